Source: an optimization exercise on an open RTL-to-GDS flow (aim: small area and a short achievable clock period). Production flows keep margins and buffers that such runs may drop. Only simulation tests tie the RTL to the original design; equivalence was not proved. Runs are listed by start time; runs that overlapped did not see each other's results, and the first one shown may already differ from the original design. Some runs may be left out. An edit can pass the tests and still lose a function that they never use.

File: design/flow/config.mk
export PLATFORM = sky130hd
export DESIGN_NAME = divider_top
export DESIGN_NICKNAME = divider_top
export VERILOG_FILES = /design/flow/design.v
export SDC_FILE = /design/flow/constraint.sdc
export NUM_CORES = 4
export LEC_CHECK = 0
export CAP_MARGIN = 20
export CORE_MARGIN = 2
export CORE_UTILIZATION = 40
export SLEW_MARGIN = 20
File: design/flow/constraint.sdc
create_clock -name core_clock -period 140.0 [get_ports {clk}]
set_input_delay 28.0000 -clock core_clock [delete_from_list [all_inputs] [get_ports {clk}]]
set_output_delay 28.0000 -clock core_clock [all_outputs]
set_load 0.01 [all_outputs]
File: design/flow/design.v
module divider_top (
    input  wire        clk,
    input  wire [31:0] dividend,
    input  wire [31:0] divisor,
    output reg  [31:0] quotient,
    output reg  [31:0] remainder
);
    reg  [31:0] dividend_q, divisor_q;
    wire [31:0] quotient_d, remainder_d;
    signed_divider #(.WIDTH(32)) u_div (
        .dividend (dividend_q),
        .divisor  (divisor_q),
        .quotient (quotient_d),
        .remainder(remainder_d)
    );
    always @(posedge clk) begin
        dividend_q <= dividend;
        divisor_q  <= divisor;
        quotient   <= quotient_d;
        remainder  <= remainder_d;
    end
endmodule

module signed_divider #(parameter WIDTH = 8) (
    input  signed [WIDTH-1:0] dividend,
    input  signed [WIDTH-1:0] divisor,
    output reg   signed [WIDTH-1:0] quotient,
    output reg   signed [WIDTH-1:0] remainder
);
    integer i;
    reg [WIDTH-1:0] abs_dividend, abs_divisor;
    reg [WIDTH:0]   abs_rem;       
    reg [WIDTH-1:0] abs_quotient;
    reg             dividend_sign, divisor_sign;
    always @(*) begin
        dividend_sign = dividend[WIDTH-1];
        divisor_sign  = divisor[WIDTH-1];
        abs_dividend = dividend_sign ? -dividend : dividend;
        abs_divisor  = divisor_sign  ? -divisor  : divisor;
        abs_quotient = 0;
        abs_rem      = 0;
        for (i = WIDTH-1; i >= 0; i = i - 1) begin
            abs_rem = {abs_rem[WIDTH-1:0], abs_dividend[i]};
            if (abs_rem >= abs_divisor) begin
                abs_rem = abs_rem - abs_divisor;
                abs_quotient[i] = 1'b1;
            end else begin
                abs_quotient[i] = 1'b0;
            end
        end
        if (dividend_sign ^ divisor_sign)
            quotient = -abs_quotient;
        else
            quotient = abs_quotient;
        if (dividend_sign)
            remainder = -abs_rem[WIDTH-1:0];
        else
            remainder = abs_rem[WIDTH-1:0];
    end
endmodule
File: design/flow/run.sh
#!/bin/bash
# synth_recipe.tcl (not shown) runs the flow's synth.tcl, then flattens the netlist and writes it again
# the make line also repeats each setting of config.mk as NAME=value (left out here)
make -C /OpenROAD-flow-scripts/flow DESIGN_CONFIG=/design/flow/config.mk WORK_HOME=/design/flow/orfs CLKGATE_MAP_FILE= SYNTH_SCRIPT=/design/flow/synth_recipe.tcl finish
==> results of run 1 <==
[cell usage in the layout, fill, tap and decap left out, types with 80 or more instances in the layout]
| master | count |
|---|---|
| buf_4 | 2478 |
| nor2_1 | 690 |
| o21ai_2 | 88 |
| o21ai_1 | 142 |
| a21o_1 | 363 |
| mux2_2 | 593 |
| xor2_1 | 264 |
| xnor2_1 | 519 |
| inv_1 | 520 |
| o21a_1 | 94 |
| mux2i_1 | 122 |
| ha_1 | 990 |
| nor3_1 | 139 |
| dfxtp_1 | 125 |
| nand3_1 | 140 |
| nor2b_1 | 91 |
| nand2b_1 | 91 |
| clkdlybuf4s50_1 | 128 |
| a21oi_1 | 658 |
| nand2_1 | 796 |
| a21boi_1 | 80 |
| o21ai_0 | 421 |
| nand4_1 | 206 |
[area by class of cell]
cell class | instances | area [um2]
Antenna cell | 1 | 2.502
Clock buffer | 17 | 425.4
Clock inverter | 15 | 165.2
Fill cell | 15200 | 69370
Inverter | 527 | 1981
Multi-Input combinational cell | 7929 | 61410
Sequential cell | 128 | 2569
Tap cell | 2072 | 2592
Timing Repair Buffer | 2629 | 20240
[state kept, by name (all words and copies together), names as in the netlist]
name and count:
dividend_q 32, quotient 32, divisor_q 32, remainder 32
[metrics by stage]
| step | hold slack [ps] | instance area [um2] | setup TNS, ps | worst slack, ps |
|---|---|---|---|---|
| 6_report | 863.2 | 89380 | 0 | 7287 |
| 5_1_grt | 860.3 | 89380 | -31820 | -1326 |
| 4_1_cts | 839.8 | 87320 | 0 | 14.21 |
| 3_5_place_dp | 821.8 | 86470 | -226580 | -4966 |
| 3_3_place_gp | 811.4 | 86470 | -3289 | -732.8 |
| 2_1_floorplan | 481.3 | 64950 | 0 | 22.45 |
[repair_timing]
action | in CTS | in global routing
resized for setup | 108 | 500
setup endpoints to repair | 64 | 64
endpoints found under the hold margin | 0 | 0
setup buffers | 11 | 87
gates cloned | 0 | 1
pin swaps | 18 | 357
[cell families after synthesis]
kind of cell / count (synthesis) / share of synthesized area (%)
multiplexers: 756 / 13.01
XOR/XNOR: 813 / 11.10
AND/OR/NAND/NOR: 2620 / 19.58
AO/OA/AOI/OAI: 2711 / 27.43
adder cells (fa/ha/maj): 1029 / 20.44
buffers and inverters: 737 / 4.436
flip-flops: 128 / 3.995
[routing by layer]
metal | share of wire [%] | vias up
li1 | - | 37400
met1 | 44 | 37000
met2 | 44 | 2850
met3 | 6.8 | 613
met4 | 5.7 | 0
met5 | 0 | -
==> metrics.yaml, run 1 <==
yosysMostFrequentCell: "ha_1"
fmax_ghz: 0.007535
synthTopCellsByCount: "ha_1, nand2_1, a21oi_1, nor2_1, o21ai_0"
cpMaxStageDelayCell: "or4_1"
grt_util_met3_pct: 3.908
crit_top_cell: "o21ai_1"
io_buffers: 128
cp-start-kind: "flop"
status: "no timing/DRC/antenna violations"
clk_path_buf_depth: 2
path_delay_family: "compound AO/OA/AOI/OAI gates"
cts_tree: "done"
grt_util_met1_pct: 46.89
crit_end: "quotient[31]"
finalClockSkew_ps: 35.52
slew_viol_final: 0
ys_ff_latch: 128
ys_types: 121
numCtsBuffers: 17
yosysSeqAreaShare_pct: 3.995
grt_first_pass_wirelength_um: 443500
clk_pin_slew_ps: 70
drtIter0Drc: 6464
via_per_inst: 5.846
finalCriticalPeriod_ps: 132710
rows: 146
r2r_end: "quotient[31]"
ant_nets: 0
r2r_start: "dividend_q[3]"
min_to: "remainder[1]"
grt_use_total_pct: 35.04
design.core.area_um2: 158700
drt-total-wl_um: 299100
initial_core_util_pct: 40.40
num_io_pins: 129
cts_max_level: 4
syn_area_um2: 64140
synth_top_area_share_pct: 19.47
grt_max_degree: 56
hold_class: "reg2reg"
crit_type: "reg2reg"
synth_edf_count: 0
setup_viol: 0
dp.cells: 13190
max_stage_delay_ps: 540
die_y_um: 404.4
busiest_layer: "met2"
reg2reg_depth: 757
cp_num_buf_inv: 42
cp.depth: 934
min_delay_path_depth: 3
die_w_um: 404.4
cts_hold_buf: 0
required_ps: 140440
grt_util_met2_pct: 55.74
cap_violations: 0
finalCritPeriodShare_pct: 94.80
endpoint_kind: "flop"
syn_to_final_growth_pct: 39.36
post_drt_wl_per_cell_um: 22.46
postSynthCellCount: 8794
slew_headroom_pct: 25.53
dieArea_um2: 163600
avgSynthCellArea_um2: 7.293
post-route-util_pct: 56.30
grt_pass1_vias: 74820
drc: 0
synth_area_leaders: "ha_1, mux2_2, xnor2_1, a21oi_1, o21ai_0"
nets: 12330
yosysTopAreaCell: "ha_1"
synth_ff_type: "dfxtp_1"
r2r_slack_ps: 7290
max_slew.worst_pin.slew_ps: 1115
antenna_found_initial: 8
clockRootBuffer: "clkbuf_16"
place.gp.congestion: 1.031
synth_nets: 9888
cp.arrival_ps: 133150
vias: 77860
layout-drive-gt1-share_pct: 32.83
worstSkewPairLatency_ps: 570
crit_start: "dividend_q[3]"
hpwl_um: 244500
overflow: 0
clock_sinks: 128
async_reset_ff_share_pct: 0
final_hold_viol_count: 0
dr.pass1.iters: 8
yosysWarnings: 2
worstHoldStart: "dividend_q[31]"
crit_fanout: 11
instances_no_fill: 13320
Power of run 1 is not shown: the default activity estimate is doubtful for this run.
==> run 2: too many edits to list; what changed since run 1 <==
design/flow/design.v: 60 -> 6345 lines; modules unchanged: 1
  signed_divider: edited, 37 -> 6322 lines, shown in part
==> module signed_divider, changes in run 2, first 48 of 6355 lines <==
@@ -1,37 +1,6322 @@
 module signed_divider #(parameter WIDTH = 8) (
     input  signed [WIDTH-1:0] dividend,
     input  signed [WIDTH-1:0] divisor,
-    output reg   signed [WIDTH-1:0] quotient,
-    output reg   signed [WIDTH-1:0] remainder
+    output signed [WIDTH-1:0] quotient,
+    output signed [WIDTH-1:0] remainder
 );
-    integer i;
-    reg [WIDTH-1:0] abs_dividend, abs_divisor;
-    reg [WIDTH:0]   abs_rem;       
-    reg [WIDTH-1:0] abs_quotient;
-    reg             dividend_sign, divisor_sign;
-    always @(*) begin
-        dividend_sign = dividend[WIDTH-1];
-        divisor_sign  = divisor[WIDTH-1];
-        abs_dividend = dividend_sign ? -dividend : dividend;
-        abs_divisor  = divisor_sign  ? -divisor  : divisor;
-        abs_quotient = 0;
-        abs_rem      = 0;
-        for (i = WIDTH-1; i >= 0; i = i - 1) begin
-            abs_rem = {abs_rem[WIDTH-1:0], abs_dividend[i]};
-            if (abs_rem >= abs_divisor) begin
-                abs_rem = abs_rem - abs_divisor;
-                abs_quotient[i] = 1'b1;
-            end else begin
-                abs_quotient[i] = 1'b0;
-            end
-        end
-        if (dividend_sign ^ divisor_sign)
-            quotient = -abs_quotient;
-        else
-            quotient = abs_quotient;
-        if (dividend_sign)
-            remainder = -abs_rem[WIDTH-1:0];
-        else
-            remainder = abs_rem[WIDTH-1:0];
-    end
+  wire sa = dividend[WIDTH-1];
+  wire sb = divisor[WIDTH-1];
+  wire [31:0] ua = sa ? -dividend : dividend;
+  wire [31:0] ub = sb ? -divisor : divisor;
+  wire [33:0] m1 = 34'd1 * {2'd0, ub};
+  wire [33:0] m2 = 34'd2 * {2'd0, ub};
+  wire [33:0] m3 = 34'd3 * {2'd0, ub};
+  wire [1:0] t1 = {ua[31], ua[30]};
+  wire G2 = t1[0] & ~m1[0];
--- a/design/flow/config.mk
+++ b/design/flow/config.mk
@@ -5,6 +5,7 @@
 export SDC_FILE = /design/flow/constraint.sdc
 export NUM_CORES = 4
 export LEC_CHECK = 0
+export ABC_AREA = 1
 export CAP_MARGIN = 20
 export CORE_MARGIN = 2
 export CORE_UTILIZATION = 40
==> metrics.yaml, run 2 <==
numCtsBuffers: 17  # unchanged
met3_wirelength_um: 14710  # was 20390 um
drtIter0Drc: 4132  # was 6464
layout_commonest_cell: "nand2_1"  # was buf_4
drt-total-wl_um: 174900  # was 299100 um
worstSkewPairLatency_ps: 570  # about the same
cts-resized-gates: 0  # was 108
cp-start-kind: "flop"  # unchanged
die_y_um: 335.0  # was 404.4 um
synth_ff_type: "dfxtp_1"  # unchanged
finalCriticalPeriod_ps: 62330  # was 132710 ps
max_slew.worst_pin.slew_ps: 1054  # was 1115 ps
cts_hold_buf: 0  # unchanged
hold_class: "reg2reg"  # unchanged
finalCritPeriodShare_pct: 44.52  # was 94.80%
syn_area_um2: 43830  # was 64140 um2
cts_tree: "done"  # unchanged
drc: 0  # unchanged
cts_max_level: 4  # unchanged
highest_layer: "met5"  # was met4
layout_common_cells: "nand2_1, inv_1, ha_1"  # was buf_4, ha_1, nand2_1
via_per_inst: 5.618  # was 5.846
avgSynthCellArea_um2: 6.564  # was 7.293 um2
die_w_um: 335.0  # was 404.4 um
yosysMostFrequentCell: "nand2_1"  # was ha_1
crit_fanout: 31  # was 11
max_stage_delay_ps: 900  # was 540 ps
synth_area_leaders: "ha_1, nand2_1, fa_1, inv_1, dfxtp_1"  # was ha_1, mux2_2, xnor2_1, a21oi_1, o21ai_0
final_hold_viol_count: 0  # unchanged
clockRootBuffer: "clkbuf_16"  # unchanged
setup_slack_ps: 77670  # was 7287 ps
yosysSeqAreaShare_pct: 5.847  # was 3.995%
ys_types: 76  # was 121
initial_core_util_pct: 40.32  # was 40.40%
slew_viol_final: 0  # unchanged
postCtsSetupRepairBufs: 0  # was 11
async_reset_ff_share_pct: 0  # unchanged
dr.pass1.iters: 9  # was 8
num_io_pins: 129  # unchanged
io_buffers: 128  # unchanged
route.met2.wl_um: 76660  # was 130300 um
pre_cts_slack_ps: 79400  # was -4966 ps
endpoint_kind: "flop"  # unchanged
layout-drive-gt1-share_pct: 9.587  # was 32.83%
grt_first_pass_wirelength_um: 263400  # was 443500 um
cpMaxStageDelayCell: "clkinv_1"  # was or4_1
status: "no timing/DRC/antenna violations"  # unchanged
grt_pass1_vias: 43810  # was 74820
ant_nets: 0  # unchanged
clk_path_buf_depth: 2  # unchanged
antenna_found_initial: 5  # was 8
synth_nets: 7708  # was 9888
design.core.area_um2: 108700  # was 158700 um2
ys_ff_latch: 128  # unchanged
nets: 7850  # was 12330
slew_headroom_pct: 29.49  # was 25.53%
crit_type: "reg2reg"  # unchanged
synth_edf_count: 0  # unchanged
clk_pin_slew_ps: 110  # was 70 ps
cap_violations: 0  # unchanged
rows: 121  # was 146
setup_viol: 0  # unchanged
holdWs_ps: 598.9  # was 863.2 ps
synthTopCellsByCount: "nand2_1, inv_1, ha_1, nor2_1, a21oi_1"  # was ha_1, nand2_1, a21oi_1, nor2_1, o21ai_0
overflow: 0  # unchanged
crit_top_cell: "nand2_1"  # was o21ai_1
post-route-util_pct: 43.94  # was 56.30%
dieArea_um2: 112200  # was 163600 um2
clock_sinks: 128  # unchanged
rsz0062_at_grt: "no"
postSynthCellCount: 6677  # was 8794
grt_use_total_pct: 30.80  # was 35.04%
synth_top_area_share_pct: 22.44  # was 19.47%
cp.arrival_ps: 62780  # was 133150 ps
finalSetupTns_ps: 0  # unchanged
fmax_ghz: 0.01604  # was 0.007535 GHz
grt_max_degree: 46  # was 56
yosysTopAreaCell: "ha_1"  # unchanged
post_drt_wl_per_cell_um: 21.20  # was 22.46 um
hpwl_um: 141000  # was 244500 um
finalClockSkew_ps: 42.27  # was 35.52 ps
routedLengthMet1_um: 74270  # was 131300 um
syn_to_final_growth_pct: 8.973  # was 39.36%
place.gp.congestion: 1.034  # was 1.031
vias: 46330  # was 77860
yosysWarnings: 1  # was 2
required_ps: 140450  # was 140440 ps
## run 2: cell type report
class / instances / area (um2)
clock buffers: 17 / 425.4
flip-flops and latches: 128 / 2566
diodes: 1 / 2.502
clock inverters: 15 / 217.7
repair buffers: 203 / 1844
inverters: 905 / 3405
well taps: 1414 / 1769
fillers: 11370 / 60940
multi-input cells: 5564 / 37530
## run 2: path summary, 6_finish.rpt
path | startpoint | to | slack (ps) | cells past startpoint
setup / recovery | divisor_q[0] | quotient[26] | 77670 | 380
hold / removal | dividend_q[0] | remainder[0] | 600 | 2
setup reg to reg | divisor_q[0] | quotient[26] | 77670 | 380
hold reg to reg | dividend_q[0] | remainder[0] | 600 | 2
## run 2: critical path, delay by kind of cell, from the launching register on
kind | cells | cell delay, ps
DFF | 1 | 340
xor gates and xnor gates | 2 | 360
buffers and inverters | 33 | 8680
and+or+nand+nor | 276 | 36730
adders and majority gates | 18 | 6060
AOI/OAI and AO/OA | 51 | 9760
## run 2: logic make-up after synthesis
family                   share of synthesized area (%)
AND/OR/NAND/NOR                                  32.05
buffers and inverters                            8.759
XOR/XNOR                                         7.894
adder cells (fa/ha/maj)                          30.66
flip-flops                                       5.847
AO/OA/AOI/OAI                                    14.79
## run 2: routing by layer
layer,vias up,track usage (%)
li1,22480,-
met1,21450,39.73
met2,1951,49.79
met3,441,5.384
met4,2,14.35
met5,-,0
## run 2: through the flow
step	std cells	cell area (um2)
finish	8247	47760
global route	8246	47760
CTS	8246	47760
detailed placement	8214	47110
global placement	8214	47110
floorplan	6677	43830
Power of run 2 is not shown: the default activity estimate is doubtful for this run.
==> run 3: too many edits to list; what changed since run 2 <==
design/flow/design.v: 6345 -> 4832 lines; modules unchanged: 1
  signed_divider: edited, 6322 -> 4809 lines, shown in part
==> module signed_divider as of run 3, first 51 of 4809 lines <==
module signed_divider #(parameter WIDTH = 8) (
    input  signed [WIDTH-1:0] dividend,
    input  signed [WIDTH-1:0] divisor,
    output signed [WIDTH-1:0] quotient,
    output signed [WIDTH-1:0] remainder
);
  wire sa = dividend[WIDTH-1];
  wire sb = divisor[WIDTH-1];
  wire [31:0] ua = sa ? -dividend : dividend;
  wire [31:0] ub = sb ? -divisor : divisor;
  wire [33:0] m1 = 34'd1 * {2'd0, ub};
  wire [33:0] m2 = 34'd2 * {2'd0, ub};
  wire [33:0] m3 = 34'd3 * {2'd0, ub};
  wire [1:0] t1 = {ua[31], ua[30]};
  wire G2 = t1[0] & ~m1[0];
  wire T3 = t1[0] | ~m1[0];
  wire G4 = t1[1] & ~m1[1];
  wire T5 = t1[1] | ~m1[1];
  wire g6 = G4 | (T5 & T3);
  wire p7 = T5 & T3;
  wire ge8 = g6 & ~|m1[33:2];
  wire G9 = t1[0] & ~m2[0];
  wire T10 = t1[0] | ~m2[0];
  wire G11 = t1[1] & ~m2[1];
  wire T12 = t1[1] | ~m2[1];
  wire g13 = G11 | (T12 & T10);
  wire p14 = T12 & T10;
  wire ge15 = g13 & ~|m2[33:2];
  wire G16 = t1[0] & ~m3[0];
  wire T17 = t1[0] | ~m3[0];
  wire G18 = t1[1] & ~m3[1];
  wire T19 = t1[1] | ~m3[1];
  wire g20 = G18 | (T19 & T17);
  wire p21 = T19 & T17;
  wire ge22 = g20 & ~|m3[33:2];
  wire sel23 = ~ge8;
  wire sel24 = ge8 & ~ge15;
  wire sel25 = ge15 & ~ge22;
  wire sel26 = ge22;
  wire uq30 = sel24 | sel26;
  wire uq31 = sel25 | sel26;
  wire [1:0] r27;
  assign r27[0] = t1[0] ^ ((sel24 & ~m1[0]) | (sel25 & ~m2[0]) | (sel26 & ~m3[0])) ^ ((sel24 & 1'b1) | (sel25 & 1'b1) | (sel26 & 1'b1));
  assign r27[1] = t1[1] ^ ((sel24 & ~m1[1]) | (sel25 & ~m2[1]) | (sel26 & ~m3[1])) ^ ((sel24 & T3) | (sel25 & T10) | (sel26 & T17));
  wire [3:0] t28 = {r27[1], r27[0], ua[29], ua[28]};
  wire G29 = t28[0] & ~m1[0];
  wire T30 = t28[0] | ~m1[0];
  wire G31 = t28[1] & ~m1[1];
  wire T32 = t28[1] | ~m1[1];
  wire G33 = t28[2] & ~m1[2];
  wire T34 = t28[2] | ~m1[2];
removed: design/flow/run.sh
==> design/flow/flow/run.sh (new file) <==
#!/bin/bash
# The standard layout (standard.sh), with ORFS's repair_timing steps asked to
# leave a setup margin of 98 ns, so that they size and buffer the divider's
# critical paths; clock period, constraints and every other step are unchanged.
set -euo pipefail
bash standard.sh SETUP_SLACK_MARGIN=98 finish > standard_make.log 2>&1
==> design/flow/standard.sh (new file) <==
#!/bin/bash
# synth_recipe.tcl (not shown) runs the flow's synth.tcl, then flattens the netlist and writes it again
# the make line also repeats each setting of config.mk as NAME=value (left out here)
make -C /OpenROAD-flow-scripts/flow DESIGN_CONFIG=/design/flow/config.mk WORK_HOME=/design/flow/orfs CLKGATE_MAP_FILE= SYNTH_SCRIPT=/design/flow/synth_recipe.tcl "${@:-finish}"
==> metrics.yaml, run 3 <==
fmax_ghz: 0.02470  # was 0.01604 GHz
post_drt_wl_per_cell_um: 24.21  # was 21.20 um
required_ps: 140450  # about the same
yosysSeqAreaShare_pct: 4.738  # was 5.847%
worstHoldStart: "dividend_q[0]"  # unchanged
layout_common_cells: "nand2_1, nand3_1, nor2_1"  # was nand2_1, inv_1, ha_1
fillCellCount: 15140  # was 11370
finalSetupTns_ps: 0  # unchanged
synth_nets: 10760  # was 7708
final_hold_viol_count: 0  # unchanged
layout_commonest_cell: "nand2_1"  # unchanged
crit_type: "reg2reg"  # unchanged
cap_violations: 0  # unchanged
worstSkewPairLatency_ps: 570  # about the same
placed_area_um2: 55260  # was 47110 um2
max_slew.worst_pin.slew_ps: 1354  # was 1054 ps
regArea_um2: 2564  # was 2566 um2
drc: 0  # unchanged
endpoint_kind: "flop"  # unchanged
avgSynthCellArea_um2: 5.073  # was 6.564 um2
max_stage_delay_ps: 600  # was 900 ps
syn_area_um2: 54080  # was 43830 um2
path_delay_family: "simple AND/OR/NAND/NOR gates"  # unchanged
numCtsBuffers: 17  # unchanged
rows: 134  # was 121
design.core.area_um2: 133800  # was 108700 um2
grt_use_total_pct: 41.50  # was 30.80%
synthTopCellsByCount: "nand2_1, nand3_1, nor2_1, inv_1, a21oi_1"  # was nand2_1, inv_1, ha_1, nor2_1, a21oi_1
setup_viol: 0  # unchanged
clockRootBuffer: "clkbuf_16"  # unchanged
die_y_um: 371.7  # was 335.0 um
place.gp.congestion: 1.088  # was 1.034
synth_top_area_share_pct: 28.75  # was 22.44%
clk_path_buf_depth: 2  # unchanged
r2r_slack_ps: 99520  # was 77670 ps
cp_num_buf_inv: 32  # was 33
cp.arrival_ps: 40930  # was 62780 ps
ant_nets: 0  # unchanged
slew_viol_final: 0  # unchanged
cpMaxStageDelayCell: "buf_4"  # was clkinv_1
synth_area_leaders: "nand2_1, nand3_1, nor2_1, inv_1, dfxtp_1"  # was ha_1, nand2_1, fa_1, inv_1, dfxtp_1
slew_headroom_pct: 8.896  # was 29.49%
overflow: 0  # unchanged
rsz0062_at_grt: "no"  # unchanged
r2r_end: "quotient[20]"  # was quotient[26]
status: "no timing/DRC/antenna violations"  # unchanged
cp-start-kind: "flop"  # unchanged
hold_class: "reg2reg"  # unchanged
clock_sinks: 128  # unchanged
via_per_inst: 6.104  # was 5.618
cts_tree: "done"  # unchanged
postSynthCellCount: 10660  # was 6677
ys_ff_latch: 128  # unchanged
min_delay_path_depth: 2  # unchanged
die_w_um: 371.7  # was 335.0 um
drtIter0Drc: 10950  # was 4132
yosysWarnings: 1  # unchanged
grt_pass1_vias: 66690  # was 43810
design_area_um2: 56950  # was 47760 um2
io_buffers: 128  # unchanged
finalClockSkew_ps: 43.13  # was 42.27 ps
reg2reg_depth: 245  # was 380
yosysTopAreaCell: "nand2_1"  # was ha_1
synth_ff_type: "dfxtp_1"  # unchanged
dr.pass1.iters: 12  # was 9
crit_fanout: 46  # was 31
finalCriticalPeriod_ps: 40480  # was 62330 ps
ys_types: 92  # was 76
cts_max_level: 4  # unchanged
vias: 75770  # was 46330
grt_max_degree: 54  # was 46
drt-total-wl_um: 300500  # was 174900 um
min_to: "remainder[0]"  # unchanged
clk_pin_slew_ps: 100  # was 110 ps
yosysMostFrequentCell: "nand2_1"  # unchanged
num_io_pins: 129  # unchanged
r2r_start: "divisor_q[0]"  # unchanged
finalCritPeriodShare_pct: 28.92  # was 44.52%
grt_first_pass_wirelength_um: 430500  # was 263400 um
cts_hold_buf: 0  # unchanged
layout-drive-gt1-share_pct: 12.46  # was 9.587%
async_reset_ff_share_pct: 0  # unchanged
synth_edf_count: 0  # unchanged
hpwl_um: 221500  # was 141000 um
syn_to_final_growth_pct: 5.298  # was 8.973%
antenna_found_initial: 20  # was 5
dieArea_um2: 138200  # was 112200 um2
nets: 10720  # was 7850
initial_core_util_pct: 40.42  # was 40.32%
multiInputGateArea_um2: 44460  # was 37530 um2
crit_top_cell: "nand2_1"  # unchanged
dp.cells: 12300  # was 8214
instances_no_fill: 12410  # was 8247
holdWs_ps: 737.4  # was 598.9 ps
==> run 3: changes by cell type in the layout (fill, tap and decap cells not counted), sizes merged, moves of 131 or more <==
cell and change:
fa -179, ha -753, nand2 +2796, nand3 +1445, nand4 +270, nor2 +331, xnor2 -131
==> run 3: what timing repair did <==
action / 4_1_cts / 5_1_grt
gates cloned: 4 / 4
pin swaps: 7 / 24
gates resized for setup: 15 / 90
buffers inserted: 6 / 49
setup endpoints to repair: 64 / 64
==> run 3: logic make-up after synthesis <==
logic type / share of synthesized area, %
adders and majority gates: 0.8375
and+or+nand+nor: 66.25
AOI/OAI and AO/OA: 10.88
xor gates and xnor gates: 2.846
DFF: 4.738
buffers and inverters: 14.44
==> run 3: final cells by class <==
type / count / area share, %
Multi-Input combinational cell: 9064 / 78.06
Tap cell: 1768 / 3.884
Timing Repair Buffer: 323 / 5.141
Sequential cell: 128 / 4.502
Clock inverter: 13 / 0.2636
Clock buffer: 19 / 0.7778
Antenna cell: 15 / 0.06591
Inverter: 1083 / 7.301
==> run 3: tightest hold or removal path, cell delays in order, from the launching register on <==
cell	delay, ps
dfxtp_1	400
o21ai_1	110
nand2_1	140
==> run 3: layer usage <==
metal | routed length (um) | vias up | share of wire [%] | GRT usage [%]
met5 | 112 | - | 0.037 | 0
met1 | 113900 | 34400 | 38 | 52.37
li1 | - | 34550 | - | -
met2 | 117500 | 5512 | 39 | 58.95
met4 | 25100 | 18 | 8.4 | 29.53
met3 | 43810 | 1299 | 15 | 13.40
==> run 3: worst max path at each step <==
stage / start / to / slack, ps / cells after the start
after floorplan: divisor_q[0] / remainder[20] / 111520 / 268
after global placement: divisor_q[1] / remainder[28] / 95370 / 254
after detailed placement: divisor_q[1] / remainder[28] / 95320 / 251
after CTS: divisor_q[0] / remainder[28] / 98020 / 253
after global routing: divisor_q[1] / remainder[28] / 98030 / 266
final: divisor_q[0] / quotient[20] / 99520 / 245
==> run 3: metrics by stage <==
step / utilization (%) / worst slack, ps
floorplan: - / 111520
global placement: 41.28 / 95370
detailed placement: 41.30 / 95320
CTS: 41.86 / 98020
global route: 42.55 / 98030
finish: 42.56 / 99520
Power of run 3 is not shown: the default activity estimate is doubtful for this run.
## Run 4: large edit since run 3, in outline
design/flow/design.v: 4832 -> 3592 lines; modules unchanged: 1
  signed_divider: edited, 4809 -> 3569 lines, shown in part
==> module signed_divider, changes in run 4, first 51 of 8353 lines <==
@@ -8,4802 +8,3562 @@
   wire sb = divisor[WIDTH-1];
   wire [31:0] ua = sa ? -dividend : dividend;
   wire [31:0] ub = sb ? -divisor : divisor;
-  wire [33:0] m1 = 34'd1 * {2'd0, ub};
-  wire [33:0] m2 = 34'd2 * {2'd0, ub};
-  wire [33:0] m3 = 34'd3 * {2'd0, ub};
-  wire [1:0] t1 = {ua[31], ua[30]};
+  wire [32:0] m1 = 33'd1 * {1'd0, ub};
+  wire [0:0] t1 = {ua[31]};
   wire G2 = t1[0] & ~m1[0];
   wire T3 = t1[0] | ~m1[0];
-  wire G4 = t1[1] & ~m1[1];
-  wire T5 = t1[1] | ~m1[1];
-  wire g6 = G4 | (T5 & T3);
-  wire p7 = T5 & T3;
-  wire ge8 = g6 & ~|m1[33:2];
-  wire G9 = t1[0] & ~m2[0];
-  wire T10 = t1[0] | ~m2[0];
-  wire G11 = t1[1] & ~m2[1];
-  wire T12 = t1[1] | ~m2[1];
+  wire ge4 = T3 & ~|m1[32:1];
+  wire sel5 = ~ge4;
+  wire sel6 = ge4;
+  wire uq31 = sel6;
+  wire [0:0] r7;
+  assign r7[0] = t1[0] ^ ((sel6 & ~m1[0])) ^ ((sel6 & 1'b1));
+  wire [1:0] t8 = {r7[0], ua[30]};
+  wire G9 = t8[0] & ~m1[0];
+  wire T10 = t8[0] | ~m1[0];
+  wire G11 = t8[1] & ~m1[1];
+  wire T12 = t8[1] | ~m1[1];
   wire g13 = G11 | (T12 & T10);
   wire p14 = T12 & T10;
-  wire ge15 = g13 & ~|m2[33:2];
-  wire G16 = t1[0] & ~m3[0];
-  wire T17 = t1[0] | ~m3[0];
-  wire G18 = t1[1] & ~m3[1];
-  wire T19 = t1[1] | ~m3[1];
-  wire g20 = G18 | (T19 & T17);
-  wire p21 = T19 & T17;
-  wire ge22 = g20 & ~|m3[33:2];
-  wire sel23 = ~ge8;
-  wire sel24 = ge8 & ~ge15;
-  wire sel25 = ge15 & ~ge22;
-  wire sel26 = ge22;
-  wire uq30 = sel24 | sel26;
-  wire uq31 = sel25 | sel26;
-  wire [1:0] r27;
-  assign r27[0] = t1[0] ^ ((sel24 & ~m1[0]) | (sel25 & ~m2[0]) | (sel26 & ~m3[0])) ^ ((sel24 & 1'b1) | (sel25 & 1'b1) | (sel26 & 1'b1));
-  assign r27[1] = t1[1] ^ ((sel24 & ~m1[1]) | (sel25 & ~m2[1]) | (sel26 & ~m3[1])) ^ ((sel24 & T3) | (sel25 & T10) | (sel26 & T17));
==> design/flow/flow/run.sh (replaced) <==
#!/bin/bash
# The standard layout (standard.sh), with ORFS's repair_timing steps asked to
# leave a setup margin of 96 ns, so that they size and buffer the divider's
# critical paths; clock period, constraints and every other step are unchanged.
set -euo pipefail
bash standard.sh SETUP_SLACK_MARGIN=96 finish > standard_make.log 2>&1
==> metrics.yaml, run 4 <==
syn_to_final_growth_pct: 11.23  # was 5.298%
setup_viol: 0  # unchanged
cts_hold_buf: 0  # unchanged
yosysWarnings: 1  # unchanged
ys_types: 84  # was 92
multiInputGateArea_um2: 36980  # was 44460 um2
finalSetupTns_ps: 0  # unchanged
clk_pin_slew_ps: 70  # was 100 ps
drt-total-wl_um: 190100  # was 300500 um
nets: 8294  # was 10720
r2r_end: "quotient[20]"  # unchanged
synthTopCellsByCount: "nand2_1, nand3_1, inv_1, nor2_1, nand2_2"  # was nand2_1, nand3_1, nor2_1, inv_1, a21oi_1
final_hold_viol_count: 0  # unchanged
crit_top_cell: "nand2_1"  # unchanged
yosysMostFrequentCell: "nand2_1"  # unchanged
endpoint_kind: "flop"  # unchanged
ys_ff_latch: 128  # unchanged
synth_ff_type: "dfxtp_1"  # unchanged
rsz0062_at_grt: "no"  # unchanged
avgSynthCellArea_um2: 5.661  # was 5.073 um2
post-route-util_pct: 44.92  # was 42.56%
setup_slack_ps: 98630  # was 99520 ps
place.gp.congestion: 1.008  # was 1.088
cp-start-kind: "flop"  # unchanged
clockRootBuffer: "clkbuf_16"  # unchanged
fmax_ghz: 0.02417  # was 0.02470 GHz
finalCritPeriodShare_pct: 29.55  # was 28.92%
regArea_um2: 2572  # was 2564 um2
grt_use_total_pct: 29.91  # was 41.50%
cts_max_level: 4  # unchanged
r2r_start: "divisor_q[0]"  # unchanged
status: "no timing/DRC/antenna violations"  # unchanged
grt_max_degree: 60  # was 54
crit_fanout: 22  # was 46
grt_pass1_vias: 45490  # was 66690
cts_tree: "done"  # unchanged
dieArea_um2: 116400  # was 138200 um2
slew_viol_final: 0  # unchanged
required_ps: 140410  # was 140450 ps
finalCriticalPeriod_ps: 41370  # was 40480 ps
fillCellCount: 12190  # was 15140
io_buffers: 128  # unchanged
pre_cts_slack_ps: 92090  # was 95320 ps
ant_nets: 0  # unchanged
drtIter0Drc: 5623  # was 10950
overflow: 0  # unchanged
cpMaxStageDelayCell: "a211oi_1"  # was buf_4
synth_nets: 8103  # was 10760
syn_area_um2: 45490  # was 54080 um2
antenna_found_initial: 8  # was 20
reg2reg_depth: 334  # was 245
die_y_um: 341.2  # was 371.7 um
yosysSeqAreaShare_pct: 5.633  # was 4.738%
worstSkewPairLatency_ps: 550  # was 570 ps
cp_num_buf_inv: 39  # was 32
min_delay_path_depth: 3  # was 2
worstHoldStart: "dividend_q[0]"  # unchanged
hpwl_um: 135200  # was 221500 um
die_w_um: 341.2  # was 371.7 um
layout_common_cells: "nand2_1, nand3_1, inv_1"  # was nand2_1, nand3_1, nor2_1
max_slew.worst_pin.slew_ps: 1102  # was 1354 ps
synth_area_leaders: "nand2_1, nand3_1, inv_1, nand2_2, xor2_1"  # was nand2_1, nand3_1, nor2_1, inv_1, dfxtp_1
postSynthCellCount: 8035  # was 10660
grt_first_pass_wirelength_um: 269800  # was 430500 um
path_delay_family: "simple AND/OR/NAND/NOR gates"  # unchanged
cap_violations: 0  # unchanged
layout-drive-gt1-share_pct: 23.15  # was 12.46%
max_stage_delay_ps: 560  # was 600 ps
synth_top_area_share_pct: 23.25  # was 28.75%
synth_edf_count: 0  # unchanged
clk_path_buf_depth: 2  # unchanged
r2r_slack_ps: 98630  # was 99520 ps
via_per_inst: 5.432  # was 6.104
initial_core_util_pct: 40.38  # was 40.42%
min_to: "remainder[0]"  # unchanged
crit_type: "reg2reg"  # unchanged
slew_headroom_pct: 26.29  # was 8.896%
clock_sinks: 128  # unchanged
design.core.area_um2: 112700  # was 133800 um2
rows: 123  # was 134
hold_class: "reg2reg"  # unchanged
post_drt_wl_per_cell_um: 19.51  # was 24.21 um
layout_commonest_cell: "nand2_1"  # unchanged
finalClockSkew_ps: 33.76  # was 43.13 ps
cp.arrival_ps: 41780  # was 40930 ps
num_io_pins: 129  # unchanged
dr.pass1.iters: 6  # was 12
drc: 0  # unchanged
yosysTopAreaCell: "nand2_1"  # unchanged
async_reset_ff_share_pct: 0  # unchanged
numCtsBuffers: 17  # unchanged
vias: 52940  # was 75770
run 4: changes by cell type in the layout (fill, tap and decap cells not counted), moves of 58 or more:
cell	delta
nand2_1	-1397
nand3_1	-752
nor2_1	-445
a21oi_1	-291
xor2_1	+269
nand2_2	+178
o21ai_0	-131
inv_2	-101
buf_4	+95
nor2_2	+90
inv_1	+82
nand4_1	-73
nand2_4	+58
run 4: cell families (layout without fill, tap and decap cells):
family                   count (synthesis)  count (layout)  synth area share [%]
other                                    0               6                     0
buffers and inverters                 1412            1560                 19.00
adder cells (fa/ha/maj)                  5               5                0.1320
flip-flops                             128             128                 5.633
AND/OR/NAND/NOR                       5626            5677                 60.77
AO/OA/AOI/OAI                          466             471                 6.623
XOR/XNOR                               398             398                 7.845
run 4: timing repair:
item / 4_1_cts / 5_1_grt
endpoints found under the setup margin: 64 / 64
gates resized for setup: 54 / 435
buffers inserted: 24 / 206
cloned: 13 / 48
pin swaps: 14 / 145
run 4: worst min-delay path, stage by stage (launching register included):
cell and delay (ps):
dfxtp_1 370, inv_2 110, buf_4 140, xor2_4 110
run 4: routing by layer:
metal	global-route usage, %	up-vias	routed length, um
li1	-	25740	-
met4	14.42	2	11260
met2	45.88	2558	79700
met5	0	-	18
met3	4.889	485	19300
met1	40.54	24150	79840
run 4: cell type report:
type / count / area share [%]
diodes: 6 / 0.02967
clock buffers: 20 / 0.8828
clock inverters: 12 / 0.2943
inverters: 1090 / 8.944
multi-input cells: 6551 / 73.09
flip-flops and latches: 128 / 5.084
well taps: 1500 / 3.709
repair buffers: 437 / 7.953
repair inverters: 1 / 0.01731
run 4: worst max path at each step:
stage                     slack [ps]    startpoint            end  cells past startpoint
after floorplan               105040  divisor_q[0]  remainder[18]                    366
after global placement         92860  divisor_q[0]   quotient[20]                    332
after global routing           95720  divisor_q[1]  remainder[22]                    380
after detailed placement       92090  divisor_q[0]  remainder[31]                    340
final                          98630  divisor_q[0]   quotient[20]                    334
after CTS                      96000  divisor_q[0]  remainder[31]                    359
run 4: per-stage QoR:
step           instance area [um2]  hold slack [ps]  instances
2_1_floorplan                45490            507.0       8035
3_3_place_gp                 45140            714.6       9416
3_5_place_dp                 45140            715.5       9416
4_1_cts                      46370            688.4       9485
5_1_grt                      50590            786.2       9743
6_report                     50600            794.6       9745
Power of run 4 is not shown: the default activity estimate is doubtful for this run.
==> inputs of run 5 (changes only) <==
==> design/flow/flow/run.sh (replaced) <==
#!/bin/bash
# The standard layout (standard.sh), with ORFS's repair_timing steps asked to
# leave a setup margin of 99 ns and limited to resizing gates (no buffering,
# cloning, buffer removal or pin swaps), so the netlist's structure stays that of
# the standard synthesis; clock period, constraints and every other step are unchanged.
set -euo pipefail
bash standard.sh SETUP_SLACK_MARGIN=99 SETUP_MOVE_SEQUENCE=sizeup SKIP_GATE_CLONING=1 \
  SKIP_BUFFER_REMOVAL=1 SKIP_PIN_SWAP=1 finish > standard_make.log 2>&1
==> metrics.yaml, run 5 <==
setup_viol: 0  # unchanged
layout-drive-gt1-share_pct: 26.58  # was 23.15%
cpMaxStageDelayCell: "dfxtp_4"  # was a211oi_1
pre_cts_slack_ps: 92090  # unchanged
r2r_slack_ps: 95830  # was 98630 ps
synth_ff_type: "dfxtp_1"  # unchanged
cp-start-kind: "flop"  # unchanged
max_stage_delay_ps: 910  # was 560 ps
drc: 0  # unchanged
hpwl_um: 135200  # unchanged
clk_path_buf_depth: 2  # unchanged
syn_area_um2: 45490  # unchanged
grt_max_degree: 80  # was 60
reg2reg_depth: 325  # was 334
cts_tree: "done"  # unchanged
drt-total-wl_um: 179200  # was 190100 um
yosysWarnings: 1  # unchanged
min_delay_path_depth: 2  # was 3
antenna_found_initial: 8  # unchanged
grt_pass1_vias: 45700  # was 45490
fillCellCount: 12170  # was 12190
ys_types: 84  # unchanged
drtIter0Drc: 4888  # was 5623
cts_max_level: 4  # unchanged
holdWs_ps: 722.0  # was 794.6 ps
setup_slack_ps: 95830  # was 98630 ps
dr.pass1.iters: 6  # unchanged
grt_use_total_pct: 29.60  # was 29.91%
numCtsBuffers: 17  # unchanged
ant_nets: 0  # unchanged
r2r_start: "divisor_q[0]"  # unchanged
async_reset_ff_share_pct: 0  # unchanged
initial_core_util_pct: 40.38  # unchanged
layout_common_cells: "nand2_1, inv_1, nand3_1"  # was nand2_1, nand3_1, inv_1
yosysSeqAreaShare_pct: 5.633  # unchanged
routedLengthMet1_um: 78330  # was 79840 um
rows: 123  # unchanged
endpoint_kind: "flop"  # unchanged
final_hold_viol_count: 0  # unchanged
crit_top_cell: "nand2_4"  # was nand2_1
synth_edf_count: 0  # unchanged
nets: 8004  # was 8294
finalClockSkew_ps: 33.20  # was 33.76 ps
io_buffers: 128  # unchanged
hold_class: "reg2reg"  # unchanged
syn_to_final_growth_pct: 10.36  # was 11.23%
synthTopCellsByCount: "nand2_1, nand3_1, inv_1, nor2_1, nand2_2"  # unchanged
design.core.area_um2: 112700  # unchanged
dieArea_um2: 116400  # unchanged
min_to: "remainder[0]"  # unchanged
synth_nets: 8103  # unchanged
yosysTopAreaCell: "nand2_1"  # unchanged
clock_sinks: 128  # unchanged
route.met2.wl_um: 76530  # was 79700 um
required_ps: 140430  # was 140410 ps
crit_type: "reg2reg"  # unchanged
place.gp.congestion: 1.008  # unchanged
finalSetupTns_ps: 0  # unchanged
highest_layer: "met4"  # was met5
clockRootBuffer: "clkbuf_16"  # unchanged
r2r_end: "quotient[31]"  # was quotient[20]
die_y_um: 341.2  # unchanged
slew_viol_final: 0  # unchanged
crit_fanout: 79  # was 22
ys_ff_latch: 128  # unchanged
grt_first_pass_wirelength_um: 268200  # was 269800 um
synth_area_leaders: "nand2_1, nand3_1, inv_1, nand2_2, xor2_1"  # unchanged
status: "no timing/DRC/antenna violations"  # unchanged
slew_headroom_pct: 21.83  # was 26.29%
vias: 51240  # was 52940
postSynthCellCount: 8035  # unchanged
overflow: 0  # unchanged
met3_wirelength_um: 15090  # was 19300 um
clk_pin_slew_ps: 70  # about the same
via_per_inst: 5.420  # was 5.432
cp.arrival_ps: 44590  # was 41780 ps
worstSkewPairLatency_ps: 550  # about the same
fmax_ghz: 0.02264  # was 0.02417 GHz
worstHoldStart: "dividend_q[0]"  # unchanged
synth_top_area_share_pct: 23.25  # unchanged
cap_violations: 0  # unchanged
avgSynthCellArea_um2: 5.661  # unchanged
yosysMostFrequentCell: "nand2_1"  # unchanged
finalCriticalPeriod_ps: 44170  # was 41370 ps
rsz0062_at_grt: "yes"  # was no
post_drt_wl_per_cell_um: 18.95  # was 19.51 um
finalCritPeriodShare_pct: 31.55  # was 29.55%
max_slew.worst_pin.slew_ps: 1168  # was 1102 ps
die_w_um: 341.2  # unchanged
num_io_pins: 129  # unchanged
layout_commonest_cell: "nand2_1"  # unchanged
[run 5: cell counts after synthesis]
Identical to the previous run, type by type.
[run 5: worst max-delay path, delay by kind of cell, from the launching register on]
| family | cells | cell delay [ps] |
|---|---|---|
| xor gates and xnor gates | 6 | 1060 |
| AOI/OAI and AO/OA | 24 | 5730 |
| and+or+nand+nor | 266 | 32850 |
| DFF | 1 | 910 |
| buffers and inverters | 29 | 3080 |
[run 5: worst max path at each step]
stage,from,endpoint,cells after the start
finish,divisor_q[0],quotient[31],325
global route,divisor_q[0],remainder[22],363
CTS,divisor_q[0],quotient[31],356
detailed placement,divisor_q[0],remainder[31],340
global placement,divisor_q[0],quotient[20],332
floorplan,divisor_q[0],remainder[18],366
[run 5: kinds of logic after synthesis]
logic type      after synthesis  share of synthesized area (%)
compound gates              466                          6.623
flops                       128                          5.633
buf+inv                    1412                          19.00
xor+xnor                    398                          7.845
fa+ha+maj                     5                         0.1320
simple gates               5626                          60.77
[run 5: layer usage]
metal,global-route usage (%),vias up
li1,-,25040
met1,40.35,23810
met2,45.50,2036
met3,4.517,365
met4,13.99,0
met5,0,-
[run 5: area by class of cell]
| cell class | instances | area, um2 | share of cell area, % |
|---|---|---|---|
| Antenna cell | 6 | 15.01 | 0.02991 |
| Clock buffer | 20 | 446.7 | 0.8897 |
| Clock inverter | 12 | 148.9 | 0.2966 |
| Inverter | 1090 | 4584 | 9.132 |
| Multi-Input combinational cell | 6495 | 38670 | 77.04 |
| Sequential cell | 128 | 2569 | 5.117 |
| Tap cell | 1500 | 1877 | 3.738 |
| Timing Repair Buffer | 204 | 1888 | 3.761 |
[run 5: repair_timing]
item	4_1_cts	5_1_grt
resized for setup	585	520
endpoints found under the setup margin	64	64
endpoints found under the hold margin	0	0
hold buffers	0	0
buffers inserted	0	0
[run 5: through the flow]
step                area [um2]  instances  utilization [%]
global placement         45140       9416            40.07
finish                   50200       9455            44.56
global route             50200       9454            44.56
CTS                      48200       9448            42.79
floorplan                45490       8035                -
detailed placement       45140       9416            40.07
Power of run 5 is not shown: the default activity estimate is doubtful for this run.
==> inputs of run 6 (changes only) <==
==> design/flow/run.sh (new file) <==
#!/bin/bash
# synth_recipe.tcl (not shown) runs the flow's synth.tcl, then flattens the netlist and writes it again
# the make line also repeats each setting of config.mk as NAME=value (left out here)
make -C /OpenROAD-flow-scripts/flow DESIGN_CONFIG=/design/flow/config.mk WORK_HOME=/design/flow/orfs CLKGATE_MAP_FILE= SYNTH_SCRIPT=/design/flow/synth_recipe.tcl finish
removed: design/flow/flow/run.sh
removed: design/flow/standard.sh
==> metrics.yaml, run 6 <==
status: "no timing/DRC/antenna violations"  # unchanged
post_drt_wl_per_cell_um: 18.48  # was 18.95 um
ys_types: 84  # unchanged
crit_fanout: 44  # was 79
clockRootBuffer: "clkbuf_16"  # unchanged
layout-drive-gt1-share_pct: 17.31  # was 26.58%
synth_top_area_share_pct: 23.25  # unchanged
final_hold_viol_count: 0  # unchanged
vias: 50390  # was 51240
crit_top_cell: "nand2_1"  # was nand2_4
finalClockSkew_ps: 31.62  # was 33.20 ps
synth_area_leaders: "nand2_1, nand3_1, inv_1, nand2_2, xor2_1"  # unchanged
cts_hold_buf: 0  # unchanged
rows: 123  # unchanged
yosysMostFrequentCell: "nand2_1"  # unchanged
grt_pass1_vias: 44840  # was 45700
slew_viol_final: 0  # unchanged
max_slew.worst_pin.slew_ps: 1114  # was 1168 ps
layout_commonest_cell: "nand2_1"  # unchanged
syn_to_final_growth_pct: 0.5858  # was 10.36%
fmax_ghz: 0.02051  # was 0.02264 GHz
grt_first_pass_wirelength_um: 264600  # was 268200 um
yosysTopAreaCell: "nand2_1"  # unchanged
finalCritPeriodShare_pct: 34.83  # was 31.55%
overflow: 0  # unchanged
initial_core_util_pct: 40.38  # unchanged
io_buffers: 128  # unchanged
cp.arrival_ps: 49170  # was 44590 ps
async_reset_ff_share_pct: 0  # unchanged
cap_violations: 0  # unchanged
numCtsBuffers: 17  # unchanged
antenna_found_initial: 7  # was 8
finalCriticalPeriod_ps: 48760  # was 44170 ps
yosysWarnings: 1  # unchanged
drt-total-wl_um: 174700  # was 179200 um
yosysSeqAreaShare_pct: 5.633  # unchanged
design.core.area_um2: 112700  # unchanged
synth_nets: 8103  # unchanged
synthTopCellsByCount: "nand2_1, nand3_1, inv_1, nor2_1, nand2_2"  # unchanged
grt_use_total_pct: 29.24  # was 29.60%
clk_pin_slew_ps: 70  # about the same
syn_area_um2: 45490  # unchanged
place.gp.congestion: 1.008  # unchanged
cpMaxStageDelayCell: "dfxtp_4"  # unchanged
dr.pass1.iters: 6  # unchanged
grt_max_degree: 80  # unchanged
nets: 8003  # was 8004
drc: 0  # unchanged
crit_type: "reg2reg"  # unchanged
cp-start-kind: "flop"  # unchanged
via_per_inst: 5.330  # was 5.420
synth_edf_count: 0  # unchanged
clk_path_buf_depth: 2  # unchanged
die_w_um: 341.2  # unchanged
cts-resized-gates: 0  # was 585
ys_ff_latch: 128  # unchanged
die_y_um: 341.2  # unchanged
avgSynthCellArea_um2: 5.661  # unchanged
synth_ff_type: "dfxtp_1"  # unchanged
finalSetupTns_ps: 0  # unchanged
num_io_pins: 129  # unchanged
dieArea_um2: 116400  # unchanged
worstSkewPairLatency_ps: 540  # was 550 ps
clock_sinks: 128  # unchanged
hold_class: "reg2reg"  # unchanged
slew_headroom_pct: 25.55  # was 21.83%
layout_common_cells: "nand2_1, nand3_1, inv_1"  # was nand2_1, inv_1, nand3_1
hpwl_um: 135200  # unchanged
required_ps: 140410  # was 140430 ps
postCtsSetupRepairBufs: 0  # unchanged
setup_viol: 0  # unchanged
max_stage_delay_ps: 830  # was 910 ps
postSynthCellCount: 8035  # unchanged
cts_tree: "done"  # unchanged
rsz0062_at_grt: "no"  # was yes
ant_nets: 0  # unchanged
cts_max_level: 4  # unchanged
endpoint_kind: "flop"  # unchanged
drtIter0Drc: 4984  # was 4888
-- run 6: cell counts after synthesis --
No cell type changed its count.
-- run 6: critical path, delay by kind of cell, from the launching register on --
kind,cells,cell delay (ps)
buffers and inverters,25,4150
XOR/XNOR,6,1660
AO/OA/AOI/OAI,22,5610
flip-flops,1,830
AND/OR/NAND/NOR,283,36040
-- run 6: metrics by stage --
| stage | worst slack (ps) | util [%] | hold WS (ps) | instance area (um2) | std cells |
|---|---|---|---|---|---|
| floorplan | 105040 | - | 507.0 | 45490 | 8035 |
| global placement | 92860 | 40.07 | 714.6 | 45140 | 9416 |
| detailed placement | 92090 | 40.07 | 715.5 | 45140 | 9416 |
| CTS | 91930 | 40.60 | 726.6 | 45740 | 9448 |
| global route | 86300 | 40.61 | 742.1 | 45750 | 9452 |
| finish | 91240 | 40.62 | 744.9 | 45760 | 9454 |
-- run 6: layout make-up --
| class | instances | area, um2 |
|---|---|---|
| clock buffers | 20 | 446.7 |
| multi-input cells | 6495 | 34440 |
| well taps | 1500 | 1877 |
| repair buffers | 203 | 1844 |
| fillers | 12570 | 66900 |
| diodes | 6 | 15.01 |
| clock inverters | 12 | 148.9 |
| inverters | 1090 | 4413 |
| flip-flops and latches | 128 | 2569 |
-- run 6: cell families after synthesis --
logic type / Yosys count / share of synthesized area [%]
buffers and inverters: 1412 / 19.00
AND/OR/NAND/NOR: 5626 / 60.77
flip-flops: 128 / 5.633
XOR/XNOR: 398 / 7.845
AO/OA/AOI/OAI: 466 / 6.623
adder cells (fa/ha/maj): 5 / 0.1320
-- run 6: routing by layer --
metal	vias to the layer above	wire length, um	global-route usage [%]
met5	-	0	0
met3	352	15600	4.689
li1	25030	-	-
met1	23000	77080	40.01
met4	0	8600	13.25
met2	2012	73430	44.86
-- run 6: final timing paths --
check	startpoint	to	slack, ps	cells past startpoint
min reg2reg	dividend_q[0]	remainder[0]	740	2
max reg2reg	divisor_q[0]	quotient[20]	91240	336
max	divisor_q[0]	quotient[20]	91240	336
min	dividend_q[0]	remainder[0]	740	2
Power of run 6 is not shown: the default activity estimate is doubtful for this run.
==> inputs of run 7 (changes only) <==
--- a/design/flow/config.mk
+++ b/design/flow/config.mk
@@ -6,7 +6,7 @@
 export NUM_CORES = 4
 export LEC_CHECK = 0
 export ABC_AREA = 1
-export CAP_MARGIN = 20
+export CAP_MARGIN = 50
 export CORE_MARGIN = 2
 export CORE_UTILIZATION = 40
-export SLEW_MARGIN = 20
+export SLEW_MARGIN = 50
==> metrics.yaml, run 7 <==
overflow: 0  # unchanged
cpMaxStageDelayCell: "buf_4"  # was dfxtp_4
grt_max_degree: 80  # unchanged
finalClockSkew_ps: 28.82  # was 31.62 ps
dr.pass1.iters: 6  # unchanged
postSynthCellCount: 8035  # unchanged
fmax_ghz: 0.02097  # was 0.02051 GHz
dieArea_um2: 116400  # unchanged
setup_viol: 0  # unchanged
cp-start-kind: "flop"  # unchanged
synth_top_area_share_pct: 23.25  # unchanged
max_stage_delay_ps: 550  # was 830 ps
design_area_um2: 45930  # was 45760 um2
cp_num_buf_inv: 33  # was 25
worstSkewPairLatency_ps: 530  # was 540 ps
crit_top_cell: "nand2_1"  # unchanged
yosysWarnings: 1  # unchanged
ant_nets: 0  # unchanged
nets: 8011  # was 8003
syn_to_final_growth_pct: 0.9681  # was 0.5858%
yosysMostFrequentCell: "nand2_1"  # unchanged
rows: 123  # unchanged
yosysSeqAreaShare_pct: 5.633  # unchanged
vias: 50290  # was 50390
synth_area_leaders: "nand2_1, nand3_1, inv_1, nand2_2, xor2_1"  # unchanged
instances_no_fill: 9460  # was 9454
postCtsSetupRepairBufs: 0  # unchanged
die_y_um: 341.2  # unchanged
post-route-util_pct: 40.77  # was 40.62%
final_hold_viol_count: 0  # unchanged
clockRootBuffer: "clkbuf_16"  # unchanged
die_w_um: 341.2  # unchanged
clk_pin_slew_ps: 70  # about the same
placed_area_um2: 45290  # was 45140 um2
num_io_pins: 129  # unchanged
clock_sinks: 128  # unchanged
status: "no timing/DRC/antenna violations"  # unchanged
synth_nets: 8103  # unchanged
rsz0062_at_grt: "no"  # unchanged
ys_ff_latch: 128  # unchanged
ys_types: 84  # unchanged
synthTopCellsByCount: "nand2_1, nand3_1, inv_1, nor2_1, nand2_2"  # unchanged
finalCriticalPeriod_ps: 47680  # was 48760 ps
synth_edf_count: 0  # unchanged
dp.cells: 9421  # was 9416
fillCellCount: 12620  # was 12570
drc: 0  # unchanged
cts_max_level: 4  # unchanged
cts_tree: "done"  # unchanged
slew_viol_final: 0  # unchanged
antenna_found_initial: 6  # was 7
crit_type: "reg2reg"  # unchanged
cts_hold_buf: 0  # unchanged
async_reset_ff_share_pct: 0  # unchanged
drt-total-wl_um: 174900  # was 174700 um
crit_fanout: 79  # was 44
required_ps: 140410  # about the same
max_slew.worst_pin.slew_ps: 811.2  # was 1114 ps
finalSetupTns_ps: 0  # unchanged
numCtsBuffers: 17  # unchanged
post_drt_wl_per_cell_um: 18.49  # was 18.48 um
layout-drive-gt1-share_pct: 17.56  # was 17.31%
syn_area_um2: 45490  # unchanged
initial_core_util_pct: 40.38  # unchanged
path_delay_family: "simple AND/OR/NAND/NOR gates"  # unchanged
cp.arrival_ps: 48090  # was 49170 ps
hpwl_um: 135300  # was 135200 um
yosysTopAreaCell: "nand2_1"  # unchanged
grt_pass1_vias: 44840  # about the same
grt_use_total_pct: 29.30  # was 29.24%
grt_first_pass_wirelength_um: 264800  # was 264600 um
cts-resized-gates: 0  # unchanged
synth_ff_type: "dfxtp_1"  # unchanged
avgSynthCellArea_um2: 5.661  # unchanged
finalCritPeriodShare_pct: 34.06  # was 34.83%
cap_violations: 0  # unchanged
endpoint_kind: "flop"  # unchanged
design.core.area_um2: 112700  # unchanged
place.gp.congestion: 1.008  # unchanged
layout_common_cells: "nand2_1, nand3_1, inv_1"  # unchanged
clk_path_buf_depth: 2  # unchanged
slew_headroom_pct: 45.74  # was 25.55%
layout_commonest_cell: "nand2_1"  # unchanged
hold_class: "reg2reg"  # unchanged
io_buffers: 128  # unchanged
via_per_inst: 5.316  # was 5.330
drtIter0Drc: 5032  # was 4984
-- run 7: cell types whose count changed in the layout (fill, tap and decap cells not counted), sizes merged --
cell	change
diode	-2
bufinv	-1
clkinvlp	-1
clkinv	+3
buf	+8
inv	+1
clkbuf	-2
-- run 7: final timing paths --
path         slack (ps)  depth (start not counted)          start             to
max               92320                        347   divisor_q[0]  remainder[31]
min                 720                          2  dividend_q[0]   remainder[0]
max reg2reg       92320                        347   divisor_q[0]  remainder[31]
min reg2reg         720                          2  dividend_q[0]   remainder[0]
-- run 7: logic make-up after synthesis --
logic type	share of synthesized area (%)
AND/OR/NAND/NOR	60.77
buffers and inverters	19.00
flip-flops	5.633
AO/OA/AOI/OAI	6.623
adder cells (fa/ha/maj)	0.1320
XOR/XNOR	7.845
-- run 7: layer usage --
metal  part of all wire, %  global-route usage [%]  vias to the layer above
li1                      -                       -                    25050
met1                    45                   40.53                    22850
met2                    42                   44.47                     2058
met3                   8.7                   4.411                      335
met4                   5.0                   13.58                        2
met5                 0.013                       0                        -
-- run 7: layout make-up --
cell class / instances / area (um2) / share of cell area, %
antenna: 4 / 10.01 / 0.02179
clock buffer: 18 / 429.2 / 0.9344
clock inverter: 14 / 145.1 / 0.3160
inverter: 1090 / 4418 / 9.619
multi-input combinational: 6495 / 34500 / 75.11
sequential: 128 / 2571 / 5.598
tap: 1500 / 1877 / 4.086
timing repair buffer: 211 / 1983 / 4.318
-- run 7: through the flow --
step / hold slack [ps] / setup slack (ps)
global route: 709.8 / 87480
global placement: 714.6 / 92860
CTS: 690.8 / 92370
detailed placement: 692.9 / 92510
finish: 716.3 / 92320
floorplan: 507.0 / 105040
-- run 7: tightest hold or removal path, cell delays in order (launching register included) --
cell and delay, ps:
dfxtp_1 350, inv_2 110, xor2_1 190
Power of run 7 is not shown: the default activity estimate is doubtful for this run.
==> inputs of run 8 (changes only) <==
==> design/flow/flow/run.sh (new file) <==
#!/bin/bash
# The standard layout (standard.sh), with ORFS's repair_timing steps asked to
# leave a setup margin of 97 ns and limited to resizing gates and inserting buffers
# (no gate cloning, buffer removal or pin swaps); clock period, constraints and
# every other step are unchanged.
set -euo pipefail
bash standard.sh SETUP_SLACK_MARGIN=97 SETUP_MOVE_SEQUENCE=sizeup,buffer SKIP_GATE_CLONING=1 \
  SKIP_BUFFER_REMOVAL=1 SKIP_PIN_SWAP=1 finish > standard_make.log 2>&1
==> design/flow/standard.sh (new file) <==
#!/bin/bash
# synth_recipe.tcl (not shown) runs the flow's synth.tcl, then flattens the netlist and writes it again
# the make line also repeats each setting of config.mk as NAME=value (left out here)
make -C /OpenROAD-flow-scripts/flow DESIGN_CONFIG=/design/flow/config.mk WORK_HOME=/design/flow/orfs CLKGATE_MAP_FILE= SYNTH_SCRIPT=/design/flow/synth_recipe.tcl "${@:-finish}"
--- a/design/flow/config.mk
+++ b/design/flow/config.mk
@@ -6,7 +6,7 @@
 export NUM_CORES = 4
 export LEC_CHECK = 0
 export ABC_AREA = 1
-export CAP_MARGIN = 50
+export CAP_MARGIN = 20
 export CORE_MARGIN = 2
 export CORE_UTILIZATION = 40
-export SLEW_MARGIN = 50
+export SLEW_MARGIN = 20
removed: design/flow/run.sh
==> metrics.yaml, run 8 <==
postSynthCellCount: 8035  # unchanged
clockRootBuffer: "clkbuf_16"  # unchanged
cts_max_level: 4  # unchanged
drtIter0Drc: 5131  # was 5032
via_per_inst: 5.409  # was 5.316
max_slew.worst_pin.slew_ps: 1354  # was 811.2 ps
reg2reg_depth: 309  # was 347
synth_top_area_share_pct: 23.25  # unchanged
synth_area_leaders: "nand2_1, nand3_1, inv_1, nand2_2, xor2_1"  # unchanged
cp.arrival_ps: 43190  # was 48090 ps
slew_headroom_pct: 9.401  # was 45.74%
initial_core_util_pct: 40.38  # unchanged
grt_use_total_pct: 29.54  # was 29.30%
fmax_ghz: 0.02337  # was 0.02097 GHz
synth_ff_type: "dfxtp_1"  # unchanged
worstSkewPairLatency_ps: 550  # was 530 ps
crit_top_cell: "nand2_2"  # was nand2_1
finalClockSkew_ps: 31.02  # was 28.82 ps
max_stage_delay_ps: 810  # was 550 ps
die_y_um: 341.2  # unchanged
nets: 8452  # was 8011
finalSetupTns_ps: 0  # unchanged
post_drt_wl_per_cell_um: 18.82  # was 18.49 um
syn_to_final_growth_pct: 21.27  # was 0.9681%
endpoint_kind: "flop"  # unchanged
avgSynthCellArea_um2: 5.661  # unchanged
overflow: 0  # unchanged
synth_fa_ha_area_share_pct: 0.1320  # unchanged
min_to: "remainder[0]"  # unchanged
finalCritPeriodShare_pct: 30.56  # was 34.06%
synth_top_family_by_area: "simple AND/OR/NAND/NOR gates"  # unchanged
clk_pin_slew_ps: 70  # about the same
grt_util_met3_pct: 4.894  # was 4.411%
rows: 123  # unchanged
ys_types: 84  # unchanged
drc: 0  # unchanged
drt-total-wl_um: 186400  # was 174900 um
ys_ff_latch: 128  # unchanged
status: "no timing/DRC/antenna violations"  # unchanged
synth-compound-area-share_pct: 6.623  # unchanged
r2r_slack_ps: 97220  # was 92320 ps
vias: 53570  # was 50290
crit_type: "reg2reg"  # unchanged
place.gp.congestion: 1.008  # unchanged
layout-drive-gt1-share_pct: 34.51  # was 17.56%
grt_first_pass_wirelength_um: 267600  # was 264800 um
async_reset_ff_share_pct: 0  # unchanged
cap_violations: 0  # unchanged
slew_viol_final: 0  # unchanged
grt_util_met1_pct: 40.20  # was 40.53%
io_buffers: 128  # unchanged
post-route-util_pct: 48.97  # was 40.77%
dieArea_um2: 116400  # unchanged
synth_nets: 8103  # unchanged
hpwl_um: 135200  # was 135300 um
rsz0062_at_grt: "yes"  # was no
cp-start-kind: "flop"  # unchanged
grt_max_degree: 80  # unchanged
synthSimpleGateAreaFrac_pct: 60.77  # unchanged
setup_viol: 0  # unchanged
r2r_end: "quotient[20]"  # was remainder[31]
numCtsBuffers: 17  # unchanged
clock_sinks: 128  # unchanged
dr.pass1.iters: 5  # was 6
grt_util_met2_pct: 45.02  # was 44.47%
layout_common_cells: "nand2_1, nand2_2, inv_1"  # was nand2_1, nand3_1, inv_1
finalCriticalPeriod_ps: 42780  # was 47680 ps
cpMaxStageDelayCell: "nor3_1"  # was buf_4
syn_area_um2: 45490  # unchanged
antenna_found_initial: 9  # was 6
r2r_start: "dividend_q[0]"  # was divisor_q[0]
worstHoldStart: "dividend_q[0]"  # unchanged
required_ps: 140410  # about the same
yosysTopAreaCell: "nand2_1"  # unchanged
busiest_layer: "met2"  # unchanged
yosysSeqAreaShare_pct: 5.633  # unchanged
crit_fanout: 43  # was 79
yosysWarnings: 1  # unchanged
min_delay_path_depth: 3  # was 2
grt_pass1_vias: 45580  # was 44840
yosysMostFrequentCell: "nand2_1"  # unchanged
synth-xor-area-share_pct: 7.845  # unchanged
layout_commonest_cell: "nand2_1"  # unchanged
synthTopCellsByCount: "nand2_1, nand3_1, inv_1, nor2_1, nand2_2"  # unchanged
ant_nets: 0  # unchanged
cts_tree: "done"  # unchanged
final_hold_viol_count: 0  # unchanged
design.core.area_um2: 112700  # unchanged
synth_edf_count: 0  # unchanged
die_w_um: 341.2  # unchanged
hold_class: "reg2reg"  # unchanged
clk_path_buf_depth: 2  # unchanged
synthMuxAreaShare_pct: 0  # unchanged
num_io_pins: 129  # unchanged
[run 8: cell counts after synthesis]
No cell type changed its count.
[run 8: critical path, delay by kind of cell (launching register included)]
family | cells | cell delay [ps]
AND/OR/NAND/NOR | 242 | 29470
AO/OA/AOI/OAI | 20 | 5750
buffers and inverters | 36 | 4300
XOR/XNOR | 9 | 1870
adder cells (fa/ha/maj) | 2 | 570
flip-flops | 1 | 360
[run 8: kinds of logic (layout without fill, tap and decap cells)]
logic type               after synthesis  count (layout)
adder cells (fa/ha/maj)                5               5
AND/OR/NAND/NOR                     5626            5626
AO/OA/AOI/OAI                        466             466
other                                  0               7
XOR/XNOR                             398             398
flip-flops                           128             128
buffers and inverters               1412            1774
[run 8: metrics by stage]
stage	instances	hold WS, ps	instance area, um2	worst slack, ps
final	9904	834.1	55160	97220
after CTS	9531	691.4	47310	97000
after detailed placement	9416	715.5	45140	92090
after global placement	9416	714.6	45140	92860
after global routing	9901	845.7	55160	94620
after floorplan	8035	507.0	45490	105040
[run 8: worst max-delay path by stage]
stage               slack [ps]     startpoint             to  cells after the start
floorplan               105040   divisor_q[0]  remainder[18]                    366
global placement         92860   divisor_q[0]   quotient[20]                    332
detailed placement       92090   divisor_q[0]  remainder[31]                    340
CTS                      97000   divisor_q[0]  remainder[18]                    380
global route             94620   divisor_q[0]  remainder[22]                    354
finish                   97220  dividend_q[0]   quotient[20]                    309
[run 8: area by class of cell]
type / count / area [um2]
clock inverters: 12 / 148.9
clock buffers: 20 / 446.7
diodes: 7 / 17.52
inverters: 1090 / 4573
flip-flops and latches: 128 / 2569
repair buffers: 652 / 5594
fillers: 11700 / 57490
well taps: 1500 / 1877
multi-input cells: 6495 / 39940
[run 8: what timing repair did]
action                                  CTS  global route
resized for setup                       177          1351
endpoints found under the setup margin   64            64
setup buffers                            83           366
hold buffers                              0             0
pin swaps                                 0             0
[run 8: routing by layer]
metal	vias up	wire [um]	share of wire [%]
li1	25920	-	-
met1	24880	79060	42
met2	2281	80110	43
met3	485	16520	8.9
met4	0	10740	5.8
met5	-	0	0
Power of run 8 is not shown: the default activity estimate is doubtful for this run.
==> inputs of run 9 (changes only) <==
==> design/flow/run.sh (new file) <==
#!/bin/bash
# synth_recipe.tcl (not shown) runs the flow's synth.tcl, then flattens the netlist and writes it again
# the make line also repeats each setting of config.mk as NAME=value (left out here)
make -C /OpenROAD-flow-scripts/flow DESIGN_CONFIG=/design/flow/config.mk WORK_HOME=/design/flow/orfs CLKGATE_MAP_FILE= SYNTH_SCRIPT=/design/flow/synth_recipe.tcl finish
--- a/design/flow/config.mk
+++ b/design/flow/config.mk
@@ -6,7 +6,7 @@
 export NUM_CORES = 4
 export LEC_CHECK = 0
 export ABC_AREA = 1
-export CAP_MARGIN = 20
+export CAP_MARGIN = 80
 export CORE_MARGIN = 2
 export CORE_UTILIZATION = 40
-export SLEW_MARGIN = 20
+export SLEW_MARGIN = 80
removed: design/flow/flow/run.sh
removed: design/flow/standard.sh
==> metrics.yaml, run 9 <==
dieArea_um2: 116400  # unchanged
ys_ff_latch: 128  # unchanged
yosysMostFrequentCell: "nand2_1"  # unchanged
overflow: 0  # unchanged
avgSynthCellArea_um2: 5.661  # unchanged
num_io_pins: 129  # unchanged
max_slew.worst_pin.slew_ps: 341.2  # was 1354 ps
placed_area_um2: 48930  # was 45140 um2
drt-total-wl_um: 177000  # was 186400 um
grt_max_degree: 32  # was 80
r2r_start: "divisor_q[0]"  # was dividend_q[0]
setup_viol: 0  # unchanged
grt_util_met1_pct: 40.94  # was 40.20%
finalCritPeriodShare_pct: 32.20  # was 30.56%
grt_first_pass_wirelength_um: 267400  # was 267600 um
crit_fanout: 31  # was 43
finalSetupTns_ps: 0  # unchanged
cpMaxStageDelayCell: "dfxtp_4"  # was nor3_1
post-route-util_pct: 44.37  # was 48.97%
die_w_um: 341.2  # unchanged
clk_pin_slew_ps: 70  # about the same
layout_common_cells: "nand2_1, nand3_1, inv_1"  # was nand2_1, nand2_2, inv_1
grt_pass1_vias: 45470  # was 45580
ys_types: 84  # unchanged
postCtsSetupRepairBufs: 0  # was 83
yosysTopAreaCell: "nand2_1"  # unchanged
dr.pass1.iters: 6  # was 5
finalClockSkew_ps: 40.26  # was 31.02 ps
finalCriticalPeriod_ps: 45080  # was 42780 ps
vias: 51090  # was 53570
multiInputGateArea_um2: 36120  # was 39940 um2
async_reset_ff_share_pct: 0  # unchanged
r2r_end: "quotient[31]"  # was quotient[20]
via_per_inst: 5.324  # was 5.409
fillCellCount: 12030  # was 11700
io_buffers: 128  # unchanged
numCtsBuffers: 17  # unchanged
crit_type: "reg2reg"  # unchanged
clock_sinks: 128  # unchanged
place.gp.congestion: 1.008  # unchanged
grt_util_met2_pct: 44.58  # was 45.02%
min_delay_path_depth: 2  # was 3
design.core.area_um2: 112700  # unchanged
worstHoldStart: "dividend_q[0]"  # unchanged
cp.arrival_ps: 45530  # was 43190 ps
cts_max_level: 4  # unchanged
postSynthCellCount: 8035  # unchanged
layout_commonest_cell: "nand2_1"  # unchanged
crit_start: "divisor_q[0]"  # was dividend_q[0]
min_to: "remainder[0]"  # unchanged
fmax_ghz: 0.02218  # was 0.02337 GHz
synthTopCellsByCount: "nand2_1, nand3_1, inv_1, nor2_1, nand2_2"  # unchanged
crit_top_cell: "nand2_1"  # was nand2_2
yosysSeqAreaShare_pct: 5.633  # unchanged
reg2reg_depth: 386  # was 309
grt_use_total_pct: 29.56  # was 29.54%
rsz0062_at_grt: "no"  # was yes
design_area_um2: 49990  # was 55160 um2
ant_nets: 0  # unchanged
final_hold_viol_count: 0  # unchanged
grt_util_met3_pct: 3.650  # was 4.894%
syn_area_um2: 45490  # unchanged
cap_violations: 0  # unchanged
busiest_layer: "met2"  # unchanged
cp-start-kind: "flop"  # unchanged
max_stage_delay_ps: 380  # was 810 ps
clk_path_buf_depth: 2  # unchanged
nets: 8146  # was 8452
post_drt_wl_per_cell_um: 18.45  # was 18.82 um
syn_to_final_growth_pct: 9.885  # was 21.27%
synth_edf_count: 0  # unchanged
yosysWarnings: 1  # unchanged
cts_hold_buf: 0  # unchanged
synth_ff_type: "dfxtp_1"  # unchanged
drtIter0Drc: 4952  # was 5131
regArea_um2: 2587  # was 2569 um2
worstSkewPairLatency_ps: 550  # about the same
synth_nets: 8103  # unchanged
slew_viol_final: 0  # unchanged
clockRootBuffer: "clkbuf_16"  # unchanged
r2r_slack_ps: 94920  # was 97220 ps
die_y_um: 341.2  # unchanged
cts_tree: "done"  # unchanged
rows: 123  # unchanged
hold_class: "reg2reg"  # unchanged
status: "no timing/DRC/antenna violations"  # unchanged
hpwl_um: 146000  # was 135200 um
slew_headroom_pct: 77.22  # was 9.401%
endpoint_kind: "flop"  # unchanged
drc: 0  # unchanged
synth_top_area_share_pct: 23.25  # unchanged
synth_area_leaders: "nand2_1, nand3_1, inv_1, nand2_2, xor2_1"  # unchanged
layout-drive-gt1-share_pct: 20.95  # was 34.51%
initial_core_util_pct: 40.38  # unchanged
required_ps: 140460  # was 140410 ps
cts-resized-gates: 0  # was 177
antenna_found_initial: 8  # was 9
[run 9: cell counts after synthesis]
Identical to the previous run, type by type.
[run 9: logic make-up (layout without fill, tap and decap cells)]
| kind of cell | Yosys count | count (layout) | share of synthesized area (%) |
|---|---|---|---|
| buffers and inverters | 1412 | 1468 | 19.00 |
| flip-flops | 128 | 128 | 5.633 |
| adder cells (fa/ha/maj) | 5 | 5 | 0.1320 |
| XOR/XNOR | 398 | 398 | 7.845 |
| AND/OR/NAND/NOR | 5626 | 5626 | 60.77 |
| AO/OA/AOI/OAI | 466 | 466 | 6.623 |
| other | 0 | 5 | 0 |
[run 9: worst max-delay path: cells and delay by family (launching register included)]
| kind | cells | cell delay (ps) |
|---|---|---|
| adder cells (fa/ha/maj) | 1 | 200 |
| XOR/XNOR | 1 | 140 |
| flip-flops | 1 | 380 |
| buffers and inverters | 56 | 7700 |
| AO/OA/AOI/OAI | 18 | 3560 |
| AND/OR/NAND/NOR | 310 | 32690 |
[run 9: area by class of cell]
type / count / share of cell area, %
antenna: 5 / 0.02503
clock buffer: 18 / 0.8586
clock inverter: 14 / 0.2904
inverter: 1090 / 8.976
multi-input combinational: 6495 / 72.26
sequential: 128 / 5.176
tap: 1500 / 3.755
timing repair buffer: 346 / 8.656
[run 9: per-stage QoR]
stage / cells / hold slack, ps / setup WS (ps)
after floorplan: 8035 / 507.0 / 105040
after global placement: 9416 / 714.6 / 92860
after detailed placement: 9551 / 667.7 / 95580
after CTS: 9583 / 673.6 / 95420
after global routing: 9596 / 686.3 / 90210
final: 9596 / 676.4 / 94920
[run 9: layer usage]
layer	routed length [um]	share of wire [%]
met4	10130	5.7
met5	21	0.012
met2	73480	42
met1	78150	44
met3	15250	8.6
[run 9: how the worst max path moves through the flow]
| stage | endpoint | cells past startpoint |
|---|---|---|
| floorplan | remainder[18] | 366 |
| global placement | quotient[20] | 332 |
| detailed placement | quotient[31] | 373 |
| CTS | quotient[31] | 368 |
| global route | remainder[31] | 380 |
| finish | quotient[31] | 386 |
Power of run 9 is not shown: the default activity estimate is doubtful for this run.

separate check: timing with driven ports:
In the flow no input, the clock included, has a driving cell. The finished layouts below were timed again as built, in two steps. Step 1 (the two cells are an assumption about what drives the block):
set clk [get_ports {clk}]
set_driving_cell -lib_cell sky130_fd_sc_hd__clkbuf_16 $clk
set_driving_cell -lib_cell sky130_fd_sc_hd__buf_2 [delete_from_list [all_inputs] $clk]
Step 2 moves the port delays by t, midway between the first and last clock arrival at a register: inputs arrive t later, outputs are due t later. That takes back most of the time a late clock gives input paths. Three values: ideal, step 1, step 2; two values: the first two.
run | shift t [ns] | setup WS [ns] | clock arrival spread, ns | worst slew at a driven data input, ns | pins driven straight from the clock port
run 1 | 0.631 | 7.287 / 7.287 / 7.287 | 0.036 / 0.035 | 0.10 | 1
run 2 | 0.626 | 77.670 / 77.670 / 77.670 | 0.042 / 0.042 | 0.06 | 1
run 3 | 0.623 | 99.516 / 99.516 / 99.516 | 0.043 / 0.043 | 0.14 | 1
run 4 | 0.605 | 98.630 / 98.630 / 98.630 | 0.034 / 0.034 | 0.13 | 1
run 5 | 0.607 | 95.832 / 95.832 / 95.832 | 0.033 / 0.033 | 0.13 | 1
run 6 | 0.604 | 91.242 / 91.242 / 91.242 | 0.031 / 0.032 | 0.13 | 1
run 7 | 0.599 | 92.321 / 92.321 / 92.321 | 0.029 / 0.029 | 0.14 | 1
run 8 | 0.607 | 97.216 / 97.216 / 97.216 | 0.031 / 0.031 | 0.13 | 1
run 9 | 0.599 | 94.923 / 94.923 / 94.923 | 0.041 / 0.040 | 0.13 | 1
After both steps every run listed still meets setup and hold.
